What follows belongs to an exercise in optimizing a design on an open flow for small area and a short achievable clock period; a production flow would make more cautious choices. In this exercise RTL edits were held to simulation tests only and were not proved equivalent to the original. Runs are listed by start time; runs that overlapped did not see each other's results, and the first one shown may already differ from the original design. The series may have gaps, and a smaller design here may also do less where the tests do not look. Power is estimated from default activity; no workload was simulated.

**config.mk**
```make
export PLATFORM = sky130hd
export DESIGN_NAME = mips_pipeline
export DESIGN_NICKNAME = mips_pipeline
export VERILOG_FILES = /design/flow/design.v
export SDC_FILE = /design/flow/constraint.sdc
export NUM_CORES = 4
export LEC_CHECK = 0
export CAP_MARGIN = 20
export CORE_MARGIN = 2
export CORE_UTILIZATION = 40
export PLACE_DENSITY = 0.6
export SLEW_MARGIN = 20
```
**constraint.sdc**
```tcl
create_clock -name core_clock -period 8.0 [get_ports {clk}]
set_input_delay 1.6000 -clock core_clock [delete_from_list [all_inputs] [get_ports {clk}]]
set_output_delay 1.6000 -clock core_clock [all_outputs]
set_load 0.01 [all_outputs]
```
**design.v**
```verilog
`timescale 1ns / 1ps
module pl_adder(
    input  logic [31:0] op1,
    input  logic [31:0] op2,
    output logic [31:0] sum
    );
    assign sum = op1 + op2;
endmodule
`timescale 1ns / 1ps
module pl_alu(
    input  logic [31:0] op1,
    input  logic [31:0] op2,
    input  logic [3:0]  alu_control,
    output logic [31:0] res,
    output logic        zero,
    output logic        overflow
    );
    always_comb begin
        overflow = 1'b0;
        case(alu_control)
            4'b0000: begin  
                res = op1 & op2;
            end
            4'b0001: begin  
                res = op1 | op2;
            end
            4'b0010: begin  
                res = op1 + op2;
                overflow = (op1[31] == op2[31]) && (res[31] != op1[31]);
            end
            4'b0110: begin  
                res = op1 - op2;
                overflow = (op1[31] != op2[31]) && (res[31] == op2[31]);
            end
            default: begin
                res = 32'd0;
            end
        endcase
    end
    assign zero = (res == 32'd0);
endmodule
`timescale 1ns / 1ps
module pl_alu_control(
    input  logic [5:0] funct,
    input  logic [1:0] alu_op,
    output logic [3:0] alu_control,
    output logic       undefined_instr
    );
    always_comb begin
        alu_control = 4'b1111;
        undefined_instr = 1'b0;
        case(alu_op)
            2'b00: begin
                alu_control = 4'b0010;
            end
            2'b01: begin
                alu_control = 4'b0110;
            end
            2'b10: begin
                case(funct)
                    6'b100000:  
                        alu_control = 4'b0010;
                    6'b100010:  
                        alu_control = 4'b0110;
                    6'b100100:  
                        alu_control = 4'b0000;
                    6'b100101:  
                        alu_control = 4'b0001;
                    default: begin
                        undefined_instr = 1'b1;
                    end
                endcase
            end
            default: begin
            end
        endcase
    end   
endmodule
`timescale 1ns / 1ps
module pl_branch_control(
    input  logic zero,
    input  logic branch_eq,
    input  logic branch_ne,
    output logic pc_src
    );
    assign pc_src = (zero & branch_eq) | (~zero & branch_ne);
endmodule
`timescale 1ns / 1ps
module pl_branch_prediction(
    input  logic clk,
    input  logic reset,
    input  logic enable,
    input  logic is_branch_instruction,
    input  logic branch_taken_actual,  
    output logic predicted_taken      
);
    typedef enum logic [1:0] {
        SNT = 2'b00,  
        WNT = 2'b01,  
        WT  = 2'b10,  
        ST  = 2'b11   
    } state_t;
    state_t current_state, next_state;
    always_comb begin
        case (current_state)
            SNT: next_state = branch_taken_actual ? WNT : SNT;
            WNT: next_state = branch_taken_actual ? WT  : SNT;
            WT:  next_state = branch_taken_actual ? ST  : WNT;
            ST:  next_state = branch_taken_actual ? ST  : WT;
            default: next_state = SNT;
        endcase
    end
    always_ff @(posedge clk) begin
        if (reset)
            current_state <= SNT;
        else if (enable && is_branch_instruction)
            current_state <= next_state;
    end
    always_comb begin
        case (current_state)
            SNT, WNT: predicted_taken = 0;
            WT,  ST:  predicted_taken = 1;
        endcase
    end
endmodule
`timescale 1ns / 1ps
module pl_control(
    input  logic [5:0] opcode,
    input  logic       nop,
    output logic       jump,
    output logic       branch_eq,
    output logic       branch_ne,
    output logic       alu_src,
    output logic       mem_write,
    output logic       mem_read,
    output logic [1:0] alu_op,
    output logic       mem_to_reg,
    output logic       reg_write,
    output logic       reg_dst,
    output logic       undefined_instr
    );
    always_comb begin
        jump = 1'b0;
        branch_eq = 1'b0;
        branch_ne = 1'b0;
        alu_src = 1'b0;
        mem_write = 1'b0;
        mem_read = 1'b0;
        alu_op = 2'b11;
        mem_to_reg = 1'b0;
        reg_write = 1'b0;
        reg_dst = 1'b0;
        undefined_instr = 1'b0;
        if (nop) begin
        end else
        case(opcode)
            6'b000000: begin
                reg_dst   = 1'b1;
                reg_write = 1'b1;
                alu_op    = 2'b10;
            end
            6'b100011: begin
                alu_src    = 1'b1;
                mem_to_reg = 1'b1;
                reg_write  = 1'b1;
                mem_read   = 1'b1;
                alu_op     = 2'b00;
            end
            6'b101011: begin
                alu_src   = 1'b1;
                mem_write = 1'b1;
                alu_op    = 2'b00;
            end
            6'b001000: begin
                reg_write = 1'b1;
                alu_src   = 1'b1;
                alu_op    = 2'b00;
            end
            6'b000100: begin
                branch_eq = 1'b1;
                alu_op = 2'b01;
            end
            6'b000101: begin
                branch_ne = 1'b1;
                alu_op = 2'b01;
            end
            6'b000010 : begin
                jump = 1'b1;
            end
            default:begin
                undefined_instr = 1'b1;
            end
        endcase
    end
endmodule
`timescale 1ns / 1ps
module pl_exception_control(
    input  logic        clk,
    input  logic        reset,
    input  logic        enable,
    input  logic        control_undefined_instr,
    input  logic        alu_control_undefined_instr,
    input  logic        overflow,
    input  logic [31:0] pc_current,
    output logic        undefined_instr,
    output logic [31:0] exception_vector,
    output logic        write_epc,
    output logic [31:0] epc_reg
);
    assign undefined_instr = control_undefined_instr | alu_control_undefined_instr;
    assign exception_vector = undefined_instr ? 32'h80000000 :
                              overflow        ? 32'h80000180 :
                              32'h0;
    assign write_epc = undefined_instr || overflow;
    always_ff @(posedge clk) begin
        if (reset) begin
            epc_reg <= 32'h0;
        end else if (enable && write_epc) begin
            epc_reg <= pc_current;
        end
    end
endmodule
`timescale 1ns / 1ps
module pl_forwarding_control(
    input  logic [4:0] ID_EX_rs,
    input  logic [4:0] ID_EX_rt,
    input  logic [4:0] EX_MEM_rd,
    input  logic [4:0] MEM_WB_rd,
    input  logic       EX_MEM_reg_write,
    input  logic       MEM_WB_reg_write,
    output logic [1:0] forward_a,
    output logic [1:0] forward_b,
    output logic [1:0] forward_store_data
);
    always_comb begin
        if (EX_MEM_reg_write && (EX_MEM_rd != 0) && (EX_MEM_rd == ID_EX_rs)) begin
            forward_a = 2'b10;
        end else if (MEM_WB_reg_write && (MEM_WB_rd != 0) && (MEM_WB_rd == ID_EX_rs)) begin
            forward_a = 2'b01;
        end else begin
            forward_a = 2'b00;
        end
        if (EX_MEM_reg_write && (EX_MEM_rd != 0) && (EX_MEM_rd == ID_EX_rt)) begin
            forward_b = 2'b10;
        end else if (MEM_WB_reg_write && (MEM_WB_rd != 0) && (MEM_WB_rd == ID_EX_rt)) begin
            forward_b = 2'b01;
        end else begin
            forward_b = 2'b00;
        end
        if (EX_MEM_reg_write && (EX_MEM_rd != 0) && (EX_MEM_rd == ID_EX_rt)) begin
            forward_store_data = 2'b10;
        end else if (MEM_WB_reg_write && (MEM_WB_rd != 0) && (MEM_WB_rd == ID_EX_rt)) begin
            forward_store_data = 2'b01;
        end else begin
            forward_store_data = 2'b00;
        end
    end
endmodule
`timescale 1ns / 1ps
module pl_hazard_detection(
   input logic [31:0] instr,
   input logic        ID_EX_mem_read,
   input logic [4:0]  ID_EX_rt,
   output logic       nop,
   output logic       pc_write,
   output logic       IF_ID_write
);
    always_comb begin
       if(ID_EX_mem_read && (ID_EX_rt == instr[25:21] || ID_EX_rt == instr[20:16])) begin
           nop = 1'b1;
           pc_write = 1'b0;
           IF_ID_write = 1'b0;
       end else begin
           nop = 1'b0;
           pc_write = 1'b1;
           IF_ID_write = 1'b1;
       end
    end
endmodule
`timescale 1ns / 1ps
module pl_mux2 #(parameter N = 32)(
    input  logic [N-1:0] a, b,
    input  logic        sel,
    output logic [N-1:0] out
    );
    assign out = (sel == 0) ? a :
                 (sel == 1) ? b : 32'hx;
endmodule
`timescale 1ns / 1ps
module pl_mux3 (
    input logic [31:0] a, b, c,
    input logic [1:0] sel,
    output logic [31:0] out
);
    assign out = (sel == 2'b00) ? a :
                 (sel == 2'b01) ? b :
                 (sel == 2'b10) ? c : a;
endmodule
`timescale 1ns / 1ps
module pl_pipe_reg #(parameter W = 32) (
    input  logic [W-1:0] in,
    input  logic         clk, 
    input  logic         reset, 
    input  logic         enable,
    input  logic         flush,
    output logic [W-1:0] out
);
  always_ff @(posedge clk) begin
    if (reset || flush)
      out <= '0;
    else if (enable)
      out <= in;
  end
endmodule
`timescale 1ns / 1ps
module pl_program_counter(
    input  logic [31:0] in,
    input  logic        clk,
    input  logic        reset,
    input  logic        enable,
    output logic [31:0] out
    );
    always_ff @(posedge clk) begin
        if(reset) begin
            out <= 32'd0;
        end
        else if (enable) begin
            out <= in;
        end
    end
endmodule
`timescale 1ns / 1ps
module pl_reg_file(
    input  logic [4:0]  read_reg_1,
    input  logic [4:0]  read_reg_2,
    input  logic [4:0]  write_reg,
    input  logic [31:0] write_data,
    input  logic        reg_write,
    input  logic        clk,
    input  logic        reset,
    input  logic        enable,
    output logic [31:0] read_data_1,
    output logic [31:0] read_data_2
    );
    logic [31:0] registers [0:31];
    always_comb begin
        read_data_1 = (reg_write && (write_reg == read_reg_1) && (write_reg != 0)) 
                  ? write_data 
                  : registers[read_reg_1];
        read_data_2 = (reg_write && (write_reg == read_reg_2) && (write_reg != 0)) 
                  ? write_data 
                  : registers[read_reg_2];
    end
    always_ff @(posedge clk) begin
        if (reset) begin
            for (int i = 0; i < 32; i = i + 1)
                registers[i] <= 32'd0;
        end else if (enable && reg_write) begin
            if (write_reg != 5'd0)
                registers[write_reg] <= write_data;
        end
    end
endmodule
`timescale 1ns / 1ps
module pl_shift_left_2 #(parameter IN = 32, parameter OUT = 32)(
    input  logic [IN-1:0] in,
    output logic [OUT-1:0] out
    );
    assign out = in << 2;
endmodule
`timescale 1ns / 1ps
module pl_sign_extend(
    input  logic [15:0] in,
    output logic [31:0] out
    );
    assign out = {{16{in[15]}}, in};
endmodule
`timescale 1ns / 1ps
module mips_pipeline(
    input  logic        clk,
    input  logic        reset,
    input  logic        enable,
    output logic [31:0] imem_addr,
    input  logic [31:0] imem_rdata,
    output logic [31:0] dmem_addr,
    output logic [31:0] dmem_wdata,
    output logic        dmem_we,
    output logic        dmem_re,
    input  logic [31:0] dmem_rdata,
    output logic        exception,
    output logic [31:0] epc
    );
    typedef struct packed {
        logic [31:0] pc_current;
        logic [31:0] pc_plus_4;
        logic [31:0] instr;
        logic        predicted_taken;
        logic [31:0] predicted_target;
    } IF_ID_t;
    typedef struct packed {
        logic [31:0] pc_current;
        logic [31:0] pc_plus_4;
        logic [31:0] instr;
        logic [31:0] reg_file_read_data;
        logic [31:0] instr_extend;
        logic [27:0] instr_shift;
        logic [31:0] alu_op1;
        logic [3:0]  alu_control_input;
        logic        alu_src;
        logic        mem_read;
        logic        mem_write;
        logic        mem_to_reg;
        logic        reg_write;
        logic        reg_dst;
        logic        branch_eq;
        logic        branch_ne;
        logic        jump;
        logic        control_undefined_instr;
        logic        alu_control_undefined_instr;
        logic        predicted_taken;
        logic [31:0] predicted_target;
    } ID_EX_t;
    typedef struct packed {
        logic [31:0] pc_current;
        logic [31:0] pc_plus_4;
        logic [31:0] branch_target_address;
        logic [31:0] alu_res;
        logic [31:0] reg_file_read_data;
        logic [4:0]  write_reg;
        logic        zero;
        logic        branch_eq;
        logic        branch_ne;
        logic        jump;
        logic        mem_read;
        logic        mem_write;
        logic        mem_to_reg;
        logic        reg_write;
        logic        control_undefined_instr;
        logic        alu_control_undefined_instr;
        logic        overflow;
        logic        predicted_taken;
        logic [31:0] predicted_target;
    } EX_MEM_t;
    typedef struct packed {
        logic [31:0] pc_current;
        logic [31:0] alu_res;
        logic [31:0] data_memory_read_data;
        logic [4:0]  write_reg;
        logic        mem_to_reg;
        logic        reg_write;
        logic        control_undefined_instr;
        logic        alu_control_undefined_instr;
        logic        overflow;
    } MEM_WB_t;
    IF_ID_t IF_ID_in, IF_ID_out;
    ID_EX_t ID_EX_in, ID_EX_out;
    EX_MEM_t EX_MEM_in, EX_MEM_out;
    MEM_WB_t MEM_WB_in, MEM_WB_out;
    logic [31:0] pc_next;
    logic [31:0] instr_extend_shift;
    logic [31:0] write_data;
    logic [31:0] alu_op1;
    logic [31:0] alu_op2;
    logic [31:0] branch_or_plus4_address;
    logic [31:0] branch_or_plus4_address_or_jump;
    logic [1:0]  control_alu_op;
    logic        pc_src;
    logic        branch_flush;
    logic        nop;
    logic        pc_write;
    logic        IF_ID_write;
    logic        reg_write;
    logic        control_undefined_instr;
    logic        alu_control_undefined_instr;
    logic        undefined_instr;
    logic        overflow;
    logic [31:0] epc_reg; 
    logic        write_epc;
    logic [31:0] exception_vector;
    logic [31:0] predicted_branch_target;
    logic [31:0] branch_predicted_address;
    logic [31:0] branch_correction_address;
    logic        predicted_taken;
    logic        branch_taken_actual;
    logic        branch_mispredicted;
    logic        is_branch_instruction;
    pl_branch_prediction bp_inst(
        .clk(clk),
        .reset(reset),
        .enable(enable),
        .is_branch_instruction(is_branch_instruction),
        .branch_taken_actual(branch_taken_actual),
        .predicted_taken(predicted_taken)
    );
    pl_program_counter pc_inst(
        .in(pc_next),
        .clk(clk),
        .reset(reset),
        .enable(enable && pc_write),
        .out(IF_ID_in.pc_current)
    );
    pl_adder adder_pc(
        .op1(32'd4),
        .op2(IF_ID_in.pc_current),
        .sum(IF_ID_in.pc_plus_4)
    );
    assign imem_addr = IF_ID_in.pc_current;
    assign IF_ID_in.instr = (IF_ID_in.pc_current == 32'h80000000) ? 32'h08000000 :
                            (IF_ID_in.pc_current == 32'h80000180)  ? 32'h08200060 :
                            imem_rdata;
    logic [31:0] if_branch_target;
    logic [31:0] if_branch_target_shifted;
    logic        if_is_branch;
    pl_sign_extend sign_extend_if_branch_target(
        .in(IF_ID_in.instr[15:0]),
        .out(if_branch_target)
    );
    pl_shift_left_2 shift_left_2_if_branch_target(
        .in(if_branch_target),
        .out(if_branch_target_shifted)
    );
    pl_adder adder_if_branch(
        .op1(IF_ID_in.pc_plus_4),
        .op2(if_branch_target_shifted),
        .sum(predicted_branch_target)
    );
    assign if_is_branch = (IF_ID_in.instr[31:26] == 6'b000100) || (IF_ID_in.instr[31:26] == 6'b000101);
    assign IF_ID_in.predicted_taken = predicted_taken && if_is_branch;
    assign IF_ID_in.predicted_target = predicted_branch_target;
    pl_mux2 mux2_pc_prediction(
        .a(IF_ID_in.pc_plus_4),
        .b(IF_ID_in.predicted_target),
        .sel(IF_ID_in.predicted_taken),
        .out(branch_predicted_address)
    );
    assign branch_correction_address = EX_MEM_out.predicted_taken ? EX_MEM_out.pc_plus_4 : EX_MEM_out.branch_target_address;
    pl_mux2 mux2_pc_correction(
        .a(branch_predicted_address),
        .b(branch_correction_address),
        .sel(branch_mispredicted),
        .out(branch_or_plus4_address)
    );
    pl_mux2 mux2_jump(
        .a(branch_or_plus4_address),
        .b({IF_ID_in.pc_plus_4[31:28], ID_EX_in.instr_shift}),
        .sel(ID_EX_in.jump),
        .out(branch_or_plus4_address_or_jump)
    );
    pl_mux2 mux2_exception(
        .a(branch_or_plus4_address_or_jump),
        .b(exception_vector),
        .sel(undefined_instr || MEM_WB_out.overflow),
        .out(pc_next)
    );
    pl_pipe_reg #(.W($bits(IF_ID_in))) reg_IF_ID (
        .in(IF_ID_in),
        .clk(clk),
        .reset(reset),
        .enable(enable && IF_ID_write),
        .flush(branch_flush),
        .out(IF_ID_out)
    );
    pl_hazard_detection hazard_detection_inst(
        .instr(IF_ID_out.instr),
        .ID_EX_mem_read(ID_EX_out.mem_read),
        .ID_EX_rt(ID_EX_out.instr[20:16]),
        .nop(nop),
        .pc_write(pc_write),
        .IF_ID_write(IF_ID_write)
    );
    pl_control control_inst(
        .opcode(IF_ID_out.instr[31:26]),
        .nop(nop),
        .jump(ID_EX_in.jump),
        .branch_eq(ID_EX_in.branch_eq),
        .branch_ne(ID_EX_in.branch_ne),
        .alu_src(ID_EX_in.alu_src),
        .mem_write(ID_EX_in.mem_write),
        .mem_read(ID_EX_in.mem_read),
        .alu_op(control_alu_op),
        .mem_to_reg(ID_EX_in.mem_to_reg),
        .reg_write(ID_EX_in.reg_write),
        .reg_dst(ID_EX_in.reg_dst),
        .undefined_instr(control_undefined_instr)
    );
    pl_alu_control alu_control_inst(
        .funct(IF_ID_out.instr[5:0]),
        .alu_op(control_alu_op),
        .alu_control(ID_EX_in.alu_control_input),
        .undefined_instr(alu_control_undefined_instr)
    );
    pl_reg_file reg_file_inst(
        .read_reg_1(IF_ID_out.instr[25:21]),
        .read_reg_2(IF_ID_out.instr[20:16]),
        .write_reg(MEM_WB_out.write_reg),
        .write_data(write_data),
        .reg_write(MEM_WB_out.reg_write),
        .clk(clk),
        .reset(reset),
        .enable(enable),
        .read_data_1(ID_EX_in.alu_op1),
        .read_data_2(ID_EX_in.reg_file_read_data)
    );
    pl_sign_extend sign_extend_inst(
        .in(IF_ID_out.instr[15:0]),
        .out(ID_EX_in.instr_extend)
    );
    pl_shift_left_2 #(.IN(26), .OUT(28)) shift_instr(
        .in(IF_ID_out.instr[25:0]),
        .out(ID_EX_in.instr_shift)
    );
    assign ID_EX_in.pc_current = IF_ID_out.pc_current;
    assign ID_EX_in.pc_plus_4 = IF_ID_out.pc_plus_4;
    assign ID_EX_in.instr = IF_ID_out.instr;
    assign ID_EX_in.control_undefined_instr = control_undefined_instr;
    assign ID_EX_in.alu_control_undefined_instr = alu_control_undefined_instr && (IF_ID_out.instr != 32'd0);
    assign ID_EX_in.predicted_taken = IF_ID_out.predicted_taken;
    assign ID_EX_in.predicted_target = IF_ID_out.predicted_target;
    pl_pipe_reg #(.W($bits(ID_EX_in))) reg_ID_EX (
        .in(ID_EX_in),
        .clk(clk),
        .reset(reset),
        .enable(enable),
        .flush(branch_flush),
        .out(ID_EX_out)
    );
    logic [1:0] forward_a, forward_b, forward_store_data;
    logic [31:0] alu_op2_src;
    pl_forwarding_control forwarding_control_inst(
        .ID_EX_rs(ID_EX_out.instr[25:21]),
        .ID_EX_rt(ID_EX_out.instr[20:16]),
        .EX_MEM_rd(EX_MEM_out.write_reg),
        .MEM_WB_rd(MEM_WB_out.write_reg),
        .EX_MEM_reg_write(EX_MEM_out.reg_write),
        .MEM_WB_reg_write(MEM_WB_out.reg_write),
        .forward_a(forward_a),
        .forward_b(forward_b),
        .forward_store_data(forward_store_data)
    );
    pl_mux3 mux3_forward_a(
        .a(ID_EX_out.alu_op1),
        .b(write_data),
        .c(EX_MEM_out.alu_res),
        .sel(forward_a),
        .out(alu_op1)
    );
    pl_mux3 mux3_forward_b(
        .a(ID_EX_out.reg_file_read_data),
        .b(write_data),
        .c(EX_MEM_out.alu_res),
        .sel(forward_b),
        .out(alu_op2)
    );
    pl_mux3 mux3_forward_store_data(
        .a(ID_EX_out.reg_file_read_data),
        .b(write_data),
        .c(EX_MEM_out.alu_res),
        .sel(forward_store_data),
        .out(EX_MEM_in.reg_file_read_data)
    );
    pl_shift_left_2 shift_instr_extend(
        .in(ID_EX_out.instr_extend),
        .out(instr_extend_shift)
    );
    pl_adder adder_branch_address(
        .op1(ID_EX_out.pc_plus_4),
        .op2(instr_extend_shift),
        .sum(EX_MEM_in.branch_target_address)
    );
    pl_mux2 #(5) mux2_reg_dst(
        .a(ID_EX_out.instr[20:16]),
        .b(ID_EX_out.instr[15:11]),
        .sel(ID_EX_out.reg_dst),
        .out(EX_MEM_in.write_reg)
    );
    pl_mux2 mux2_alu_src(
        .a(alu_op2),
        .b(ID_EX_out.instr_extend),
        .sel(ID_EX_out.alu_src),
        .out(alu_op2_src)
    );
    pl_alu alu_inst(
        .op1(alu_op1),
        .op2(alu_op2_src),
        .alu_control(ID_EX_out.alu_control_input),
        .res(EX_MEM_in.alu_res),
        .zero(EX_MEM_in.zero),
        .overflow(EX_MEM_in.overflow)
    );
    assign EX_MEM_in.pc_current = ID_EX_out.pc_current;
    assign EX_MEM_in.pc_plus_4 = ID_EX_out.pc_plus_4;
    assign EX_MEM_in.branch_eq = ID_EX_out.branch_eq;
    assign EX_MEM_in.branch_ne = ID_EX_out.branch_ne;
    assign EX_MEM_in.jump = ID_EX_out.jump;
    assign EX_MEM_in.mem_read = ID_EX_out.mem_read;
    assign EX_MEM_in.mem_write = ID_EX_out.mem_write;
    assign EX_MEM_in.mem_to_reg = ID_EX_out.mem_to_reg;
    assign EX_MEM_in.reg_write = ID_EX_out.reg_write;
    assign EX_MEM_in.control_undefined_instr = ID_EX_out.control_undefined_instr;
    assign EX_MEM_in.alu_control_undefined_instr = ID_EX_out.alu_control_undefined_instr;
    assign EX_MEM_in.predicted_taken = ID_EX_out.predicted_taken;
    assign EX_MEM_in.predicted_target = ID_EX_out.predicted_target;
    pl_pipe_reg #(.W($bits(EX_MEM_in))) reg_EX_MEM (
        .in(EX_MEM_in),
        .clk(clk),
        .reset(reset),
        .enable(enable),
        .flush(branch_flush),
        .out(EX_MEM_out)
    );
    assign dmem_addr  = EX_MEM_out.alu_res;
    assign dmem_wdata = EX_MEM_out.reg_file_read_data;
    assign dmem_we    = enable && EX_MEM_out.mem_write;
    assign dmem_re    = EX_MEM_out.mem_read;
    assign MEM_WB_in.data_memory_read_data = dmem_rdata;
    pl_branch_control branch_control_inst(
        .zero(EX_MEM_out.zero),
        .branch_eq(EX_MEM_out.branch_eq),
        .branch_ne(EX_MEM_out.branch_ne),
        .pc_src(pc_src)
    );
    assign is_branch_instruction = EX_MEM_out.branch_eq || EX_MEM_out.branch_ne;
    assign branch_taken_actual = pc_src && is_branch_instruction;
    assign branch_mispredicted = is_branch_instruction && ((EX_MEM_out.predicted_taken && !pc_src) || (!EX_MEM_out.predicted_taken && pc_src)); 
    assign branch_flush = branch_mispredicted;
    assign MEM_WB_in.pc_current = EX_MEM_out.pc_current;
    assign MEM_WB_in.alu_res = EX_MEM_out.alu_res;
    assign MEM_WB_in.write_reg = EX_MEM_out.write_reg;
    assign MEM_WB_in.mem_to_reg = EX_MEM_out.mem_to_reg;
    assign MEM_WB_in.reg_write = EX_MEM_out.reg_write;
    assign MEM_WB_in.control_undefined_instr = EX_MEM_out.control_undefined_instr;
    assign MEM_WB_in.alu_control_undefined_instr = EX_MEM_out.alu_control_undefined_instr;
    assign MEM_WB_in.overflow = EX_MEM_out.overflow;
    pl_pipe_reg #(.W($bits(MEM_WB_in))) reg_MEM_WB (
        .in(MEM_WB_in),
        .clk(clk),
        .reset(reset),
        .enable(enable),
        .flush(1'b0),
        .out(MEM_WB_out)
    );
    pl_mux2 mux2_mem_to_reg(
        .a(MEM_WB_out.alu_res),
        .b(MEM_WB_out.data_memory_read_data),
        .sel(MEM_WB_out.mem_to_reg),
        .out(write_data)
    );
    pl_exception_control exception_control_inst(
        .clk(clk),
        .reset(reset),
        .enable(enable),
        .control_undefined_instr(MEM_WB_out.control_undefined_instr),
        .alu_control_undefined_instr(MEM_WB_out.alu_control_undefined_instr),
        .overflow(MEM_WB_out.overflow),
        .pc_current(MEM_WB_out.pc_current),
        .undefined_instr(undefined_instr),
        .exception_vector(exception_vector),
        .write_epc(write_epc),
        .epc_reg(epc_reg)
    );
    assign exception = write_epc;
    assign epc       = epc_reg;
endmodule
```
**run.sh**
```bash
#!/bin/bash
# synth_recipe.tcl (not shown) runs the flow's synth.tcl, then flattens the netlist and writes it again
# the make line also repeats each setting of config.mk as NAME=value (left out here)
make -C /OpenROAD-flow-scripts/flow DESIGN_CONFIG=/design/flow/config.mk WORK_HOME=/design/flow/orfs CLKGATE_MAP_FILE= SYNTH_SCRIPT=/design/flow/synth_recipe.tcl finish
```
==> summary.txt, run 1 <==
Status
  • Run status: complete, no violations

Worst setup path
  • Worst Path Buf+Inv: 1
  • CP arrival: 7.56 ns
  • Critical Path RT: 8.75 ns
  • Startpoint types: flip-flop
  • CP most frequent cell: o21ai_0
  • Max incr delay on CP: 0.83 ns
  • Worst Path Max Fanout: 50
  • Critical path class: flip-flop to flip-flop
  • Cell Chain, Critical Path: nor3_1, a211o_1, nor2_4, buf_4, nand2_1, o21ai_0, o21ai_0, nor2_1, a21o_1, ha_1, and3_1, o2111ai_1, a211oi_1, o41a_1, a22oi_1, or3_1, a41o_1, o21ai_0, a21oi_1, a211oi_2, xnor2_1, o22ai_2, o31ai_2
  • CP endpoint kind: flip-flop
  • Max stage delay cell, worst path: nor3_1
  • CP top delay family: compound AO/OA/AOI/OAI gates

STA
  • Fin Setup TNS: 0 ns
  • Max Slew Vio Count: 0
  • Hold Slack: 0.453 ns
  • RSZ-0062 raised after global routing: false
  • Period minus WS final: 6.81 ns
  • Clk_skew: 0.0460 ns
  • Final worst-path cycle share: 0.851
  • Slew @ Worst Pin: 1.13 ns
  • Fmax: 147 MHz
  • Finish-stage setup viols: 0
  • Fin worst setup slack: 1.19 ns
  • Worst slew margin: 0.242
  • Final hold vios: 0

Yosys
  • Post-Syn Instances: 7457
  • Avg Cell Area, Syn: 11.5 um2
  • Most numerous cell in the Yosys netlist: nor2_1
  • Async set-reset flop share out of synthesis: 0
  • EDFF count, synth: 1024
  • Area leader, netlist: edfxtp_1
  • Most used DFF post-synth: edfxtp_1
  • Post-synthesis sequential area ratio: 0.499
  • Flops & latches, synth: 1628
  • Synthesized area: 0.0858 mm2
  • Synth warn: 13
  • Most frequent cells after synthesis: 1686 x nor2_1, 1024 x edfxtp_1, 640 x mux4_2
  • Cell variety after synth: 91
  • Top cells by area, synth: edfxtp_1 36%, mux4_2 17%, dfxtp_1 14%
  • Top cell type's share of synthesized area: 0.358

Die
  • Area of the core: 0.214 mm2
  • # IOs: 198
  • Die Wd: 467 um
  • Die area: 0.218 mm2
  • Die height: 467 um
  • Initial Util: 0.401
  • Row cnt: 170

Final layout
  • Largest Register: reg_file_inst.registers
  • Number of flip-flops in the largest register: 1024
  • Synth-to-Final Area Change: 12.1%
  • Final Core Density: 0.449
  • Final net count: 7534
  • Largest regs: reg_file_inst.registers: 1024 flops, reg_EX_MEM.out: 171 flops, reg_ID_EX.out: 166 flops
  • Fillers: 19522
  • Share of cells above drive strength 1: 0.170

Global routing
  • Vias in the first global route: 60787
  • First-pass GRT wire length: 435000 um
  • Total GRT Usage: 0.274
  • Largest net degree at the start of global routing: 169
  • GRT overflow: 0
  • Initial antenna violation count: 8

Power
  • Max VDD drop: 0.000179 V
  • Flop pwr share: 0.457
  • Clock power share: 0.377
  • Internal power: 15000 uW
  • Total power: 20900 uW
  • Sw Share: 0.284
  • Net Sw Power: 5940 uW
  • Comb pwr share: 0.166
  • Static Leak: 0.0336 uW
  • P per Cell Area: 217 mW/mm2

Clock tree
  • Clk Latency, worst-skew pair: 0.83 ns
  • CTS tree: done
  • Setup bufs post-CTS: 0
  • Post-cts sizing count: 0
  • CTS max path bufs: 3
  • CTS H-Tree Depth: 4
  • Hold-fix buffers, CTS: 0
  • TritonCTS Buffers: 172
  • Root Buffer: clkbuf_16
  • Clock tree sinks: 1628
  • Clock-pin slew on the worst setup and hold paths: 0.06 ns

Place
  • Pre-CTS WS: 1.31 ns
  • Post-DP HPWL: 189000 um
  • Routability Congestion: 0.920
  • PortBufs: 197

Route
  • DRC violations left: 0
  • Initial DRT Pass Iterations: 6
  • Routed via count: 62601
  • 1st-iter DRT viols: 8714
  • Vias per inst: 6.08
  • Final wirelength: 305000 um
  • DRT antenna net count: 0
  • Per-cell routed wire length: 29.6 um

Job
  • Max cap viols: 0

Min path
  • Hold Path Class: flip-flop to flip-flop
layout make-up:
cell class / instances / area, um2 / share of cell area
repair buffers: 374 / 3500 / 0.0364
diodes: 2 / 5.00 / 0.0000520
clock inverters: 86 / 709 / 0.00738
multi-input cells: 4970 / 40100 / 0.417
flip-flops and latches: 1628 / 42900 / 0.446
clock buffers: 236 / 4780 / 0.0497
well taps: 2838 / 3550 / 0.0369
inverters: 158 / 593 / 0.00617
logic make-up (layout without fill, tap and decap cells):
group	count (synthesis)	after routing	synth area share
AO/OA/AOI/OAI	870	870	0.0636
other	1	34	0.0000437
buffers and inverters	890	854	0.0433
XOR/XNOR	136	136	0.0139
AND/OR/NAND/NOR	2579	2579	0.123
multiplexers	1188	1188	0.233
adder cells (fa/ha/maj)	165	165	0.0244
flip-flops	1628	1628	0.499
tightest hold or removal path, cell delays in order (launching register included):
cell	delay (ns)
dfxtp_1	0.31
nand2_1	0.05
a21oi_1	0.05
cells in the final DEF (no fill, tap or decap), types with 67 or more instances in the layout:
master and count:
nor2_1 1682, edfxtp_1 1024, mux4_2 640, dfxtp_1 591
mux2i_1 474, nand2_1 468, a21oi_1 269, o21ai_0 236
clkdlybuf4s50_1 195, clkbuf_16 175, buf_4 163, ha_1 159
inv_1 156, xnor2_1 96, a211oi_1 88, nor3_1 86
nand3_1 67
power groups by stage:
stage	combinational (uW)	sequential (uW)	clock [uW]
final	3470	9560	7880
after CTS	3410	9550	7950
after global routing	3660	9590	8260
after detailed placement	3400	9730	0
after global placement	3400	9710	0
after floorplan	2340	9540	0
final timing paths:
path,start,to,slack [ns],cells after the start
worst max-delay path,reg_MEM_WB.out[8]$_SDFFE_PP0P_,reg_EX_MEM.out[43]$_SDFFE_PP0P_,1.19,23
worst min-delay path,exception_control_inst.epc_reg[13]$_SDFFE_PP0P_,exception_control_inst.epc_reg[13]$_SDFFE_PP0P_,0.45,2
worst max register to register,reg_MEM_WB.out[8]$_SDFFE_PP0P_,reg_EX_MEM.out[43]$_SDFFE_PP0P_,1.19,23
worst min register to register,exception_control_inst.epc_reg[13]$_SDFFE_PP0P_,exception_control_inst.epc_reg[13]$_SDFFE_PP0P_,0.45,2
metrics by stage:
| stage | cells | area [um2] |
|---|---|---|
| global route | 10291 | 96200 |
| detailed placement | 9964 | 90600 |
| finish | 10292 | 96200 |
| floorplan | 7488 | 85900 |
| global placement | 9962 | 90500 |
| CTS | 10286 | 96100 |
routing by layer:
| layer | track usage | part of all wire | vias up |
|---|---|---|---|
| li1 | - | - | 26655 |
| met1 | 0.373 | 0.39 | 31541 |
| met2 | 0.434 | 0.46 | 3780 |
| met3 | 0.0593 | 0.11 | 617 |
| met4 | 0.0957 | 0.038 | 8 |
| met5 | 0 | 0.00018 | - |
==> run 2: changes to the inputs <==
==> design.v (replaced) <==
`timescale 1ns / 1ps
module pl_adder(
    input  logic [31:0] op1,
    input  logic [31:0] op2,
    output logic [31:0] sum
    );
    assign sum = op1 + op2;
endmodule
`timescale 1ns / 1ps
module pl_alu(
    input  logic [31:0] op1,
    input  logic [31:0] op2,
    input  logic [3:0]  alu_control,
    output logic [31:0] res,
    output logic        zero,
    output logic        overflow
    );
    always_comb begin
        overflow = 1'b0;
        case(alu_control)
            4'b0000: begin  
                res = op1 & op2;
            end
            4'b0001: begin  
                res = op1 | op2;
            end
            4'b0010: begin  
                res = op1 + op2;
                overflow = (op1[31] == op2[31]) && (res[31] != op1[31]);
            end
            4'b0110: begin  
                res = op1 - op2;
                overflow = (op1[31] != op2[31]) && (res[31] == op2[31]);
            end
            default: begin
                res = 32'd0;
            end
        endcase
    end
    assign zero = (res == 32'd0);
endmodule
`timescale 1ns / 1ps
module pl_alu_control(
    input  logic [5:0] funct,
    input  logic [1:0] alu_op,
    output logic [3:0] alu_control,
    output logic       undefined_instr
    );
    always_comb begin
        alu_control = 4'b1111;
        undefined_instr = 1'b0;
        case(alu_op)
            2'b00: begin
                alu_control = 4'b0010;
            end
            2'b01: begin
                alu_control = 4'b0110;
            end
            2'b10: begin
                case(funct)
                    6'b100000:  
                        alu_control = 4'b0010;
                    6'b100010:  
                        alu_control = 4'b0110;
                    6'b100100:  
                        alu_control = 4'b0000;
                    6'b100101:  
                        alu_control = 4'b0001;
                    default: begin
                        undefined_instr = 1'b1;
                    end
                endcase
            end
            default: begin
            end
        endcase
    end   
endmodule
`timescale 1ns / 1ps
module pl_branch_control(
    input  logic zero,
    input  logic branch_eq,
    input  logic branch_ne,
    output logic pc_src
    );
    assign pc_src = (zero & branch_eq) | (~zero & branch_ne);
endmodule
`timescale 1ns / 1ps
module pl_branch_prediction(
    input  logic clk,
    input  logic reset,
    input  logic enable,
    input  logic is_branch_instruction,
    input  logic branch_taken_actual,  
    output logic predicted_taken      
);
    typedef enum logic [1:0] {
        SNT = 2'b00,  
        WNT = 2'b01,  
        WT  = 2'b10,  
        ST  = 2'b11   
    } state_t;
    state_t current_state, next_state;
    always_comb begin
        case (current_state)
            SNT: next_state = branch_taken_actual ? WNT : SNT;
            WNT: next_state = branch_taken_actual ? WT  : SNT;
            WT:  next_state = branch_taken_actual ? ST  : WNT;
            ST:  next_state = branch_taken_actual ? ST  : WT;
            default: next_state = SNT;
        endcase
    end
    always_ff @(posedge clk) begin
        if (reset)
            current_state <= SNT;
        else if (enable && is_branch_instruction)
            current_state <= next_state;
    end
    always_comb begin
        case (current_state)
            SNT, WNT: predicted_taken = 0;
            WT,  ST:  predicted_taken = 1;
        endcase
    end
endmodule
`timescale 1ns / 1ps
module pl_control(
    input  logic [5:0] opcode,
    input  logic       nop,
    output logic       jump,
    output logic       branch_eq,
    output logic       branch_ne,
    output logic       alu_src,
    output logic       mem_write,
    output logic       mem_read,
    output logic [1:0] alu_op,
    output logic       mem_to_reg,
    output logic       reg_write,
    output logic       reg_dst,
    output logic       undefined_instr
    );
    always_comb begin
        jump = 1'b0;
        branch_eq = 1'b0;
        branch_ne = 1'b0;
        alu_src = 1'b0;
        mem_write = 1'b0;
        mem_read = 1'b0;
        alu_op = 2'b11;
        mem_to_reg = 1'b0;
        reg_write = 1'b0;
        reg_dst = 1'b0;
        undefined_instr = 1'b0;
        if (nop) begin
        end else
        case(opcode)
            6'b000000: begin
                reg_dst   = 1'b1;
                reg_write = 1'b1;
                alu_op    = 2'b10;
            end
            6'b100011: begin
                alu_src    = 1'b1;
                mem_to_reg = 1'b1;
                reg_write  = 1'b1;
                mem_read   = 1'b1;
                alu_op     = 2'b00;
            end
            6'b101011: begin
                alu_src   = 1'b1;
                mem_write = 1'b1;
                alu_op    = 2'b00;
            end
            6'b001000: begin
                reg_write = 1'b1;
                alu_src   = 1'b1;
                alu_op    = 2'b00;
            end
            6'b000100: begin
                branch_eq = 1'b1;
                alu_op = 2'b01;
            end
            6'b000101: begin
                branch_ne = 1'b1;
                alu_op = 2'b01;
            end
            6'b000010 : begin
                jump = 1'b1;
            end
            default:begin
                undefined_instr = 1'b1;
            end
        endcase
    end
endmodule
`timescale 1ns / 1ps
module pl_exception_control(
    input  logic        clk,
    input  logic        reset,
    input  logic        enable,
    input  logic        control_undefined_instr,
    input  logic        alu_control_undefined_instr,
    input  logic        overflow,
    input  logic [31:0] pc_current,
    output logic        undefined_instr,
    output logic [31:0] exception_vector,
    output logic        write_epc,
    output logic [31:0] epc_reg
);
    assign undefined_instr = control_undefined_instr | alu_control_undefined_instr;
    assign exception_vector = undefined_instr ? 32'h80000000 :
                              overflow        ? 32'h80000180 :
                              32'h0;
    assign write_epc = undefined_instr || overflow;
    always_ff @(posedge clk) begin
        if (reset) begin
            epc_reg <= 32'h0;
        end else if (enable && write_epc) begin
            epc_reg <= pc_current;
        end
    end
endmodule
`timescale 1ns / 1ps
module pl_forwarding_control(
    input  logic [4:0] ID_EX_rs,
    input  logic [4:0] ID_EX_rt,
    input  logic [4:0] EX_MEM_rd,
    input  logic [4:0] MEM_WB_rd,
    input  logic       EX_MEM_reg_write,
    input  logic       MEM_WB_reg_write,
    output logic [1:0] forward_a,
    output logic [1:0] forward_b,
    output logic [1:0] forward_store_data
);
    always_comb begin
        if (EX_MEM_reg_write && (EX_MEM_rd != 0) && (EX_MEM_rd == ID_EX_rs)) begin
            forward_a = 2'b10;
        end else if (MEM_WB_reg_write && (MEM_WB_rd != 0) && (MEM_WB_rd == ID_EX_rs)) begin
            forward_a = 2'b01;
        end else begin
            forward_a = 2'b00;
        end
        if (EX_MEM_reg_write && (EX_MEM_rd != 0) && (EX_MEM_rd == ID_EX_rt)) begin
            forward_b = 2'b10;
        end else if (MEM_WB_reg_write && (MEM_WB_rd != 0) && (MEM_WB_rd == ID_EX_rt)) begin
            forward_b = 2'b01;
        end else begin
            forward_b = 2'b00;
        end
        if (EX_MEM_reg_write && (EX_MEM_rd != 0) && (EX_MEM_rd == ID_EX_rt)) begin
            forward_store_data = 2'b10;
        end else if (MEM_WB_reg_write && (MEM_WB_rd != 0) && (MEM_WB_rd == ID_EX_rt)) begin
            forward_store_data = 2'b01;
        end else begin
            forward_store_data = 2'b00;
        end
    end
endmodule
`timescale 1ns / 1ps
module pl_hazard_detection(
   input logic [31:0] instr,
   input logic        ID_EX_mem_read,
   input logic [4:0]  ID_EX_rt,
   output logic       nop,
   output logic       pc_write,
   output logic       IF_ID_write
);
    always_comb begin
       if(ID_EX_mem_read && (ID_EX_rt == instr[25:21] || ID_EX_rt == instr[20:16])) begin
           nop = 1'b1;
           pc_write = 1'b0;
           IF_ID_write = 1'b0;
       end else begin
           nop = 1'b0;
           pc_write = 1'b1;
           IF_ID_write = 1'b1;
       end
    end
endmodule
`timescale 1ns / 1ps
module pl_mux2 #(parameter N = 32)(
    input  logic [N-1:0] a, b,
    input  logic        sel,
    output logic [N-1:0] out
    );
    assign out = (sel == 0) ? a :
                 (sel == 1) ? b : 32'hx;
endmodule
`timescale 1ns / 1ps
module pl_mux3 (
    input logic [31:0] a, b, c,
    input logic [1:0] sel,
    output logic [31:0] out
);
    assign out = (sel == 2'b00) ? a :
                 (sel == 2'b01) ? b :
                 (sel == 2'b10) ? c : a;
endmodule
`timescale 1ns / 1ps
module pl_pipe_reg #(parameter W = 32) (
    input  logic [W-1:0] in,
    input  logic         clk, 
    input  logic         reset, 
    input  logic         enable,
    input  logic         flush,
    output logic [W-1:0] out
);
  always_ff @(posedge clk) begin
    if (reset || flush)
      out <= '0;
    else if (enable)
      out <= in;
  end
endmodule
`timescale 1ns / 1ps
module pl_program_counter(
    input  logic [31:0] in,
    input  logic        clk,
    input  logic        reset,
    input  logic        enable,
    output logic [31:0] out
    );
    always_ff @(posedge clk) begin
        if(reset) begin
            out <= 32'd0;
        end
        else if (enable) begin
            out <= in;
        end
    end
endmodule
`timescale 1ns / 1ps
module pl_reg_file(
    input  logic [4:0]  read_reg_1,
    input  logic [4:0]  read_reg_2,
    input  logic [4:0]  write_reg,
    input  logic [31:0] write_data,
    input  logic        reg_write,
    input  logic        clk,
    input  logic        reset,
    input  logic        enable,
    output logic [31:0] read_data_1,
    output logic [31:0] read_data_2
    );
    logic [31:0] registers [0:31];
    always_comb begin
        read_data_1 = (reg_write && (write_reg == read_reg_1) && (write_reg != 0)) 
                  ? write_data 
                  : registers[read_reg_1];
        read_data_2 = (reg_write && (write_reg == read_reg_2) && (write_reg != 0)) 
                  ? write_data 
                  : registers[read_reg_2];
    end
    always_ff @(posedge clk) begin
        if (reset) begin
            for (int i = 0; i < 32; i = i + 1)
                registers[i] <= 32'd0;
        end else if (enable && reg_write) begin
            if (write_reg != 5'd0)
                registers[write_reg] <= write_data;
        end
    end
endmodule
`timescale 1ns / 1ps
module pl_shift_left_2 #(parameter IN = 32, parameter OUT = 32)(
    input  logic [IN-1:0] in,
    output logic [OUT-1:0] out
    );
    assign out = in << 2;
endmodule
`timescale 1ns / 1ps
module pl_sign_extend(
    input  logic [15:0] in,
    output logic [31:0] out
    );
    assign out = {{16{in[15]}}, in};
endmodule
`timescale 1ns / 1ps
module mips_pipeline(
    input  logic        clk,
    input  logic        reset,
    input  logic        enable,
    output logic [31:0] imem_addr,
    input  logic [31:0] imem_rdata,
    output logic [31:0] dmem_addr,
    output logic [31:0] dmem_wdata,
    output logic        dmem_we,
    output logic        dmem_re,
    input  logic [31:0] dmem_rdata,
    output logic        exception,
    output logic [31:0] epc
    );
    logic [29:0] pc;             
    logic [1:0]  bp;             
    logic [31:0] d_instr;        
    logic        d_pred;         
    logic [29:0] d_pc;
    logic        e_beq, e_bne, e_mr, e_mw, e_m2r, e_rw, e_und, e_pred, e_ar;   
    logic        e_sub, e_and, e_or, e_alusrc, e_regdst;
    logic [25:0] e_ins;
    logic [29:0] e_pc;
    logic [31:0] e_a, e_b;
    logic        m_beq, m_bne, m_mr, m_mw, m_m2r, m_rw, m_und, m_ovf, m_pred;   
    logic        m_zero;
    logic [31:0] m_res, m_sd;
    logic [4:0]  m_wr;
    logic [29:0] m_pc;
    logic [15:0] m_imm;
    logic        w_rw, w_und, w_ovf;    
    logic [31:0] w_wd;
    logic [4:0]  w_wr;
    logic [29:0] w_pc;
    logic [29:0] epc_r;
    logic [31:1][31:0] rf;
    logic [31:1]       rf_v;
    logic exc;
    assign exc = w_und | w_ovf;
    assign exception = exc;
    assign epc = {epc_r, 2'b00};
    logic m_isbr, m_taken, mispred;
    assign m_isbr  = m_beq | m_bne;
    assign m_taken = (m_zero & m_beq) | (~m_zero & m_bne);
    assign mispred = m_isbr & (m_pred ^ m_taken);
    logic [29:0] m_alt;
    assign m_alt = m_pc + 30'd1 + (m_pred ? 30'd0 : {{14{m_imm[15]}}, m_imm});
    assign dmem_addr  = m_res;
    assign dmem_wdata = m_sd;
    assign dmem_we    = enable & m_mw;
    assign dmem_re    = m_mr;
    logic [5:0] op, fn;
    logic [4:0] rs, rt;
    assign op = d_instr[31:26];
    assign fn = d_instr[5:0];
    assign rs = d_instr[25:21];
    assign rt = d_instr[20:16];
    logic nop;
    assign nop = e_mr & ((e_ins[20:16] == rs) | (e_ins[20:16] == rt));
    logic o_r, o_lw, o_sw, o_addi, o_beq, o_bne, o_j;
    assign o_r    = (op == 6'b000000);
    assign o_lw   = (op == 6'b100011);
    assign o_sw   = (op == 6'b101011);
    assign o_addi = (op == 6'b001000);
    assign o_beq  = (op == 6'b000100);
    assign o_bne  = (op == 6'b000101);
    assign o_j    = (op == 6'b000010);
    logic f_add, f_sub, f_and, f_or;
    assign f_add = (fn == 6'b100000);
    assign f_sub = (fn == 6'b100010);
    assign f_and = (fn == 6'b100100);
    assign f_or  = (fn == 6'b100101);
    logic id_jump, id_cu, id_acu;
    assign id_jump = ~nop & o_j;
    assign id_cu   = ~nop & ~(o_r | o_lw | o_sw | o_addi | o_beq | o_bne | o_j);
    assign id_acu  = ~nop & o_r & ~(f_add | f_sub | f_and | f_or) & (d_instr != 32'd0);
    logic [31:0] rd1, rd2;
    logic        byp1, byp2;
    assign byp1 = w_rw & (w_wr == rs) & (w_wr != 5'd0);
    assign byp2 = w_rw & (w_wr == rt) & (w_wr != 5'd0);
    always_comb begin
        logic [31:0] a1, a2;
        a1 = '0;
        a2 = '0;
        for (int i = 1; i < 32; i++) begin
            a1 = a1 | ({32{rf_v[i] & (rs == i[4:0])}} & rf[i]);
            a2 = a2 | ({32{rf_v[i] & (rt == i[4:0])}} & rf[i]);
        end
        rd1 = byp1 ? w_wd : a1;
        rd2 = byp2 ? w_wd : a2;
    end
    logic [31:0] instr_if;
    assign instr_if = (pc == 30'h20000000) ? 32'h08000000 :
                      (pc == 30'h20000060) ? 32'h08200060 :
                      imem_rdata;
    logic [29:0] pc4, tgt;
    assign pc4 = pc + 30'd1;
    assign tgt = pc4 + {{14{instr_if[15]}}, instr_if[15:0]};
    logic pred_if;
    assign pred_if = bp[1] & (instr_if[31:27] == 5'b00010);
    logic [29:0] pc_other, pc_next;
    always_comb begin
        if (exc)
            pc_other = w_und ? 30'h20000000 : 30'h20000060;
        else if (id_jump)
            pc_other = {pc4[29:26], d_instr[25:0]};
        else if (mispred)
            pc_other = m_alt;
        else
            pc_other = pc4;
    end
    assign pc_next = (pred_if & ~exc & ~id_jump & ~mispred) ? tgt : pc_other;
    assign imem_addr = {pc, 2'b00};
    always_ff @(posedge clk) begin
        if (reset)
            pc <= '0;
        else if (enable & ~nop)
            pc <= pc_next;
    end
    always_ff @(posedge clk) begin
        if (reset)
            bp <= 2'b00;
        else if (enable & m_isbr) begin
            if (m_taken) bp <= (bp == 2'b11) ? 2'b11 : bp + 2'b01;
            else         bp <= (bp == 2'b00) ? 2'b00 : bp - 2'b01;
        end
    end
    always_ff @(posedge clk) begin
        if (reset | mispred) begin
            d_instr <= '0;
            d_pred  <= 1'b0;
        end else if (enable & ~nop) begin
            d_instr <= instr_if;
            d_pred  <= pred_if;
        end
    end
    always_ff @(posedge clk) begin
        if (enable & ~nop)
            d_pc <= pc;
    end
    always_ff @(posedge clk) begin
        if (reset | mispred) begin
            e_beq  <= 1'b0;
            e_bne  <= 1'b0;
            e_mr   <= 1'b0;
            e_mw   <= 1'b0;
            e_m2r  <= 1'b0;
            e_rw   <= 1'b0;
            e_und  <= 1'b0;
            e_pred <= 1'b0;
            e_ar   <= 1'b0;
        end else if (enable) begin
            e_beq  <= ~nop & o_beq;
            e_bne  <= ~nop & o_bne;
            e_mr   <= ~nop & o_lw;
            e_mw   <= ~nop & o_sw;
            e_m2r  <= ~nop & o_lw;
            e_rw   <= ~nop & (o_r | o_lw | o_addi);
            e_und  <= id_cu | id_acu;
            e_pred <= d_pred;
            e_ar   <= ~nop & (o_lw | o_sw | o_addi | o_beq | o_bne | (o_r & (f_add | f_sub)));
        end
    end
    always_ff @(posedge clk) begin
        if (enable) begin
            e_sub    <= o_beq | o_bne | (o_r & f_sub);
            e_and    <= o_r & f_and;
            e_or     <= o_r & f_or;
            e_alusrc <= o_lw | o_sw | o_addi;
            e_regdst <= o_r;
            e_ins    <= d_instr[25:0];
            e_pc     <= d_pc;
            e_a      <= rd1;
            e_b      <= rd2;
        end
    end
    logic [4:0] e_rs, e_rt;
    assign e_rs = e_ins[25:21];
    assign e_rt = e_ins[20:16];
    logic fa_m, fa_w, fb_m, fb_w;
    assign fa_m = m_rw & (m_wr != 5'd0) & (m_wr == e_rs);
    assign fa_w = w_rw & (w_wr != 5'd0) & (w_wr == e_rs);
    assign fb_m = m_rw & (m_wr != 5'd0) & (m_wr == e_rt);
    assign fb_w = w_rw & (w_wr != 5'd0) & (w_wr == e_rt);
    logic [31:0] fa, fb, op2, op2x, sum, res;
    assign fa = fa_m ? m_res : fa_w ? w_wd : e_a;
    assign fb = fb_m ? m_res : fb_w ? w_wd : e_b;
    assign op2  = e_alusrc ? {{16{e_ins[15]}}, e_ins[15:0]} : fb;
    assign op2x = e_sub ? ~op2 : op2;
    assign sum  = fa + op2x + {31'd0, e_sub};
    always_comb begin
        if (e_ar)       res = sum;
        else if (e_and) res = fa & op2;
        else if (e_or)  res = fa | op2;
        else            res = 32'd0;
    end
    logic ovf;
    assign ovf = e_ar & (fa[31] == op2x[31]) & (sum[31] != fa[31]);
    always_ff @(posedge clk) begin
        if (reset | mispred) begin
            m_beq  <= 1'b0;
            m_bne  <= 1'b0;
            m_mr   <= 1'b0;
            m_mw   <= 1'b0;
            m_m2r  <= 1'b0;
            m_rw   <= 1'b0;
            m_und  <= 1'b0;
            m_ovf  <= 1'b0;
            m_pred <= 1'b0;
        end else if (enable) begin
            m_beq  <= e_beq;
            m_bne  <= e_bne;
            m_mr   <= e_mr;
            m_mw   <= e_mw;
            m_m2r  <= e_m2r;
            m_rw   <= e_rw;
            m_und  <= e_und;
            m_ovf  <= ovf;
            m_pred <= e_pred;
        end
    end
    always_ff @(posedge clk) begin
        if (enable) begin
            m_zero <= (fa == fb);
            m_res  <= res;
            m_sd   <= fb;
            m_wr   <= e_regdst ? e_ins[15:11] : e_rt;
            m_pc   <= e_pc;
            m_imm  <= e_ins[15:0];
        end
    end
    always_ff @(posedge clk) begin
        if (reset) begin
            w_rw  <= 1'b0;
            w_und <= 1'b0;
            w_ovf <= 1'b0;
        end else if (enable) begin
            w_rw  <= m_rw;
            w_und <= m_und;
            w_ovf <= m_ovf;
        end
    end
    always_ff @(posedge clk) begin
        if (enable) begin
            w_wd <= m_m2r ? dmem_rdata : m_res;
            w_wr <= m_wr;
            w_pc <= m_pc;
        end
    end
    always_ff @(posedge clk) begin
        if (reset)
            epc_r <= '0;
        else if (enable & exc)
            epc_r <= w_pc;
    end
    genvar gi;
    generate
        for (gi = 1; gi < 32; gi++) begin : g_rf
            logic we;
            assign we = enable & w_rw & (w_wr == gi);
            always_ff @(posedge clk) begin
                if (we)
                    rf[gi] <= w_wd;
            end
            always_ff @(posedge clk) begin
                if (reset)
                    rf_v[gi] <= 1'b0;
                else if (we)
                    rf_v[gi] <= 1'b1;
            end
        end
    endgenerate
endmodule
==> summary.txt, run 2 <==
STA
  • Final worst-path cycle share: 0.837
  • Final hold vios: 0
  • Max Slew Vio Count: 0
  • RSZ-0062 raised after global routing: false
  • Fin Setup TNS: 0 ns
  • Period minus WS final: 6.69 ns
  • Finish-stage setup viols: 0
  • Clk_skew: 0.0590 ns
  • Hold Slack: 0.382 ns
  • Slew @ Worst Pin: 1.30 ns
  • Fmax: 149 MHz
  • Worst slew margin: 0.125

Place
  • Routability Congestion: 0.951
  • Post-DP HPWL: 164000 um
  • PortBufs: 193

Clock tree
  • Clock-pin slew on the worst setup and hold paths: 0.06 ns
  • Clk Latency, worst-skew pair: 0.85 ns
  • Setup bufs post-CTS: 0
  • Hold-fix buffers, CTS: 0
  • Post-cts sizing count: 0
  • CTS H-Tree Depth: 4
  • CTS tree: done
  • TritonCTS Buffers: 152
  • Root Buffer: clkbuf_16
  • Clock tree sinks: 1475
  • CTS max path bufs: 3

Global routing
  • Largest net degree at the start of global routing: 78
  • GRT overflow: 0
  • Initial antenna violation count: 10
  • Total GRT Usage: 0.328
  • First-pass GRT wire length: 391000 um
  • Vias in the first global route: 49988

Final layout
  • Number of flip-flops in the largest register: 992
  • Share of cells above drive strength 1: 0.112
  • Final net count: 5458
  • Most frequent cells in the layout: 1330 x edfxtp_1, 340 x nand2_1, 292 x a221oi_1, 285 x a22o_1, 279 x a22oi_1
  • Synth-to-Final Area Change: 15.3%
  • Most common cell after layout, fill and taps aside: edfxtp_1
  • Largest Register: rf
  • Fillers: 14491

Yosys
  • Most used DFF post-synth: edfxtp_1
  • Top cells by area, synth: edfxtp_1 60%, dfxtp_1 4.3%, a221oi_1 3.8%
  • Synthesized area: 0.0668 mm2
  • Avg Cell Area, Syn: 12.9 um2
  • Most numerous cell in the Yosys netlist: edfxtp_1
  • Cell variety after synth: 83
  • Async set-reset flop share out of synthesis: 0
  • Top cell type's share of synthesized area: 0.598
  • Area leader, netlist: edfxtp_1
  • Synth warn: 1
  • EDFF count, synth: 1330
  • Flops & latches, synth: 1475
  • Post-synthesis sequential area ratio: 0.641
  • Post-Syn Instances: 5166
  • Most frequent cells after synthesis: 1330 x edfxtp_1, 346 x clkbuf_1, 342 x nand2_1

Worst setup path
  • CP arrival: 7.34 ns
  • CP top delay family: compound AO/OA/AOI/OAI gates
  • RR Startpoint: pc[0]$_SDFFE_PP0P_
  • Critical Path RT: 8.65 ns
  • Critical path class: flip-flop to flip-flop
  • Worst Path Buf+Inv: 1
  • Worst reg2reg path depth: 19
  • Reg2reg setup slack: 1.31 ns
  • Worst Path Max Fanout: 15
  • CP most frequent cell: o21ai_0
  • CP endpoint kind: flip-flop
  • Cell Chain, Critical Path: inv_1, ha_1, nor4bb_1, and4_1, nand3_1, and2_1, ha_1, fa_1, a21o_1, a21oi_1, o21ai_0, a21oi_1, o21ai_0, a41o_1, a221oi_1, o21ai_0, mux2_2, a221oi_1, nor3_1
  • Max incr delay on CP: 0.74 ns
  • Startpoint types: flip-flop
  • Max stage delay cell, worst path: nor4bb_1
  • R2r endpoint: pc[28]$_SDFFE_PP0P_

Die
  • Area of the core: 0.166 mm2
  • Row cnt: 150
  • Die Wd: 413 um
  • Die area: 0.170 mm2
  • # IOs: 198
  • Initial Util: 0.402
  • Die height: 413 um

Min path
  • Hold path depth: 0
  • Launch point of the worst hold path: e_pc[17]$_DFFE_PP_
  • Worst hold endpoint: m_pc[17]$_DFFE_PP_
  • Hold Path Class: flip-flop to flip-flop

Route
  • 1st-iter DRT viols: 12018
  • Routed via count: 53900
  • DRC violations left: 0
  • DRT antenna net count: 0
  • Final wirelength: 289000 um
  • Initial DRT Pass Iterations: 13
  • Vias per inst: 7.06
  • Per-cell routed wire length: 37.8 um

Power
  • Max VDD drop: 0.000260 V
  • P per Cell Area: 221 mW/mm2
  • Static Leak: 0.0257 uW

Job
  • Max cap viols: 0

Status
  • Run status: complete, no violations
==> run 2: metal layers <==
layer  part of all wire  up-vias  track usage  wire [um]
met5             0.0017        -       0.0158        496
met4              0.074       22        0.185      21500
met2               0.41     5268        0.466     118000
met3               0.17     1497        0.150      48700
met1               0.35    26083        0.409     100000
li1                   -    21030            -          -
==> run 2: final cells by class <==
cell class	count	area [um2]	share of cell area
Clock inverter	102	1040	0.0134
Clock buffer	181	3970	0.0514
Sequential cell	1475	42800	0.556
Tap cell	2204	2760	0.0358
Antenna cell	4	10.0	0.000130
Inverter	39	146	0.00190
Timing Repair Buffer	373	3480	0.0452
Multi-Input combinational cell	3257	22900	0.296
==> run 2: logic make-up after synthesis <==
| kind of cell | synth area share |
|---|---|
| AND/OR/NAND/NOR | 0.0858 |
| adder cells (fa/ha/maj) | 0.0177 |
| other | 0.0000561 |
| XOR/XNOR | 0.0266 |
| flip-flops | 0.641 |
| buffers and inverters | 0.0252 |
| AO/OA/AOI/OAI | 0.182 |
| multiplexers | 0.0216 |
==> run 2: worst register-to-register path: cells and delay by family, from the launching register on <==
| kind | cells | cell delay [ns] |
|---|---|---|
| multiplexers | 1 | 0.30 |
| AND/OR/NAND/NOR | 5 | 2.04 |
| flip-flops | 1 | 0.37 |
| buffers and inverters | 1 | 0.14 |
| adder cells (fa/ha/maj) | 3 | 1.01 |
| AO/OA/AOI/OAI | 9 | 2.64 |
==> run 2: how the worst max path moves through the flow <==
| stage | end | depth (start not counted) | startpoint | slack, ns |
|---|---|---|---|---|
| floorplan | m_res[24]$_DFFE_PP_ | 22 | w_wr[4]$_DFFE_PP_ | 2.95 |
| global placement | m_res[24]$_DFFE_PP_ | 19 | w_wr[3]$_DFFE_PP_ | 1.56 |
| detailed placement | m_res[24]$_DFFE_PP_ | 19 | w_wr[3]$_DFFE_PP_ | 1.50 |
| CTS | m_res[24]$_DFFE_PP_ | 19 | w_wr[3]$_DFFE_PP_ | 1.49 |
| global route | pc[28]$_SDFFE_PP0P_ | 19 | pc[0]$_SDFFE_PP0P_ | 1.03 |
| finish | pc[28]$_SDFFE_PP0P_ | 19 | pc[0]$_SDFFE_PP0P_ | 1.31 |
==> run 2: where the power goes <==
part           internal [uW]  switching, uW  leakage (uW)  total, uW
Clock                   3960           3280       0.00242       7240
Combinational            415            677       0.00976       1090
Sequential              8560            142        0.0135       8700
Total                  12900           4100        0.0257      17000
==> run 2: stage by stage <==
stage / setup WS, ns / cells / instance area [um2] / power (uW) / util
floorplan: 2.95 / 5169 / 66900 / 9460 / -
global placement: 1.56 / 7327 / 71700 / 9910 / 0.430
detailed placement: 1.50 / 7335 / 71800 / 9920 / 0.432
CTS: 1.49 / 7618 / 76800 / 17000 / 0.462
global route: 1.03 / 7632 / 77100 / 17400 / 0.463
finish: 1.31 / 7635 / 77100 / 17000 / 0.463
==> run 3: changes to the inputs <==
--- a/design.v
+++ b/design.v
@@ -400,6 +400,7 @@
     logic [25:0] e_ins;
     logic [29:0] e_pc;
     logic [31:0] e_a, e_b;
+    logic        e_fam, e_fbm;    
     logic        m_beq, m_bne, m_mr, m_mw, m_m2r, m_rw, m_und, m_ovf, m_pred;   
     logic        m_zero;
     logic [31:0] m_res, m_sd;
@@ -422,11 +423,15 @@
     assign m_taken = (m_zero & m_beq) | (~m_zero & m_bne);
     assign mispred = m_isbr & (m_pred ^ m_taken);
     logic [29:0] m_alt;
-    assign m_alt = m_pc + 30'd1 + (m_pred ? 30'd0 : {{14{m_imm[15]}}, m_imm});
+    logic [30:0] m_altc;
+    assign m_altc = {m_pc, 1'b1} + {(m_pred ? 30'd0 : {{14{m_imm[15]}}, m_imm}), 1'b1};
+    assign m_alt  = m_altc[30:1];
     assign dmem_addr  = m_res;
     assign dmem_wdata = m_sd;
     assign dmem_we    = enable & m_mw;
     assign dmem_re    = m_mr;
+    logic [31:0] m_wd;
+    assign m_wd = m_m2r ? dmem_rdata : m_res;
     logic [5:0] op, fn;
     logic [4:0] rs, rt;
     assign op = d_instr[31:26];
@@ -452,30 +457,67 @@
     assign id_jump = ~nop & o_j;
     assign id_cu   = ~nop & ~(o_r | o_lw | o_sw | o_addi | o_beq | o_bne | o_j);
     assign id_acu  = ~nop & o_r & ~(f_add | f_sub | f_and | f_or) & (d_instr != 32'd0);
-    logic [31:0] rd1, rd2;
-    logic        byp1, byp2;
+    logic [4:0] x_wr;
+    logic       x_ok, y_ok;
+    assign x_wr = e_regdst ? e_ins[15:11] : e_ins[20:16];
+    assign x_ok = e_rw & (x_wr != 5'd0);
+    assign y_ok = m_rw & (m_wr != 5'd0);
+    logic [32:0] sel1, sel2;
+    logic        mem1, mem2, byp1, byp2;
+    assign mem1 = y_ok & (m_wr == rs);
+    assign mem2 = y_ok & (m_wr == rt);
     assign byp1 = w_rw & (w_wr == rs) & (w_wr != 5'd0);
     assign byp2 = w_rw & (w_wr == rt) & (w_wr != 5'd0);
+    assign sel1[0] = mem1;
+    assign sel2[0] = mem2;
+    assign sel1[1] = ~mem1 & byp1;
+    assign sel2[1] = ~mem2 & byp2;
+    genvar gs;
+    generate
+        for (gs = 1; gs < 32; gs++) begin : g_sel
+            assign sel1[gs+1] = ~mem1 & ~byp1 & rf_v[gs] & (rs == gs);
+            assign sel2[gs+1] = ~mem2 & ~byp2 & rf_v[gs] & (rt == gs);
+        end
+    endgenerate
+    logic [32:0][31:0] src;
+    assign src[0] = m_wd;
+    assign src[1] = w_wd;
+    assign src[32:2] = rf;
+    logic [10:0][31:0] g1, g2;
+    generate
+        for (gs = 0; gs < 11; gs++) begin : g_aoi
+            mp_aoi222 aoi1(.s(sel1[3*gs+2:3*gs]), .a(src[3*gs]), .b(src[3*gs+1]), .c(src[3*gs+2]), .y(g1[gs]));
+            mp_aoi222 aoi2(.s(sel2[3*gs+2:3*gs]), .a(src[3*gs]), .b(src[3*gs+1]), .c(src[3*gs+2]), .y(g2[gs]));
+        end
+    endgenerate
+    logic [31:0] rd1, rd2;
     always_comb begin
-        logic [31:0] a1, a2;
-        a1 = '0;
-        a2 = '0;
-        for (int i = 1; i < 32; i++) begin
-            a1 = a1 | ({32{rf_v[i] & (rs == i[4:0])}} & rf[i]);
-            a2 = a2 | ({32{rf_v[i] & (rt == i[4:0])}} & rf[i]);
+        rd1 = '1;
+        rd2 = '1;
+        for (int k = 0; k < 11; k++) begin
+            rd1 = rd1 & g1[k];
+            rd2 = rd2 & g2[k];
         end
-        rd1 = byp1 ? w_wd : a1;
-        rd2 = byp2 ? w_wd : a2;
+        rd1 = ~rd1;
+        rd2 = ~rd2;
     end
+    logic at_vec;
+    assign at_vec = (pc == 30'h20000000) | (pc == 30'h20000060);
     logic [31:0] instr_if;
     assign instr_if = (pc == 30'h20000000) ? 32'h08000000 :
                       (pc == 30'h20000060) ? 32'h08200060 :
                       imem_rdata;
     logic [29:0] pc4, tgt;
-    assign pc4 = pc + 30'd1;
-    assign tgt = pc4 + {{14{instr_if[15]}}, instr_if[15:0]};
+    logic [16:0] tlo;
+    logic [13:0] hi_p, hi_m;
+    assign pc4  = pc + 30'd1;
+    mp_add16c add_tgt(.a(pc[15:0]), .b(imem_rdata[15:0]), .s(tlo));
+    assign hi_p = pc[29:16] + 14'd1;
+    assign hi_m = pc[29:16] - 14'd1;
+    assign tgt[15:0] = tlo[15:0];
+    mp_csel #(14) sel_tgt(.c(tlo[16]), .n(imem_rdata[15]), .z(pc[29:16]), .p(hi_p), .m(hi_m), .y(tgt[29:16]));
     logic pred_if;
-    assign pred_if = bp[1] & (instr_if[31:27] == 5'b00010);
+    assign pred_if = bp[1] & (imem_rdata[31:27] == 5'b00010) & ~at_vec;
     logic [29:0] pc_other, pc_next;
     always_comb begin
         if (exc)
@@ -487,7 +529,7 @@
         else
             pc_other = pc4;
     end
-    assign pc_next = (pred_if & ~exc & ~id_jump & ~mispred) ? tgt : pc_other;
+    mp_mux2 #(30) mux_pc(.s(pred_if & ~exc & ~id_jump & ~mispred), .a(pc_other), .b(tgt), .y(pc_next));
     assign imem_addr = {pc, 2'b00};
     always_ff @(posedge clk) begin
         if (reset)
@@ -550,22 +592,21 @@
             e_pc     <= d_pc;
             e_a      <= rd1;
             e_b      <= rd2;
+            e_fam    <= x_ok & (x_wr == rs);
+            e_fbm    <= x_ok & (x_wr == rt);
         end
     end
     logic [4:0] e_rs, e_rt;
     assign e_rs = e_ins[25:21];
     assign e_rt = e_ins[20:16];
-    logic fa_m, fa_w, fb_m, fb_w;
-    assign fa_m = m_rw & (m_wr != 5'd0) & (m_wr == e_rs);
-    assign fa_w = w_rw & (w_wr != 5'd0) & (w_wr == e_rs);
-    assign fb_m = m_rw & (m_wr != 5'd0) & (m_wr == e_rt);
-    assign fb_w = w_rw & (w_wr != 5'd0) & (w_wr == e_rt);
     logic [31:0] fa, fb, op2, op2x, sum, res;
-    assign fa = fa_m ? m_res : fa_w ? w_wd : e_a;
-    assign fb = fb_m ? m_res : fb_w ? w_wd : e_b;
+    logic [32:0] sumc;
+    assign fa = e_fam ? m_res : e_a;
+    assign fb = e_fbm ? m_res : e_b;
     assign op2  = e_alusrc ? {{16{e_ins[15]}}, e_ins[15:0]} : fb;
     assign op2x = e_sub ? ~op2 : op2;
-    assign sum  = fa + op2x + {31'd0, e_sub};
+    assign sumc = {fa, 1'b1} + {op2x, e_sub};
+    assign sum  = sumc[32:1];
     always_comb begin
         if (e_ar)       res = sum;
         else if (e_and) res = fa & op2;
@@ -620,7 +661,7 @@
     end
     always_ff @(posedge clk) begin
         if (enable) begin
-            w_wd <= m_m2r ? dmem_rdata : m_res;
+            w_wd <= m_wd;
             w_wr <= m_wr;
             w_pc <= m_pc;
         end
@@ -635,7 +676,7 @@
     generate
         for (gi = 1; gi < 32; gi++) begin : g_rf
             logic we;
-            assign we = enable & w_rw & (w_wr == gi);
+            assign we = w_rw & (w_wr == gi);
             always_ff @(posedge clk) begin
                 if (we)
                     rf[gi] <= w_wd;
@@ -649,3 +690,39 @@
         end
     endgenerate
 endmodule
+module mp_add16c(
+    input  logic [15:0] a,
+    input  logic [15:0] b,
+    output logic [16:0] s
+    );
+    logic [17:0] t;
+    assign t = {1'b0, a, 1'b1} + {1'b0, b, 1'b1};
+    assign s = t[17:1];
+endmodule
+module mp_csel #(parameter W = 14) (
+    input  logic         c,
+    input  logic         n,
+    input  logic [W-1:0] z,
+    input  logic [W-1:0] p,
+    input  logic [W-1:0] m,
+    output logic [W-1:0] y
+    );
+    assign y = ({W{c == n}} & z) | ({W{c & ~n}} & p) | ({W{~c & n}} & m);
+endmodule
+module mp_mux2 #(parameter W = 32) (
+    input  logic         s,
+    input  logic [W-1:0] a,
+    input  logic [W-1:0] b,
+    output logic [W-1:0] y
+    );
+    assign y = s ? b : a;
+endmodule
+module mp_aoi222(
+    input  logic [2:0]  s,
+    input  logic [31:0] a,
+    input  logic [31:0] b,
+    input  logic [31:0] c,
+    output logic [31:0] y
+    );
+    assign y = ~(({32{s[0]}} & a) | ({32{s[1]}} & b) | ({32{s[2]}} & c));
+endmodule
--- a/config.mk
+++ b/config.mk
@@ -9,4 +9,6 @@
 export CORE_MARGIN = 2
 export CORE_UTILIZATION = 40
 export PLACE_DENSITY = 0.6
+export SETUP_SLACK_MARGIN = 4
 export SLEW_MARGIN = 20
+export SYNTH_HIERARCHICAL = 1
==> summary.txt, run 3 <==
Final layout
  • Number of flip-flops in the largest register: 992
  • Most frequent cells in the layout: 1327 x edfxtp_1, 718 x a222oi_1, 254 x nand2_1, 242 x nor2_1, 215 x a21oi_1
  • Synth-to-Final Area Change: 15.6%
  • Fillers: 14372
  • Largest Register: rf
  • Final net count: 5080
  • Most common cell after layout, fill and taps aside: edfxtp_1
  • Share of cells above drive strength 1: 0.144

Yosys
  • Synthesized area: 0.0663 mm2
  • Top cell type's share of synthesized area: 0.601
  • Flops & latches, synth: 1472
  • Synth warn: 7
  • Cell variety after synth: 89
  • Top cells by area, synth: edfxtp_1 60%, a222oi_1 11%, dfxtp_1 4.4%
  • Async set-reset flop share out of synthesis: 0
  • EDFF count, synth: 1327
  • Area leader, netlist: edfxtp_1
  • Most frequent cells after synthesis: 1327 x edfxtp_1, 718 x a222oi_1, 305 x nor2_1
  • Avg Cell Area, Syn: 14.0 um2
  • Post-Syn Instances: 4723
  • Post-synthesis sequential area ratio: 0.645
  • Most used DFF post-synth: edfxtp_1
  • Most numerous cell in the Yosys netlist: edfxtp_1

Clock tree
  • Clock tree sinks: 1472
  • TritonCTS Buffers: 154
  • CTS max path bufs: 3
  • CTS H-Tree Depth: 4
  • CTS tree: done
  • Clock-pin slew on the worst setup and hold paths: 0.06 ns
  • Clk Latency, worst-skew pair: 0.82 ns
  • Root Buffer: clkbuf_16

STA
  • Clk_skew: 0.0795 ns
  • Fmax: 245 MHz
  • Max Slew Vio Count: 0
  • Period minus WS final: 4.08 ns
  • RSZ-0062 raised after global routing: true
  • Slew @ Worst Pin: 1.11 ns
  • Final hold vios: 0
  • Fin Setup TNS: 0 ns
  • Fin worst setup slack: 3.92 ns
  • Finish-stage setup viols: 0
  • Final worst-path cycle share: 0.510
  • Worst slew margin: 0.260

Global routing
  • Total GRT Usage: 0.264
  • First-pass GRT wire length: 327000 um
  • Vias in the first global route: 46409
  • Initial antenna violation count: 4
  • GRT overflow: 0
  • Largest net degree at the start of global routing: 144

Die
  • Area of the core: 0.165 mm2
  • # IOs: 198
  • Initial Util: 0.402
  • Die area: 0.169 mm2
  • Row cnt: 149
  • Die height: 411 um
  • Die Wd: 411 um

Place
  • Pre-CTS WS: 2.74 ns
  • Routability Congestion: 0.926
  • PortBufs: 193
  • Post-DP HPWL: 141000 um

Worst setup path
  • Startpoint types: flip-flop
  • Reg2reg setup slack: 3.92 ns
  • Critical Path RT: 8.50 ns
  • Worst reg2reg path depth: 12
  • RR Startpoint: d_instr[20]$_SDFFE_PP0P_
  • Critical path class: flip-flop to flip-flop
  • CP endpoint kind: flip-flop
  • Worst Path Max Fanout: 32
  • R2r endpoint: e_b[20]$_DFFE_PP_
  • CP arrival: 4.58 ns

Route
  • DRC violations left: 0
  • Vias per inst: 6.65
  • Routed via count: 48222
  • Per-cell routed wire length: 32.1 um
  • Initial DRT Pass Iterations: 12
  • 1st-iter DRT viols: 11299
  • DRT antenna net count: 0
  • Final wirelength: 233000 um

Min path
  • Hold Path Class: flip-flop to flip-flop
  • Worst hold endpoint: m_pc[19]$_DFFE_PP_
  • Launch point of the worst hold path: e_pc[19]$_DFFE_PP_
  • Hold path depth: 0

Power
  • P per Cell Area: 226 mW/mm2
  • Static Leak: 0.0256 uW
  • Max VDD drop: 0.000175 V

Job
  • Max cap viols: 0

Status
  • Run status: complete, no violations
-- run 3: cell types whose count changed after synthesis, moves of 61 or more --
cell,before,now
clkbuf_1,346,115
a222oi_1,93,718
o21ai_0,158,97
nand2_1,342,257
a221oi_1,292,5
nand4_1,133,214
a22o_1,285,0
buf_2,7,72
buf_6,0,137
a22oi_1,279,3
-- run 3: cells by family (layout without fill, tap and decap cells) --
kind of cell               Yosys count  in the layout  share of synthesized area
DFF                               1472           1472                      0.645
AOI/OAI and AO/OA                 1255           1255                      0.159
and+or+nand+nor                   1097           1097                     0.0809
buffers and inverters              438            771                     0.0430
xor gates and xnor gates           210            210                     0.0277
muxes                              166            166                     0.0288
adders and majority gates           84             84                     0.0161
other                                1              7                  0.0000565
-- run 3: stage by stage --
stage | util | power (uW) | hold slack (ns) | instance area [um2] | instances
after floorplan | - | 9590 | 0.400 | 66400 | 4726
after global placement | 0.424 | 10100 | 0.401 | 69900 | 6899
after detailed placement | 0.424 | 10100 | 0.405 | 69900 | 6899
after CTS | 0.458 | 17300 | 0.415 | 75500 | 7200
after global routing | 0.465 | 17800 | 0.422 | 76700 | 7248
final | 0.465 | 17300 | 0.416 | 76700 | 7251
-- run 3: power by group --
group          switching [uW]  internal (uW)
combinational             856            551
sequential                175           8550
clock                    3190           4000
total                    4220          13100
-- run 3: worst max-delay path, cell delays in order, from the launching register on --
cell,delay (ns)
dfxtp_1,0.41
buf_4,0.29
xor2_1,0.10
nor4_1,0.39
a31oi_1,0.23
nand2b_1,0.28
nor2b_2,0.12
and3_1,0.22
clkbuf_8,0.28
a222oi_1,0.43
nand4_1,0.35
nor2_2,0.35
nand4_1,0.25
-- run 3: per-layer routing --
layer,share of wire,track usage,vias up
li1,-,-,20330
met1,0.37,0.341,23813
met2,0.46,0.422,3432
met3,0.12,0.0677,643
met4,0.046,0.110,4
met5,0.00027,0,-
-- run 3: how the worst max path moves through the flow --
stage	startpoint	slack [ns]	cells after the start	to
final	d_instr[20]$_SDFFE_PP0P_	3.92	12	e_b[20]$_DFFE_PP_
after global routing	d_instr[20]$_SDFFE_PP0P_	3.84	12	e_b[20]$_DFFE_PP_
after CTS	e_fbm$_DFFE_PP_	3.91	13	m_res[29]$_DFFE_PP_
after detailed placement	imem_rdata[0]	2.74	17	pc[23]$_SDFFE_PP0P_
after global placement	imem_rdata[0]	2.76	17	pc[18]$_SDFFE_PP0P_
after floorplan	imem_rdata[0]	3.86	18	pc[20]$_SDFFE_PP0P_
-- run 3: layout make-up --
class	instances	area, um2	area share
Sequential cell	1472	42800	0.558
Multi-Input combinational cell	2816	21600	0.282
Timing Repair Buffer	399	4120	0.0537
Clock buffer	195	4030	0.0525
Tap cell	2189	2740	0.0357
Clock inverter	91	1070	0.0139
Inverter	86	340	0.00444
Antenna cell	3	7.51	0.0000979
-- run 3: timing repair --
action                                  4_1_cts  5_1_grt
gates resized for setup                      76      126
pin swaps                                    10       43
setup buffers                                11       22
cloned                                        4        1
hold buffers                                  0        0
endpoints found under the setup margin      146      118
-- run 3: Yosys stat by module, one instance, submodules excluded, a selection --
module / cells / flip-flops and latches / copies in the design / cell area (um2)
mips_pipeline: 3649 / 1472 / 1 / 56000
mp_aoi222: 41 / 0 / 22 / 403
mp_add16c: 104 / 0 / 1 / 753
==> run 4: changes to the inputs <==
--- a/config.mk
+++ b/config.mk
@@ -7,8 +7,8 @@
 export LEC_CHECK = 0
 export CAP_MARGIN = 20
 export CORE_MARGIN = 2
-export CORE_UTILIZATION = 40
-export PLACE_DENSITY = 0.6
+export CORE_UTILIZATION = 55
+export PLACE_DENSITY = 0.7
 export SETUP_SLACK_MARGIN = 4
 export SLEW_MARGIN = 20
 export SYNTH_HIERARCHICAL = 1
==> summary.txt, run 4 <==
Place
  • Pre-CTS WS: 2.74 ns
  • Post-DP HPWL: 132000 um
  • Routability Congestion: 1.06
  • Post-DP Area: 0.0690 mm2
  • PortBufs: 193

STA
  • Max Slew Vio Count: 0
  • Worst slew margin: 0.161
  • Slew @ Worst Pin: 1.26 ns
  • Fmax: 247 MHz
  • Finish-stage setup viols: 0
  • Final hold vios: 0
  • Hold Slack: 0.417 ns
  • Final worst-path cycle share: 0.505
  • RSZ-0062 raised after global routing: true
  • Fin worst setup slack: 3.96 ns
  • Fin Setup TNS: 0 ns
  • Clk_skew: 0.0403 ns
  • Period minus WS final: 4.04 ns

Yosys
  • Most numerous cell in the Yosys netlist: edfxtp_1
  • Compound-Gate Fraction of Synth Area: 0.159
  • Adder-cell area share of the yosys netlist: 0.0161
  • XOR/XNOR Fraction of Synth Area: 0.0277
  • Main combinational cell family by area after synthesis: compound AO/OA/AOI/OAI gates
  • Top cell type's share of synthesized area: 0.601
  • Avg Cell Area, Syn: 14.0 um2
  • Flops & latches, synth: 1472
  • Synth warn: 7
  • Cell variety after synth: 89
  • Mux cell area share after synthesis: 0.0288
  • EDFF count, synth: 1327
  • Most frequent cells after synthesis: 1327 x edfxtp_1, 718 x a222oi_1, 305 x nor2_1
  • Async set-reset flop share out of synthesis: 0
  • Top cells by area, synth: edfxtp_1 60%, a222oi_1 11%, dfxtp_1 4.4%
  • Most used DFF post-synth: edfxtp_1
  • Area leader, netlist: edfxtp_1
  • Post-synthesis sequential area ratio: 0.645
  • Synth Area in Simple Gates: 0.0809
  • Synthesized area: 0.0663 mm2
  • Post-Syn Instances: 4723

Power
  • Static Leak: 0.0251 uW
  • Total power: 17000 uW
  • Clock power share: 0.407
  • Internal power: 13000 uW
  • P per Cell Area: 226 mW/mm2
  • Flop pwr share: 0.515
  • Comb pwr share: 0.078
  • Net Sw Power: 4020 uW
  • Max VDD drop: 0.000200 V
  • Sw Share: 0.237

Clock tree
  • CTS max path bufs: 3
  • Clock-pin slew on the worst setup and hold paths: 0.06 ns
  • Root Buffer: clkbuf_16
  • Clk Latency, worst-skew pair: 0.79 ns
  • CTS H-Tree Depth: 4
  • Clock tree sinks: 1472
  • TritonCTS Buffers: 150
  • CTS tree: done

Final layout
  • Fillers: 8836
  • Largest Register: rf
  • Number of flip-flops in the largest register: 992
  • Seq. cell area: 0.0428 mm2
  • Cell area after layout: 0.0750 mm2
  • Area of the multi-input gates: 0.0216 mm2
  • Final net count: 5033
  • Most common cell after layout, fill and taps aside: edfxtp_1
  • Share of cells above drive strength 1: 0.131
  • Most frequent cells in the layout: 1327 x edfxtp_1, 718 x a222oi_1, 258 x nor2_1, 255 x nand2_1, 217 x a21oi_1
  • Synth-to-Final Area Change: 13.1%

Route
  • DRT antenna net count: 0
  • Initial DRT Pass Iterations: 15
  • Routed via count: 48954
  • Final wirelength: 223000 um
  • DRC violations left: 0
  • 1st-iter DRT viols: 11411
  • Per-cell routed wire length: 33.6 um
  • Vias per inst: 7.39

Status
  • Run status: complete, no violations

Worst setup path
  • Critical Path RT: 8.64 ns
  • CP endpoint kind: flip-flop
  • Worst Path Max Fanout: 32
  • CP arrival: 4.68 ns
  • Startpoint types: flip-flop
  • Critical path class: flip-flop to flip-flop

Global routing
  • GRT overflow: 0
  • Initial antenna violation count: 4
  • Largest net degree at the start of global routing: 74
  • Total GRT Usage: 0.348
  • Vias in the first global route: 47209
  • First-pass GRT wire length: 312000 um

Die
  • Area of the core: 0.120 mm2
  • # IOs: 198
  • Initial Util: 0.553
  • Die area: 0.123 mm2
  • Row cnt: 127
  • Die Wd: 351 um
  • Die height: 351 um

Job
  • Max cap viols: 0

Min path
  • Hold Path Class: flip-flop to flip-flop
-- run 4: changes by cell type in the layout (fill, tap and decap cells not counted), sizes merged, moves of 3 or more --
cell	delta
buf	-46
clkinv	-8
and3	+6
clkdlybuf4s50	-3
clkinvlp	-3
-- run 4: worst paths after layout --
kind | from | end | slack [ns] | cells past startpoint
worst min-delay path | d_pc[1]$_DFFE_PP_ | e_pc[1]$_DFFE_PP_ | 0.42 | 0
worst min register to register | d_pc[1]$_DFFE_PP_ | e_pc[1]$_DFFE_PP_ | 0.42 | 0
worst max-delay path | m_wr[0]$_DFFE_PP_ | e_b[2]$_DFFE_PP_ | 3.96 | 12
worst max register to register | m_wr[0]$_DFFE_PP_ | e_b[2]$_DFFE_PP_ | 3.96 | 12
-- run 4: kinds of logic (layout without fill, tap and decap cells) --
family / Yosys count / after routing
buffers and inverters: 438 / 713
adder cells (fa/ha/maj): 84 / 84
flip-flops: 1472 / 1472
AO/OA/AOI/OAI: 1255 / 1255
other: 1 / 7
multiplexers: 166 / 166
XOR/XNOR: 210 / 210
AND/OR/NAND/NOR: 1097 / 1103
-- run 4: critical path: stages, from the launching register on --
cell	delay, ns
edfxtp_1	0.46
or4_1	0.58
o21ai_2	0.28
nor4_4	0.10
bufbuf_16	0.32
a31oi_2	0.26
and3_1	0.38
and3_1	0.23
buf_4	0.49
a222oi_1	0.18
nand4_1	0.31
nor2_1	0.17
nand4_1	0.13
-- run 4: area by class of cell --
class / count / share of cell area
sequential: 1472 / 0.570
multi-input combinational: 2822 / 0.287
clock buffer: 198 / 0.0540
timing repair buffer: 350 / 0.0466
tap: 1612 / 0.0269
clock inverter: 79 / 0.0101
inverter: 86 / 0.00449
antenna: 3 / 0.000100
-- run 4: power groups by stage --
stage / Sequential (uW) / Clock, uW / Combinational (uW)
2_1_floorplan: 8840 / 0 / 753
6_report: 8750 / 6900 / 1320
3_5_place_dp: 8930 / 0 / 1180
3_3_place_gp: 8920 / 0 / 1170
4_1_cts: 8770 / 6940 / 1210
5_1_grt: 8750 / 7250 / 1410
-- run 4: repair_timing --
action | 4_1_cts | 5_1_grt
hold endpoints to repair | 0 | 0
hold buffers | 0 | 0
setup endpoints to repair | 94 | 93
setup buffers | 4 | 19
resized for setup | 69 | 97
cloned | 4 | 5
pin swaps | 5 | 26
-- run 4: Yosys stat by module (local to each module, per instance), a selection --
module,cells inside,flops+latches
mips_pipeline,3649,1472
mp_aoi222,41,0
mp_add16c,104,0
-- run 4: through the flow --
| stage | util | instances |
|---|---|---|
| floorplan | - | 4726 |
| global placement | 0.576 | 6298 |
| detailed placement | 0.576 | 6299 |
| CTS | 0.619 | 6584 |
| global route | 0.626 | 6619 |
| finish | 0.626 | 6622 |
-- run 4: routing by layer --
layer	up-vias	part of all wire	track usage
met1	23655	0.33	0.429
met2	4183	0.46	0.555
met3	856	0.14	0.0946
li1	20260	-	-
met5	-	0	0
met4	0	0.063	0.200
==> run 5: changes to the inputs <==
--- a/config.mk
+++ b/config.mk
@@ -8,6 +8,9 @@
 export CAP_MARGIN = 20
 export CORE_MARGIN = 2
 export CORE_UTILIZATION = 55
+export CTS_BUF_LIST = sky130_fd_sc_hd__clkbuf_8
+export CTS_CLUSTER_DIAMETER = 50
+export CTS_CLUSTER_SIZE = 20
 export PLACE_DENSITY = 0.7
 export SETUP_SLACK_MARGIN = 4
 export SLEW_MARGIN = 20
==> summary.txt, run 5 <==
Yosys
  • Synth warn: 7
  • Most used DFF post-synth: edfxtp_1
  • Async set-reset flop share out of synthesis: 0
  • Main combinational cell family by area after synthesis: compound AO/OA/AOI/OAI gates
  • Flops & latches, synth: 1472
  • Synth Area in Simple Gates: 0.0809
  • Compound-Gate Fraction of Synth Area: 0.159
  • Most frequent cells after synthesis: 1327 x edfxtp_1, 718 x a222oi_1, 305 x nor2_1
  • Post-Syn Instances: 4723
  • Synthesized area: 0.0663 mm2
  • Mux cell area share after synthesis: 0.0288
  • EDFF count, synth: 1327
  • Top cells by area, synth: edfxtp_1 60%, a222oi_1 11%, dfxtp_1 4.4%
  • Adder-cell area share of the yosys netlist: 0.0161
  • Post-synthesis sequential area ratio: 0.645
  • Most numerous cell in the Yosys netlist: edfxtp_1
  • XOR/XNOR Fraction of Synth Area: 0.0277
  • Cell variety after synth: 89
  • Avg Cell Area, Syn: 14.0 um2
  • Area leader, netlist: edfxtp_1
  • Top cell type's share of synthesized area: 0.601

Die
  • Row cnt: 127
  • Initial Util: 0.553
  • Die height: 351 um
  • # IOs: 198
  • Die area: 0.123 mm2
  • Die Wd: 351 um
  • Area of the core: 0.120 mm2

Place
  • PortBufs: 193
  • Post-DP HPWL: 132000 um
  • Routability Congestion: 1.06

Global routing
  • First-pass GRT wire length: 309000 um
  • Total GRT Usage: 0.345
  • Vias in the first global route: 46845
  • GRT overflow: 0
  • Initial antenna violation count: 2
  • Largest net degree at the start of global routing: 74

Final layout
  • Most common cell after layout, fill and taps aside: edfxtp_1
  • Share of cells above drive strength 1: 0.135
  • Largest Register: rf
  • Number of flip-flops in the largest register: 992
  • Fillers: 9074
  • Most frequent cells in the layout: 1327 x edfxtp_1, 718 x a222oi_1, 255 x nand2_1, 244 x nor2_1, 217 x a21oi_1
  • Synth-to-Final Area Change: 10.2%
  • Final net count: 5011

STA
  • RSZ-0062 raised after global routing: true
  • Max Slew Vio Count: 0
  • Period minus WS final: 4.02 ns
  • Fmax: 249 MHz
  • Final worst-path cycle share: 0.503
  • Worst slew margin: 0.0916
  • Slew @ Worst Pin: 1.36 ns
  • Clk_skew: 0.0714 ns
  • Fin Setup TNS: 0 ns
  • Final hold vios: 0
  • Hold Slack: 0.408 ns
  • Finish-stage setup viols: 0

Route
  • Initial DRT Pass Iterations: 13
  • DRT antenna net count: 0
  • Final wirelength: 221000 um
  • Vias per inst: 7.41
  • DRC violations left: 0
  • Routed via count: 48828
  • Per-cell routed wire length: 33.6 um
  • 1st-iter DRT viols: 11677

Clock tree
  • CTS H-Tree Depth: 4
  • Root Buffer: clkbuf_8
  • CTS tree: done
  • Hold-fix buffers, CTS: 0
  • Clock-pin slew on the worst setup and hold paths: 0.11 ns
  • Clock tree sinks: 1472
  • Clk Latency, worst-skew pair: 0.92 ns
  • CTS max path bufs: 3
  • TritonCTS Buffers: 133

Power
  • Clock power share: 0.330
  • Max VDD drop: 0.000153 V
  • Internal power: 11100 uW
  • Static Leak: 0.0243 uW
  • Flop pwr share: 0.583
  • Sw Share: 0.262
  • Comb pwr share: 0.087
  • Net Sw Power: 3930 uW
  • P per Cell Area: 205 mW/mm2
  • Total power: 15000 uW

Worst setup path
  • Worst Path Max Fanout: 28
  • CP endpoint kind: flip-flop
  • CP arrival: 4.72 ns
  • Critical Path RT: 8.70 ns
  • Startpoint types: flip-flop
  • Worst reg2reg path depth: 13
  • Critical path class: flip-flop to flip-flop

Min path
  • Hold path depth: 0
  • Hold Path Class: flip-flop to flip-flop

Job
  • Max cap viols: 0

Status
  • Run status: complete, no violations
## run 5: cell types whose count changed in the layout (fill, tap and decap cells not counted), sizes merged, moves of 3 or more
cell / delta
buf: -7
clkdlybuf4s50: +8
diode: +3
clkinvlp: +7
dlymetal6s2s: -7
clkbuf: -61
inv: +37
clkinv: -14
## run 5: routing by layer
metal | part of all wire | up-vias | global-route usage | wire, um
li1 | - | 20167 | - | -
met1 | 0.34 | 23726 | 0.426 | 74400
met2 | 0.46 | 4143 | 0.554 | 103000
met3 | 0.14 | 792 | 0.0915 | 31200
met4 | 0.059 | 0 | 0.191 | 13000
met5 | 0 | - | 0 | 0
## run 5: path summary, 6_finish.rpt
path | from | endpoint | slack, ns
setup / recovery | m_wr[0]$_DFFE_PP_ | e_b[22]$_DFFE_PP_ | 3.98
hold / removal | e_pc[21]$_DFFE_PP_ | m_pc[21]$_DFFE_PP_ | 0.41
setup reg to reg | m_wr[0]$_DFFE_PP_ | e_b[22]$_DFFE_PP_ | 3.98
hold reg to reg | e_pc[21]$_DFFE_PP_ | m_pc[21]$_DFFE_PP_ | 0.41
## run 5: through the flow
step                      instance area (um2)  worst slack [ns]  utilization  cells
final                                   73100              3.98        0.610   6586
after global placement                  69000              2.79        0.576   6298
after detailed placement                69000              2.74        0.576   6299
after global routing                    73100              3.93        0.610   6581
after CTS                               72400              4.00        0.604   6550
after floorplan                         66400              3.86            -   4726
## run 5: power groups by stage
stage	Combinational [uW]	Sequential, uW	Clock [uW]
final	1310	8740	4940
after global routing	1390	8750	5270
after floorplan	753	8840	0
after global placement	1170	8920	0
after detailed placement	1180	8930	0
after CTS	1210	8750	4970
## run 5: Yosys stat by module (local to each module, per instance), excerpt
module	area [um2]	flip-flops and latches	copies in the design	cells
mp_add16c	753	0	1	104
mp_aoi222	403	0	22	41
mips_pipeline	56000	1472	1	3649
## run 5: worst max-delay path, stage by stage, from the launching register on
cell       delay [ns]
edfxtp_1         0.47
or4_1            0.57
o21ai_2          0.28
nor4_4           0.10
bufbuf_16        0.31
a31oi_2          0.27
nand2b_2         0.22
nor2b_2          0.28
and3_1           0.42
buf_6            0.36
a222oi_1         0.13
nand4_1          0.17
nor2_4           0.08
nand4_1          0.14
## run 5: layout make-up
type                       instances  area (um2)  share of cell area
clock buffer                     136        1870              0.0256
timing repair buffer             345        3450              0.0472
clock inverter                   107        1140              0.0156
antenna                            6        15.0            0.000205
inverter                          86         337             0.00461
tap                             1612        2020              0.0276
multi-input combinational       2822       21500               0.294
sequential                      1472       42800               0.585
## run 5: repair_timing
item	4_1_cts	5_1_grt
pin swaps	4	22
gates cloned	3	6
gates resized for setup	66	96
buffers inserted	5	15
setup endpoints to repair	94	95
## run 5: cell families after synthesis
kind of cell    after synthesis
flops                      1472
other cells                   1
compound gates             1255
fa+ha+maj                    84
simple gates               1097
buf+inv                     438
xor+xnor                    210
mux                         166
==> run 6: changes to the inputs <==
--- a/design.v
+++ b/design.v
@@ -468,20 +468,17 @@
     assign mem2 = y_ok & (m_wr == rt);
     assign byp1 = w_rw & (w_wr == rs) & (w_wr != 5'd0);
     assign byp2 = w_rw & (w_wr == rt) & (w_wr != 5'd0);
-    assign sel1[0] = mem1;
-    assign sel2[0] = mem2;
-    assign sel1[1] = ~mem1 & byp1;
-    assign sel2[1] = ~mem2 & byp2;
+    assign sel1[1:0] = 2'b00;
+    assign sel2[1:0] = 2'b00;
     genvar gs;
     generate
         for (gs = 1; gs < 32; gs++) begin : g_sel
-            assign sel1[gs+1] = ~mem1 & ~byp1 & rf_v[gs] & (rs == gs);
-            assign sel2[gs+1] = ~mem2 & ~byp2 & rf_v[gs] & (rt == gs);
+            assign sel1[gs+1] = rf_v[gs] & (rs == gs);
+            assign sel2[gs+1] = rf_v[gs] & (rt == gs);
         end
     endgenerate
     logic [32:0][31:0] src;
-    assign src[0] = m_wd;
-    assign src[1] = w_wd;
+    assign src[1:0] = '0;
     assign src[32:2] = rf;
     logic [10:0][31:0] g1, g2;
     generate
@@ -490,17 +487,19 @@
             mp_aoi222 aoi2(.s(sel2[3*gs+2:3*gs]), .a(src[3*gs]), .b(src[3*gs+1]), .c(src[3*gs+2]), .y(g2[gs]));
         end
     endgenerate
-    logic [31:0] rd1, rd2;
+    logic [31:0] r1, r2, rd1, rd2;
     always_comb begin
-        rd1 = '1;
-        rd2 = '1;
+        r1 = '1;
+        r2 = '1;
         for (int k = 0; k < 11; k++) begin
-            rd1 = rd1 & g1[k];
-            rd2 = rd2 & g2[k];
+            r1 = r1 & g1[k];
+            r2 = r2 & g2[k];
         end
-        rd1 = ~rd1;
-        rd2 = ~rd2;
+        r1 = ~r1;
+        r2 = ~r2;
     end
+    assign rd1 = mem1 ? m_wd : byp1 ? w_wd : r1;
+    assign rd2 = mem2 ? m_wd : byp2 ? w_wd : r2;
     logic at_vec;
     assign at_vec = (pc == 30'h20000000) | (pc == 30'h20000060);
     logic [31:0] instr_if;
--- a/config.mk
+++ b/config.mk
@@ -12,6 +12,6 @@
 export CTS_CLUSTER_DIAMETER = 50
 export CTS_CLUSTER_SIZE = 20
 export PLACE_DENSITY = 0.7
-export SETUP_SLACK_MARGIN = 4
+export SETUP_SLACK_MARGIN = 4.3
 export SLEW_MARGIN = 20
 export SYNTH_HIERARCHICAL = 1
==> summary.txt, run 6 <==
Status
  • Run status: complete, no violations

STA
  • RSZ-0062 raised after global routing: true
  • Hold Slack: 0.402 ns
  • Final hold vios: 0
  • Finish-stage setup viols: 0
  • Slew @ Worst Pin: 1.10 ns
  • Period minus WS final: 4.03 ns
  • Max Slew Vio Count: 0
  • Fmax: 248 MHz
  • Final worst-path cycle share: 0.504
  • Fin Setup TNS: 0 ns
  • Worst slew margin: 0.264
  • Clk_skew: 0.0437 ns

Worst setup path
  • Worst reg2reg path depth: 16
  • Reg2reg setup slack: 3.97 ns
  • CP endpoint kind: flip-flop
  • Startpoint types: flip-flop
  • Max stage delay cell, worst path: edfxtp_1
  • CP most frequent cell: mux2_4
  • Worst Path Max Fanout: 6
  • Cell Chain, Critical Path: buf_12, mux2_4, mux2_4, xor2_2, ha_4, a21o_1, a31o_1, a221o_1, a41oi_4, o41ai_4, o31ai_4, o21a_1, o21ai_2, and3_1, o211ai_1, a21oi_1
  • Max incr delay on CP: 0.44 ns
  • Critical Path RT: 8.77 ns
  • R2r endpoint: m_ovf$_SDFFE_PP0P_
  • RR Startpoint: e_fbm$_DFFE_PP_
  • CP arrival: 4.80 ns
  • Critical path class: flip-flop to flip-flop

Place
  • Post-DP HPWL: 134000 um
  • Placed cell count: 6611
  • Routability Congestion: 0.941
  • PortBufs: 193
  • Post-DP Area: 0.0706 mm2

Final layout
  • Number of flip-flops in the largest register: 992
  • Synth-to-Final Area Change: 12.6%
  • Largest Register: rf
  • Final Non-Filler Cells: 6950
  • Final net count: 5363
  • Most frequent cells in the layout: 1327 x edfxtp_1, 718 x a222oi_1, 276 x nand2_1, 210 x nor2_1
  • Share of cells above drive strength 1: 0.149
  • Fillers: 9073
  • Cell area after layout: 0.0757 mm2
  • Most common cell after layout, fill and taps aside: edfxtp_1

Min path
  • Hold path depth: 0
  • Worst hold endpoint: m_pc[0]$_DFFE_PP_
  • Launch point of the worst hold path: e_pc[0]$_DFFE_PP_
  • Hold Path Class: flip-flop to flip-flop

Power
  • Total power: 15400 uW
  • Comb pwr share: 0.112
  • P per Cell Area: 203 mW/mm2
  • Internal power: 11200 uW
  • Max VDD drop: 0.000210 V
  • Clock power share: 0.319
  • Flop pwr share: 0.569
  • Sw Share: 0.269
  • Static Leak: 0.0256 uW
  • Net Sw Power: 4140 uW

Yosys
  • Avg Cell Area, Syn: 13.8 um2
  • XOR/XNOR Fraction of Synth Area: 0.0276
  • Area leader, netlist: edfxtp_1
  • Most used DFF post-synth: edfxtp_1
  • Most numerous cell in the Yosys netlist: edfxtp_1
  • Main combinational cell family by area after synthesis: compound AO/OA/AOI/OAI gates
  • Mux cell area share after synthesis: 0.0278
  • Post-Syn Instances: 4883
  • Flops & latches, synth: 1472
  • EDFF count, synth: 1327
  • Synthesized area: 0.0672 mm2
  • Synth warn: 7
  • Most frequent cells after synthesis: 1327 x edfxtp_1, 718 x a222oi_1, 285 x nand2_1
  • Post-synthesis sequential area ratio: 0.636
  • Synth Area in Simple Gates: 0.0807
  • Top cells by area, synth: edfxtp_1 59%, a222oi_1 11%, dfxtp_1 4.3%
  • Compound-Gate Fraction of Synth Area: 0.168
  • Top cell type's share of synthesized area: 0.593
  • Cell variety after synth: 96
  • Adder-cell area share of the yosys netlist: 0.0159
  • Async set-reset flop share out of synthesis: 0

Clock tree
  • CTS max path bufs: 3
  • TritonCTS Buffers: 132
  • Clock-pin slew on the worst setup and hold paths: 0.10 ns
  • Hold-fix buffers, CTS: 0
  • Clk Latency, worst-skew pair: 0.94 ns
  • Root Buffer: clkbuf_8
  • CTS tree: done
  • Clock tree sinks: 1472
  • CTS H-Tree Depth: 4

Die
  • Initial Util: 0.553
  • Area of the core: 0.122 mm2
  • Die Wd: 354 um
  • Die height: 354 um
  • Row cnt: 128
  • Die area: 0.125 mm2
  • # IOs: 198

Global routing
  • First-pass GRT wire length: 314000 um
  • Total GRT Usage: 0.340
  • Vias in the first global route: 47604
  • GRT overflow: 0
  • Largest net degree at the start of global routing: 158
  • Initial antenna violation count: 7

Route
  • Routed via count: 50407
  • Initial DRT Pass Iterations: 14
  • 1st-iter DRT viols: 12031
  • Final wirelength: 222000 um
  • Vias per inst: 7.25
  • DRC violations left: 0
  • DRT antenna net count: 0
  • Per-cell routed wire length: 31.9 um

Job
  • Max cap viols: 0
==> run 6: changes by cell type after synthesis, moves of 36 or more <==
| cell | delta |
|---|---|
| nand4_1 | -69 |
| mux2_2 | -36 |
| o21ai_0 | +61 |
| nor3_1 | +86 |
| nor2_1 | -57 |
| o211ai_1 | +58 |
==> run 6: cell type report <==
cell class | count | area, um2 | share of cell area
inverters | 113 | 439 | 0.00580
clock buffers | 138 | 1900 | 0.0251
multi-input cells | 3082 | 23300 | 0.308
clock inverters | 105 | 1070 | 0.0142
flip-flops and latches | 1472 | 42800 | 0.566
diodes | 4 | 10.0 | 0.000132
repair buffers | 411 | 4110 | 0.0543
well taps | 1625 | 2030 | 0.0269
==> run 6: power by group through the flow <==
stage               combinational (uW)  sequential, uW  clock (uW)
global route                      1830            8770        5200
detailed placement                1350            9000           0
finish                            1720            8750        4910
floorplan                          934            8870           0
global placement                  1330            9000           0
CTS                               1450            8830        4920
==> run 6: worst max-delay path by stage <==
stage / depth (start not counted) / start / endpoint
finish: 16 / e_fbm$_DFFE_PP_ / m_ovf$_SDFFE_PP0P_
global route: 16 / e_fbm$_DFFE_PP_ / m_ovf$_SDFFE_PP0P_
CTS: 16 / e_fbm$_DFFE_PP_ / m_ovf$_SDFFE_PP0P_
detailed placement: 8 / imem_rdata[28] / pc[23]$_SDFFE_PP0P_
global placement: 8 / imem_rdata[28] / pc[21]$_SDFFE_PP0P_
floorplan: 17 / imem_rdata[0] / pc[21]$_SDFFE_PP0P_
==> run 6: cells by family after synthesis <==
logic type	after synthesis
xor gates and xnor gates	212
buffers and inverters	480
and+or+nand+nor	1110
adders and majority gates	84
muxes	164
DFF	1472
AOI/OAI and AO/OA	1360
other	1
==> run 6: timing repair <==
action                                  4_1_cts  5_1_grt
endpoints found under the setup margin      133       89
pin swaps                                    36       75
cloned                                        4        0
gates resized for setup                     134      146
setup buffers                                37       20
==> run 6: metrics by stage <==
| stage | setup WS [ns] | util |
|---|---|---|
| global placement | 2.58 | 0.580 |
| finish | 3.97 | 0.623 |
| detailed placement | 2.57 | 0.581 |
| floorplan | 3.93 | - |
| global route | 3.85 | 0.623 |
| CTS | 3.99 | 0.612 |
==> run 6: worst max-delay path: cells and delay by family (launching register included) <==
kind                     cells  cell delay (ns)
AO/OA/AOI/OAI               10             2.06
XOR/XNOR                     1             0.16
adder cells (fa/ha/maj)      1             0.28
buffers and inverters        1             0.17
flip-flops                   1             0.44
multiplexers                 2             0.59
AND/OR/NAND/NOR              1             0.17
==> run 6: Yosys stat by module, one instance, submodules excluded, a selection <==
module	cell area [um2]	flops+latches	cells
mp_aoi222	403	0	41
mp_add16c	842	0	106
mips_pipeline	56700	1472	3807
==> run 6: routing by layer <==
metal | global-route usage | share of wire | vias to the layer above
met5 | 0 | 0.00012 | -
met4 | 0.136 | 0.038 | 4
met3 | 0.115 | 0.16 | 572
met2 | 0.509 | 0.44 | 4358
met1 | 0.457 | 0.36 | 24525
li1 | - | - | 20948

==> re-timing with driven ports <==
Ports are ideal in the flow. The routed layouts listed here were re-timed in OpenROAD.
Step 1: set_driving_cell puts a clkbuf_16 on clk and a buf_2 on each other input, an assumption about the parent block.
Step 2, shift: input delay + t, output delay - t, t = (earliest + latest rising clock arrival at the registers) / 2. This alone moves slack from input paths to output paths.
a / b / c = no drivers / after step 1 / after step 2; a / b = the first two.
| run | t (ns) | slack for setup (ns) | latest minus earliest clock arrival (ns) |
|---|---|---|---|
| run 1 | 0.905 | 1.189 / 1.189 / 1.189 | 0.060 / 0.061 |
| run 2 | 0.905 | 1.307 / 1.307 / 1.307 | 0.065 / 0.065 |
| run 3 | 0.873 | 3.923 / 3.923 / 3.325 | 0.094 / 0.095 |
| run 4 | 0.851 | 3.956 / 3.956 / 3.249 | 0.050 / 0.051 |
| run 5 | 0.958 | 3.979 / 3.979 / 3.124 | 0.075 / 0.075 |
| run 6 | 0.987 | 3.968 / 3.968 / 3.406 | 0.053 / 0.054 |
After both steps setup and hold are still met in every run listed. For run 5, which loses most, drivers alone change the setup slack by 0.000 ns; drivers and shift together by -0.855 ns.
